Source: an optimization exercise on an open RTL-to-GDS flow (aim: small area). Production flows keep margins and buffers that such runs may drop.
Function was checked by simulation only, so behaviour that the tests miss may differ from the original.
Order is by start time. A run may have started before the one above it ended, and the first run may already hold edits.
Not every run is shown, and edits may drop behaviour that the tests do not exercise.
No driver is modelled on the clock port, so clocking that relies on it looks cheaper here than on a real chip.
Power figures rest on the tool's default switching activity, not on a simulated workload.

--- design/flow/design.v ---
module vending_machine_topmodule(CLOCK_50, reset, KEY, SW, LEDG, HEX0, HEX1, HEX2, HEX3, LEDR);
  input CLOCK_50;
  input reset;
  input [2:0] KEY;
  input [7:0] SW;
  output [7:0] LEDG;
  output [6:0] HEX0, HEX1, HEX2, HEX3;
  output [3:0] LEDR;
  wire [11:0] money;
  wire clk;
  wire btnC,btnR,btnL;
  wire [3:0] thos,huns,tens,ones;
  assign btnC = KEY[2];
  assign btnR = KEY[0];
  assign btnL = KEY[1];
  assign clk = CLOCK_50;
  assign LEDR = 4'b0000;
  vending_machine vm( .clk(clk), .reset(reset), .coin1(btnR), .coin2(btnL), .select(SW[3:0]), .buy(btnC),
                      .load(SW[7:4]), .money(money), .products(LEDG[3:0]), .outofstock(LEDG[7:4]));
  binarytoBCD bcd1(money,thos,huns,tens,ones);
  decoder_7seg inst0 (ones, HEX0);
  decoder_7seg inst1 (tens, HEX1);
  decoder_7seg inst2 (huns, HEX2);
  decoder_7seg inst3 (thos, HEX3);
endmodule
module vending_machine(clk,reset,coin1,coin2,select,buy,load,money,products,outofstock);
  input clk;
  input reset;  
  input coin1;  
  input coin2;  
  input [3:0] select;
  input buy;
  input [3:0] load;
  output reg [11:0] money;
  output reg [3:0] products;
  output reg [3:0] outofstock;
  reg coin1_prev,coin2_prev;
  reg buy_prev;
  reg [3:0] stock1;
  reg [3:0] stock2;
  reg [3:0] stock3;
  reg [3:0] stock4;
  always @ (posedge clk) begin
   if (reset) begin
    money <= 12'd0; products <= 4'b0000; outofstock <= 4'b0000;
    coin1_prev <= 1'b0; coin2_prev <= 1'b0; buy_prev <= 1'b0;
    stock1 <= 4'b1111; stock2 <= 4'b1111; stock3 <= 4'b1111; stock4 <= 4'b1111;
   end else begin
    coin1_prev <= coin1; coin2_prev <= coin2; buy_prev <= buy;
    if (coin1_prev == 1'b0 && coin1 == 1'b1) money <= money + 12'd25;
    else if (coin2_prev == 1'b0 && coin2 == 1'b1) money <= money + 12'd100;
    else if (buy_prev == 1'b0 && buy == 1'b1)  begin
      case (select)
        4'b0001: 
          if (money >= 12'd25 && stock1 > 0) begin
	    products[0] <= 1'b1; stock1 <= stock1 - 1'b1; money <= money - 12'd25;
	  end
        4'b0010:
          if (money >= 12'd75 && stock2 > 0) begin
            products[1] <= 1'b1; stock2 <= stock2 - 1'b1; money <= money - 12'd75;
          end
        4'b0100:
          if (money >= 12'd150 && stock3 > 0) begin
            products[2] <= 1'b1; stock3 <= stock3 - 1'b1; money <= money - 12'd150;
          end
        4'b1000:
          if (money >= 12'd200 && stock4 > 0) begin
            products[3] <= 1'b1; stock4 <= stock4 - 1'b1; money <= money - 12'd200;
          end
      endcase
    end
    else if (buy_prev == 1'b1 && buy == 1'b0) begin
      products[0] <= 1'b0; products[1] <= 1'b0; products[2] <= 1'b0;    products[3] <= 1'b0;
    end
    else begin
      if (stock1 == 4'b0) outofstock[0] <= 1'b1; else outofstock[0] <= 1'b0;
      if (stock2 == 4'b0) outofstock[1] <= 1'b1; else outofstock[1] <= 1'b0;
      if (stock3 == 4'b0) outofstock[2] <= 1'b1; else outofstock[2] <= 1'b0;
      if (stock4 == 4'b0) outofstock[3] <= 1'b1; else outofstock[3] <= 1'b0;
      case (load)
        4'b0001: stock1 <= 4'b1111;
        4'b0010: stock2 <= 4'b1111;
        4'b0100: stock3 <= 4'b1111;
        4'b1000: stock4 <= 4'b1111;
      endcase
    end
   end
  end
endmodule
module binarytoBCD(binary,thos,huns,tens,ones);
  input [11:0] binary;
  output reg [3:0] thos, huns, tens, ones;
  reg [11:0] bcd_data;
  always @ (binary) begin
    bcd_data = binary;
    thos = bcd_data / 1000;
    bcd_data = bcd_data % 1000;
    huns = bcd_data / 100;
    bcd_data = bcd_data % 100;
    tens = bcd_data / 10;
    ones = bcd_data % 10;
  end
endmodule
module decoder_7seg(in1,out1);
  input [3:0] in1;
  output reg [6:0] out1;
  always @ (in1)
    case (in1)
      4'b0000 : out1=7'b1000000;  
      4'b0001 : out1=7'b1111001;  
      4'b0010 : out1=7'b0100100;  
      4'b0011 : out1=7'b0110000;  
      4'b0100 : out1=7'b0011001;  
      4'b0101 : out1=7'b0010010;  
      4'b0110 : out1=7'b0000010;  
      4'b0111 : out1=7'b1111000;  
      4'b1000 : out1=7'b0000000;  
      4'b1001 : out1=7'b0010000;  
      4'b1010 : out1=7'b0001000;  
      4'b1011 : out1=7'b0000011;  
      4'b1100 : out1=7'b1000110;  
      4'b1101 : out1=7'b0100001;  
      4'b1110 : out1=7'b0000110;  
      4'b1111 : out1=7'b0001110;  
    endcase
endmodule
--- design/flow/run.sh ---
#!/bin/bash
# synth_recipe.tcl (not shown) runs the flow's synth.tcl, then flattens the netlist and writes it again
# the make line also repeats each setting of config.mk as NAME=value (left out here)
make -C /OpenROAD-flow-scripts/flow DESIGN_CONFIG=/design/flow/config.mk WORK_HOME=/design/flow/orfs CLKGATE_MAP_FILE= SYNTH_SCRIPT=/design/flow/synth_recipe.tcl finish
--- design/flow/config.mk ---
export PLATFORM = sky130hd
export DESIGN_NAME = vending_machine_topmodule
export DESIGN_NICKNAME = vending_machine_topmodule
export VERILOG_FILES = /design/flow/design.v
export SDC_FILE = /design/flow/constraint.sdc
export NUM_CORES = 4
export LEC_CHECK = 0
export CAP_MARGIN = 20
export CORE_MARGIN = 2
export CORE_UTILIZATION = 40
export PLACE_DENSITY = 0.6
export SLEW_MARGIN = 20
--- design/flow/constraint.sdc ---
create_clock -name core_clock -period 30.0 [get_ports {CLOCK_50}]
set_input_delay 6.0000 -clock core_clock [delete_from_list [all_inputs] [get_ports {CLOCK_50}]]
set_output_delay 6.0000 -clock core_clock [all_outputs]
set_load 0.01 [all_outputs]
==> metrics.md, run 1 <==
| Metric | Value |
|---|---|
| Hold_buf cts | `0` |
| Worst Path Max Fanout | `17` |
| Status | `finished clean` |
| Worst-Skew Late Latency | `0.29 ns` |
| Fin. Hold Viols | `0` |
| RSZ-0062 raised after global routing | `false` |
| Number of library cell types mapped by synthesis | `118` |
| Gr usage total | `22.4%` |
| Yosys Warn Count | `3` |
| Final setup fails | `0` |
| Mean area per synthesized cell | `6.83 um^2` |
| Core Util, Final | `44.5%` |
| Min-Delay Path Class | `reg2reg` |
| # clock sinks | `39` |
| Max Slew Vio Count | `0` |
| Worst path buffer plus inverter count | `7` |
| Reg2Reg Launch Point | `vm.money[3]` |
| Final HPWL DP | `19300 um` |
| Syn Inst Count | `1249` |
| ANT cells | `0` |
| Crit-path leading delay family | `compound AO/OA/AOI/OAI gates` |
| Setup CP Type | `reg2out` |
| Largest net degree at the start of global routing | `35` |
| Layout Nets | `1319` |
| Setup tns final | `0 ns` |
| Postcts setup bufs | `0` |
| CP max stage delay | `0.76 ns` |
| Max cap viols | `0` |
| First-pass GRT wire length | `42700 um` |
| Layout cells sized above 1 | `8.21%` |
| Crit start category | `flip-flop` |
| Antenna violations before repair | `0` |
| Tightest Pin Transition | `0.959 ns` |
| Die area | `22500 um^2` |
| Top FF cell, synth | `dfxtp_1` |
| Min cycle time layout | `23.66 ns` |
| Port buffer count | `48` |
| Via count | `9506` |
| Worst Skew | `0.00881 ns` |
| FP Rows | `53` |
| Worst R2R Setup Slack | `26.04 ns` |
| Post-Synthesis Cell Area | `8540 um^2` |
| Required time of the worst setup path | `24.00 ns` |
| RR Endpoint | `vm.money[8]` |
| Pre-Repair DR Iteration Count | `5` |
| Worst R2R Path Depth | `13` |
| Core Area | `21000 um^2` |
| 1st-iter DRT viols | `737` |
| Sequential share of the synthesized area | `9.15%` |
| EDFF count, synth | `0` |
| Vias in the first global route | `8495` |
| CTS tree | `yes` |
| Most frequent cells in the layout | `nor2_1, nand2_1, a21oi_1` |
| Most common cell after layout, fill and taps aside | `nor2_1` |
| Period utilization | `78.9%` |
| Area grow syn2layout | `9.23%` |
| Gr ovfl total | `0` |
| Post-placement cell count | `1521` |
| Drt total wl | `25700 um` |
| ANT nets after route | `0` |
| Worst Path Arrival | `17.66 ns` |
| Placer Congestion | `0.943` |
| Kind of end point of the critical path | `output port` |
| Clock transition at path regs | `0.07 ns` |
| Hold depth | `2` |
| DR WL/cell | `16.8 um` |
| IO Pins | `53` |
| Crit path max-delay cell type | `nor2_1` |
| #FFs+latches synth | `39` |
| CP most frequent cell | `ha_1` |
| Clock buffer depth | `2` |
| Hold Path End | `vm.outofstock[1]` |
| Drc violations | `0` |
| Fmax | `42.3 MHz` |
| CTS Buf Count | `5` |
| Relative slew slack | `35.6%` |
| Width of the die | `150 um` |
| Vias per cell | `6.22` |
| Final non-filler cell total | `1529` |
| Hold Startpoint | `vm.outofstock[1]` |
| Die Y | `150 um` |
| Asr flop ratio synth | `0%` |
| Post-cts gate resize count | `0` |
| H-tree Lvls | `2` |
| Starting Density | `40.7%` |
| Root Driver | `clkbuf_16` |
## flip-flops by register name (all words and copies together) (netlist names)
name           count
vm.coin1_prev      1
vm.stock3          4
vm.stock1          4
vm.stock2          4
vm.stock4          4
vm.money          12
vm.products        4
vm.buy_prev        1
vm.coin2_prev      1
vm.outofstock      4
## through the flow
step / instance area, um^2 / hold WS, ns / worst slack (ns)
after global routing: 9320 / 0.476 / 4.65
final: 9320 / 0.462 / 6.34
after floorplan: 8550 / 0.481 / 10.05
after detailed placement: 9180 / 0.453 / 6.79
after CTS: 9320 / 0.466 / 6.44
after global placement: 9180 / 0.449 / 7.18
## area by class of cell
cell class              count  area [um^2]
well taps                 275          344
inverters                  36          135
flip-flops and latches     39          781
clock inverters             2         12.5
multi-input cells        1107         7320
fillers                  2222        11600
repair buffers             64          601
clock buffers               6          129
## kinds of logic after synthesis
group                    after synthesis  share of synthesized area [%]
flip-flops                            39                           9.15
other                                  1                         0.0439
adder cells (fa/ha/maj)               57                           8.25
multiplexers                          27                           3.50
AO/OA/AOI/OAI                        453                           38.0
buffers and inverters                106                           5.28
XOR/XNOR                              52                           5.51
AND/OR/NAND/NOR                      514                           30.2
## worst max-delay path by stage
stage	startpoint	endpoint	slack [ns]	depth (start not counted)
after CTS	vm.money[2]	HEX0[1]	6.44	62
after detailed placement	vm.money[2]	HEX0[1]	6.79	62
final	vm.money[2]	HEX0[1]	6.34	62
after floorplan	vm.money[3]	HEX0[3]	10.05	64
after global routing	vm.money[2]	HEX0[1]	4.65	62
after global placement	vm.money[2]	HEX0[1]	7.18	63
## cells in the mapped netlist, types with 33 or more instances
library cell,count,share of area [%]
clkbuf_1,38,1.7
nand3_1,45,2.6
o21ai_0,83,4.9
ha_1,53,7.8
xnor2_1,42,4.3
nand2_1,125,5.5
dfxtp_1,39,9.1
inv_1,33,1.5
a21oi_1,89,5.2
nor2_1,135,5.9
nor3_1,51,3.0
## tightest hold or removal path, delay by kind of cell (launching register included)
kind	cells	cell delay [ns]
AO/OA/AOI/OAI	1	0.05
flip-flops	1	0.31
AND/OR/NAND/NOR	1	0.05
## metal layers
metal | vias to the layer above | share of wire [%] | global-route usage [%] | wire, um
li1 | 4703 | - | - | -
met1 | 4427 | 48 | 32.0 | 12200
met2 | 346 | 45 | 36.5 | 11600
met5 | - | 0 | 0 | 0
met4 | 0 | 1.4 | 4.10 | 356
met3 | 30 | 5.9 | 2.35 | 1510
Power of run 1 is left out: the tool's default activity adds up to more than one toggle a clock period on the data nets, which glitch-free logic cannot reach.
==> inputs of run 2 (changes only) <==
==> design/flow/design.v (replaced) <==
module vending_machine_topmodule(CLOCK_50, reset, KEY, SW, LEDG, HEX0, HEX1, HEX2, HEX3, LEDR);
  input CLOCK_50;
  input reset;
  input [2:0] KEY;
  input [7:0] SW;
  output [7:0] LEDG;
  output [6:0] HEX0, HEX1, HEX2, HEX3;
  output [3:0] LEDR;
  reg [2:0] th;           
  reg [3:0] hu, te, on;   
  reg [3:0] products, outofstock;
  reg c1p, c2p, bp;
  reg [3:0] st1, st2, st3, st4;
  function [6:0] seg_on(input [3:0] c);
    begin
      seg_on[0] = (~c[3] & c[2]) | (~c[3] & ~c[1] & c[0]);
      seg_on[1] = (c[3] & ~c[2] & ~c[1]);
      seg_on[2] = (~c[3] & c[1] & ~c[0]);
      seg_on[3] = (~c[3] & c[2]) | (~c[3] & ~c[1] & c[0]) | (c[3] & c[1] & ~c[0]);
      seg_on[4] = (~c[3] & c[0]) | (c[3] & ~c[0]) | (c[2]);
      seg_on[5] = (~c[3] & c[0]) | (c[1] & ~c[0]);
      seg_on[6] = (~c[3] & ~c[2] & ~c[1]) | (c[3] & c[1] & ~c[0]);
    end
  endfunction
  function [6:0] seg_te(input [3:0] c);
    begin
      seg_te[0] = (~c[3] & c[2]) | (~c[3] & ~c[1] & c[0]);
      seg_te[1] = (c[3] & ~c[2] & ~c[1]);
      seg_te[2] = (~c[3] & c[1] & ~c[0]);
      seg_te[3] = (~c[3] & c[2]) | (~c[3] & ~c[1] & c[0]) | (c[3] & c[1] & ~c[0]);
      seg_te[4] = (~c[3] & c[0]) | (c[3] & ~c[0]) | (c[2]);
      seg_te[5] = (~c[3] & c[0]) | (c[1] & ~c[0]);
      seg_te[6] = (~c[3] & ~c[2] & ~c[1]) | (c[3] & c[1] & ~c[0]);
    end
  endfunction
  function [6:0] seg_hu(input [3:0] c);
    begin
      seg_hu[0] = (~c[3] & ~c[2] & ~c[1] & c[0]) | (c[2] & ~c[1] & ~c[0]);
      seg_hu[1] = (c[2] & ~c[1] & c[0]) | (c[2] & c[1] & ~c[0]);
      seg_hu[2] = (~c[2] & c[1] & ~c[0]);
      seg_hu[3] = (~c[3] & ~c[2] & ~c[1] & c[0]) | (c[2] & ~c[1] & ~c[0]) | (c[2] & c[1] & c[0]);
      seg_hu[4] = (c[2] & ~c[1]) | (c[0]);
      seg_hu[5] = (~c[3] & ~c[2] & c[0]) | (~c[2] & c[1]) | (c[1] & c[0]);
      seg_hu[6] = (~c[3] & ~c[2] & ~c[1]) | (c[2] & c[1] & c[0]);
    end
  endfunction
  function [6:0] seg_th(input [2:0] c);
    begin
      seg_th[0] = (c[2]) | (~c[1] & c[0]);
      seg_th[1] = 1'b0;
      seg_th[2] = (c[1] & ~c[0]);
      seg_th[3] = (c[2]) | (~c[1] & c[0]);
      seg_th[4] = (c[2]) | (c[0]);
      seg_th[5] = (c[1]) | (c[0]);
      seg_th[6] = (~c[2] & ~c[1]);
    end
  endfunction
  function [11:0] on_ops(input [3:0] c);
    begin
      on_ops[0] = (c[2]) | (c[1] & ~c[0]);
      on_ops[1] = (c[2]) | (c[1] & c[0]);
      on_ops[2] = (~c[2] & ~c[1] & ~c[0]);
      on_ops[3] = (~c[3] & c[2]) | (~c[3] & c[1]) | (~c[3] & c[0]) | (c[3] & ~c[2] & ~c[1] & ~c[0]);
      on_ops[4] = (c[2]) | (c[1] & ~c[0]);
      on_ops[5] = (c[2]) | (c[1] & c[0]);
      on_ops[6] = (~c[2] & ~c[1] & ~c[0]);
      on_ops[7] = (~c[3] & ~c[2] & ~c[1] & ~c[0]) | (c[3] & c[2]) | (c[3] & c[1]) | (c[3] & c[0]);
      on_ops[8] = (c[0]);
      on_ops[9] = (c[1]);
      on_ops[10] = (c[2]);
      on_ops[11] = (~c[3]);
    end
  endfunction
  function [2:0] on_flags(input [3:0] c);
    begin
      on_flags[0] = (c[3] & c[2]) | (c[3] & c[1]) | (c[3] & c[0]);
      on_flags[1] = (~c[3] & ~c[2] & ~c[1] & ~c[0]);
      on_flags[2] = (c[3]);
    end
  endfunction
  function [4:0] te_p2_0(input [3:0] c);
    begin
      te_p2_0[0] = (c[3] & c[2]) | (c[3] & c[1] & c[0]);
      te_p2_0[1] = (c[2]) | (~c[1] & c[0]);
      te_p2_0[2] = (~c[2] & ~c[1]);
      te_p2_0[3] = (c[1] & ~c[0]);
      te_p2_0[4] = (~c[3] & c[2]) | (~c[3] & c[1] & c[0]) | (c[3] & ~c[2] & ~c[1]) | (c[3] & ~c[2] & ~c[0]);
    end
  endfunction
  function [4:0] te_p2_1(input [3:0] c);
    begin
      te_p2_1[0] = (c[3] & c[2]) | (c[3] & c[1]);
      te_p2_1[1] = (~c[2] & ~c[1] & ~c[0]) | (c[1] & c[0]);
      te_p2_1[2] = (~c[1] & ~c[0]);
      te_p2_1[3] = (~c[1] & c[0]);
      te_p2_1[4] = (~c[3] & c[2]) | (~c[3] & c[1]) | (c[3] & ~c[2] & ~c[1]);
    end
  endfunction
  function [4:0] te_m2_0(input [3:0] c);
    begin
      te_m2_0[0] = (~c[3] & ~c[2] & ~c[1]);
      te_m2_0[1] = (~c[2] & ~c[1] & ~c[0]) | (c[1] & c[0]);
      te_m2_0[2] = (~c[1] & ~c[0]);
      te_m2_0[3] = (~c[1] & c[0]);
      te_m2_0[4] = (~c[3] & ~c[2] & ~c[1]) | (c[3] & c[2]) | (c[3] & c[1]);
    end
  endfunction
  function [4:0] te_m2_1(input [3:0] c);
    begin
      te_m2_1[0] = (~c[3] & ~c[2] & ~c[1]) | (~c[3] & ~c[2] & ~c[0]);
      te_m2_1[1] = (c[2]) | (~c[1] & c[0]);
      te_m2_1[2] = (~c[2] & ~c[1]);
      te_m2_1[3] = (c[1] & ~c[0]);
      te_m2_1[4] = (~c[3] & ~c[2] & ~c[1]) | (~c[3] & ~c[2] & ~c[0]) | (c[3] & c[2]) | (c[3] & c[1] & c[0]);
    end
  endfunction
  function [4:0] te_m7_0(input [3:0] c);
    begin
      te_m7_0[0] = (~c[3]) | (~c[2] & ~c[1]);
      te_m7_0[1] = (~c[2] & ~c[1] & ~c[0]) | (c[1] & c[0]);
      te_m7_0[2] = (~c[1] & ~c[0]);
      te_m7_0[3] = (~c[1] & c[0]);
      te_m7_0[4] = (~c[3] & c[2]) | (~c[3] & c[1]) | (c[3] & ~c[2] & ~c[1]);
    end
  endfunction
  function [4:0] te_m7_1(input [3:0] c);
    begin
      te_m7_1[0] = (~c[3]) | (~c[2] & ~c[1]) | (~c[2] & ~c[0]);
      te_m7_1[1] = (c[2]) | (~c[1] & c[0]);
      te_m7_1[2] = (~c[2] & ~c[1]);
      te_m7_1[3] = (c[1] & ~c[0]);
      te_m7_1[4] = (~c[3] & c[2]) | (~c[3] & c[1] & c[0]) | (c[3] & ~c[2] & ~c[1]) | (c[3] & ~c[2] & ~c[0]);
    end
  endfunction
  function [4:0] te_m5_0(input [3:0] c);
    begin
      te_m5_0[0] = (~c[3]);
      te_m5_0[1] = (c[0]);
      te_m5_0[2] = (c[1]);
      te_m5_0[3] = (c[2]);
      te_m5_0[4] = (~c[3]);
    end
  endfunction
  function [4:0] te_m5_1(input [3:0] c);
    begin
      te_m5_1[0] = (~c[3]) | (~c[2] & ~c[1] & ~c[0]);
      te_m5_1[1] = (c[2]) | (c[1] & ~c[0]);
      te_m5_1[2] = (c[2]) | (c[1] & c[0]);
      te_m5_1[3] = (~c[2] & ~c[1] & ~c[0]);
      te_m5_1[4] = (~c[3] & c[2]) | (~c[3] & c[1]) | (~c[3] & c[0]) | (c[3] & ~c[2] & ~c[1] & ~c[0]);
    end
  endfunction
  function [4:0] te_p0_0(input [3:0] c);
    begin
      te_p0_0[0] = 1'b0;
      te_p0_0[1] = (c[0]);
      te_p0_0[2] = (c[1]);
      te_p0_0[3] = (c[2]);
      te_p0_0[4] = (c[3]);
    end
  endfunction
  function [4:0] te_p0_1(input [3:0] c);
    begin
      te_p0_1[0] = (c[3] & c[2]);
      te_p0_1[1] = (~c[2] & ~c[0]);
      te_p0_1[2] = (~c[1] & c[0]) | (c[1] & ~c[0]);
      te_p0_1[3] = (c[1] & c[0]);
      te_p0_1[4] = (~c[3] & c[2]) | (c[3] & ~c[2]);
    end
  endfunction
  function [4:0] hu_p0_0(input [3:0] c);
    begin
      hu_p0_0[0] = 1'b0;
      hu_p0_0[1] = (c[0]);
      hu_p0_0[2] = (c[1]);
      hu_p0_0[3] = (c[2]);
      hu_p0_0[4] = (c[3]);
    end
  endfunction
  function [4:0] hu_p0_1(input [3:0] c);
    begin
      hu_p0_1[0] = (c[3] & c[0]);
      hu_p0_1[1] = (~c[0]);
      hu_p0_1[2] = (~c[3] & ~c[1] & c[0]) | (c[1] & ~c[0]);
      hu_p0_1[3] = (~c[2] & c[1] & c[0]) | (c[2] & ~c[1]) | (c[2] & ~c[0]);
      hu_p0_1[4] = (c[3] & ~c[0]) | (c[2] & c[1] & c[0]);
    end
  endfunction
  function [4:0] hu_p1_0(input [3:0] c);
    begin
      hu_p1_0[0] = (c[3] & c[0]);
      hu_p1_0[1] = (~c[0]);
      hu_p1_0[2] = (~c[3] & ~c[1] & c[0]) | (c[1] & ~c[0]);
      hu_p1_0[3] = (~c[2] & c[1] & c[0]) | (c[2] & ~c[1]) | (c[2] & ~c[0]);
      hu_p1_0[4] = (c[3] & ~c[0]) | (c[2] & c[1] & c[0]);
    end
  endfunction
  function [4:0] hu_p1_1(input [3:0] c);
    begin
      hu_p1_1[0] = (c[3]);
      hu_p1_1[1] = (c[0]);
      hu_p1_1[2] = (~c[3] & ~c[1]);
      hu_p1_1[3] = (~c[2] & c[1]) | (c[2] & ~c[1]);
      hu_p1_1[4] = (c[2] & c[1]);
    end
  endfunction
  function [4:0] hu_m0_0(input [3:0] c);
    begin
      hu_m0_0[0] = 1'b0;
      hu_m0_0[1] = (c[0]);
      hu_m0_0[2] = (c[1]);
      hu_m0_0[3] = (c[2]);
      hu_m0_0[4] = (c[3]);
    end
  endfunction
  function [4:0] hu_m0_1(input [3:0] c);
    begin
      hu_m0_1[0] = (~c[3] & ~c[2] & ~c[1] & ~c[0]);
      hu_m0_1[1] = (~c[0]);
      hu_m0_1[2] = (c[3] & ~c[0]) | (c[2] & ~c[1] & ~c[0]) | (c[1] & c[0]);
      hu_m0_1[3] = (c[3] & ~c[0]) | (c[2] & c[1]) | (c[2] & c[0]);
      hu_m0_1[4] = (~c[3] & ~c[2] & ~c[1] & ~c[0]) | (c[3] & c[0]);
    end
  endfunction
  function [4:0] hu_m1_0(input [3:0] c);
    begin
      hu_m1_0[0] = (~c[3] & ~c[2] & ~c[1] & ~c[0]);
      hu_m1_0[1] = (~c[0]);
      hu_m1_0[2] = (c[3] & ~c[0]) | (c[2] & ~c[1] & ~c[0]) | (c[1] & c[0]);
      hu_m1_0[3] = (c[3] & ~c[0]) | (c[2] & c[1]) | (c[2] & c[0]);
      hu_m1_0[4] = (~c[3] & ~c[2] & ~c[1] & ~c[0]) | (c[3] & c[0]);
    end
  endfunction
  function [4:0] hu_m1_1(input [3:0] c);
    begin
      hu_m1_1[0] = (~c[3] & ~c[2] & ~c[1]);
      hu_m1_1[1] = (c[0]);
      hu_m1_1[2] = (c[3]) | (c[2] & ~c[1]);
      hu_m1_1[3] = (c[3]) | (c[2] & c[1]);
      hu_m1_1[4] = (~c[3] & ~c[2] & ~c[1]);
    end
  endfunction
  function [4:0] hu_m2_0(input [3:0] c);
    begin
      hu_m2_0[0] = (~c[3] & ~c[2] & ~c[1]);
      hu_m2_0[1] = (c[0]);
      hu_m2_0[2] = (c[3]) | (c[2] & ~c[1]);
      hu_m2_0[3] = (c[3]) | (c[2] & c[1]);
      hu_m2_0[4] = (~c[3] & ~c[2] & ~c[1]);
    end
  endfunction
  function [4:0] hu_m2_1(input [3:0] c);
    begin
      hu_m2_1[0] = (~c[3] & ~c[2] & ~c[1]) | (~c[3] & ~c[2] & ~c[0]);
      hu_m2_1[1] = (~c[0]);
      hu_m2_1[2] = (~c[3] & ~c[2] & ~c[1] & ~c[0]) | (c[3] & c[0]) | (c[2] & ~c[1] & c[0]) | (c[2] & c[1] & ~c[0]);
      hu_m2_1[3] = (c[3]) | (~c[2] & ~c[1] & ~c[0]) | (c[2] & c[1] & c[0]);
      hu_m2_1[4] = (~c[3] & ~c[2] & ~c[1] & c[0]) | (~c[2] & c[1] & ~c[0]);
    end
  endfunction
  function [5:0] te_pred(input [3:0] c);
    begin
      te_pred[0] = (c[3] & c[2]);
      te_pred[1] = (c[3]);
      te_pred[2] = (c[3] & c[1] & ~c[0]);
      te_pred[3] = (c[3] & c[2]) | (c[3] & c[1] & c[0]);
      te_pred[4] = (~c[3] & c[1] & ~c[0]);
      te_pred[5] = (c[3]) | (c[2]) | (c[1] & c[0]);
    end
  endfunction
  function [3:0] hu_pred(input [3:0] c);
    begin
      hu_pred[0] = (c[3] & c[0]);
      hu_pred[1] = (~c[3] & ~c[2] & ~c[1] & c[0]);
      hu_pred[2] = (c[3]) | (c[2]) | (c[1]);
      hu_pred[3] = (c[3]) | (c[2]) | (c[1]) | (c[0]);
    end
  endfunction
  function [2:0] th_pred(input [2:0] c);
    begin
      th_pred[0] = (c[1] & c[0]);
      th_pred[1] = (c[2]);
      th_pred[2] = (c[2]) | (c[1]) | (c[0]);
    end
  endfunction
  function [2:0] th_inc(input [2:0] c);
    begin
      th_inc[0] = (~c[2] & ~c[0]);
      th_inc[1] = (~c[1] & c[0]) | (c[1] & ~c[0]);
      th_inc[2] = (c[2]) | (c[1] & c[0]);
    end
  endfunction
  function [2:0] th_dec(input [2:0] c);
    begin
      th_dec[0] = (c[2]) | (c[1] & ~c[0]);
      th_dec[1] = (c[2]) | (c[1] & c[0]);
      th_dec[2] = 1'b0;
    end
  endfunction
  assign LEDR = 4'b0000;
  assign LEDG = {outofstock, products};
  assign HEX0 = seg_on(on);
  assign HEX1 = seg_te(te);
  assign HEX2 = seg_hu(hu);
  assign HEX3 = seg_th(th);
  wire r1 = KEY[0] & ~c1p;
  wire r2 = KEY[1] & ~c2p & ~r1;
  wire rb = KEY[2] & ~bp & ~KEY[0] | KEY[2] & ~bp & c1p;
  wire rbuy = KEY[2] & ~bp & ~r1 & ~(KEY[1] & ~c2p);
  wire fb = ~KEY[2] & bp & ~r1 & ~(KEY[1] & ~c2p);
  wire [2:0] onf = on_flags(on);
  wire on_ge5 = onf[2], on_eq0 = onf[1], on_ge6 = onf[0];
  wire [5:0] tp = te_pred(te);
  wire [3:0] hp = hu_pred(hu);
  wire [2:0] tq = th_pred(th);
  wire ge25  = tq[2] | hp[3] | tp[5] | (tp[4] & on_ge5);
  wire ge75  = tq[2] | hp[3] | tp[3] | (tp[2] & on_ge5);
  wire ge150 = tq[2] | hp[2] | (hp[1] & tp[1]);
  wire ge200 = tq[2] | hp[2];
  wire w25  = tq[1] & (tp[3] | (tp[2] & ~on_eq0));
  wire w100 = tq[1] | (tq[0] & hp[0] & tp[0] & on_ge6);
  wire b1 = rbuy & (SW[3:0] == 4'b0001) & ge25  & (st1 != 4'd0);
  wire b2 = rbuy & (SW[3:0] == 4'b0010) & ge75  & (st2 != 4'd0);
  wire b3 = rbuy & (SW[3:0] == 4'b0100) & ge150 & (st3 != 4'd0);
  wire b4 = rbuy & (SW[3:0] == 4'b1000) & ge200 & (st4 != 4'd0);
  wire A25 = r1 & ~w25, W25 = r1 & w25;
  wire A100 = r2 & ~w100, W100 = r2 & w100;
  wire [11:0] oo = on_ops(on);
  wire [3:0] n0 = (A25 | b1 | b2) ? oo[11:8] : W25 ? oo[7:4] : W100 ? oo[3:0] : on;
  wire cy1 = A25 ? on_ge5 : (b1 | b2) ? ~on_ge5 : W25 ? on_eq0 : W100 ? on_ge6 : 1'b0;
  wire [4:0] t_p2 = cy1 ? te_p2_1(te) : te_p2_0(te);
  wire [4:0] t_m2 = cy1 ? te_m2_1(te) : te_m2_0(te);
  wire [4:0] t_m7 = cy1 ? te_m7_1(te) : te_m7_0(te);
  wire [4:0] t_m5 = te_m5_0(te);
  wire [4:0] t_p0 = cy1 ? te_p0_1(te) : te_p0_0(te);
  wire [4:0] tt = A25 ? t_p2 : b1 ? t_m2 : (b2 | W25) ? t_m7 : b3 ? t_m5 :
                  (W100 & tq[1]) ? t_p0 : W100 ? {4'd0, 1'b0} : {te, 1'b0};
  wire [3:0] n1 = tt[4:1];
  wire cy2 = tt[0];
  wire [4:0] h_p = (A100 | cy2) ? hu_p0_1(hu) : hu_p0_0(hu);
  wire [4:0] h_m = cy2 ? hu_m0_1(hu) : hu_m0_0(hu);
  wire [4:0] h_m1 = cy2 ? hu_m1_1(hu) : hu_m1_0(hu);
  wire [4:0] h_m2 = hu_m2_0(hu);
  wire [4:0] hh = (A25 | A100) ? h_p : (b1 | b2) ? h_m : b3 ? h_m1 : b4 ? h_m2 :
                  W100 ? {4'd0, 1'b0} : {hu, 1'b0};
  wire [3:0] n2 = hh[4:1];
  wire cy3 = hh[0];
  wire [2:0] n3 = (W25 | W100) ? 3'd0 : ((A25 | A100) & cy3) ? th_inc(th) :
                  ((b1 | b2 | b3 | b4) & cy3) ? th_dec(th) : th;
  wire rule5 = ~r1 & ~(KEY[1] & ~c2p) & ~(KEY[2] & ~bp) & ~(~KEY[2] & bp);
  always @(posedge CLOCK_50) begin
    if (reset) begin
      th <= 3'd0; hu <= 4'd0; te <= 4'd0; on <= 4'd0;
      products <= 4'b0000; outofstock <= 4'b0000;
      c1p <= 1'b0; c2p <= 1'b0; bp <= 1'b0;
      st1 <= 4'hf; st2 <= 4'hf; st3 <= 4'hf; st4 <= 4'hf;
    end else begin
      c1p <= KEY[0]; c2p <= KEY[1]; bp <= KEY[2];
      th <= n3; hu <= n2; te <= n1; on <= n0;
      if (b1) begin products[0] <= 1'b1; st1 <= st1 - 1'b1; end
      if (b2) begin products[1] <= 1'b1; st2 <= st2 - 1'b1; end
      if (b3) begin products[2] <= 1'b1; st3 <= st3 - 1'b1; end
      if (b4) begin products[3] <= 1'b1; st4 <= st4 - 1'b1; end
      if (fb) products <= 4'b0000;
      if (rule5) begin
        outofstock <= {st4 == 4'd0, st3 == 4'd0, st2 == 4'd0, st1 == 4'd0};
        case (SW[7:4])
          4'b0001: st1 <= 4'hf;
          4'b0010: st2 <= 4'hf;
          4'b0100: st3 <= 4'hf;
          4'b1000: st4 <= 4'hf;
          default: ;
        endcase
      end
    end
  end
endmodule
==> design/flow/flow/run.sh (new file) <==
#!/bin/bash
# Own layout flow: the standard ORFS flow with
#  - synthesis: the standard synthesis script, but without the adder extraction
#    (ADDER_MAP_FILE empty) and with a stronger area-oriented ABC script (flow/area.abc);
#    registers come out of the same yosys passes, with the same names and cells
#  - port buffers: the smallest buffer (buf_1) instead of the default choice
# Each tool's output is logged to a file of its own in this folder.
set -euo pipefail
W=$(pwd)
F=$W/flow
# synthesis script: the standard flow's, with the abc call using our script
{
  head -n 1 $W/synth_recipe.tcl
  cat <<EOT
proc abc {args} {
  set out {}
  set skip 0
  foreach a \$args {
    if {\$skip} { set skip 0; continue }
    if {\$a eq "-script"} { set skip 1; continue }
    if {\$a eq "-constr"} { set skip 1; continue }
    lappend out \$a
  }
  yosys abc -script $F/area.abc {*}\$out
}
EOT
  tail -n +2 $W/synth_recipe.tcl
} > $W/own_synth.tcl

source $F/settings.sh
MK=(make -C $FLOW_HOME DESIGN_CONFIG=$FLOW_CONFIG WORK_HOME=$W/orfs CLKGATE_MAP_FILE=
    SYNTH_SCRIPT=$W/own_synth.tcl ADDER_MAP_FILE=
    "BUFFER_PORTS_ARGS=-buffer_cell sky130_fd_sc_hd__buf_1"
    "${SETTINGS[@]}")
"${MK[@]}" synth > $W/log_synth.txt 2>&1
"${MK[@]}" floorplan > $W/log_floorplan.txt 2>&1
"${MK[@]}" place > $W/log_place.txt 2>&1
"${MK[@]}" cts > $W/log_cts.txt 2>&1
"${MK[@]}" route > $W/log_route.txt 2>&1
"${MK[@]}" finish > $W/log_finish.txt 2>&1
R=$W/orfs/results/$FLOW_PLATFORM/vending_machine_topmodule/base
: # left out here: write the final layout as DEF
==> design/flow/flow/area.abc (new file) <==
strash
&get -n
&st
&deepsyn -T 20
&dch
&nf -R 1000
&put
==> design/flow/flow/settings.sh (new file) <==
SETTINGS=(ABC_AREA=1 CAP_MARGIN=20 CORE_MARGIN=2 CORE_UTILIZATION=70 PLACE_DENSITY=0.8 SLEW_MARGIN=20
  "CTS_BUF_LIST=sky130_fd_sc_hd__clkbuf_2 sky130_fd_sc_hd__clkbuf_4 sky130_fd_sc_hd__clkbuf_8")
==> design/flow/standard.sh (new file) <==
#!/bin/bash
# synth_recipe.tcl (not shown) runs the flow's synth.tcl, then flattens the netlist and writes it again
# the make line also repeats each setting of config.mk as NAME=value (left out here)
make -C /OpenROAD-flow-scripts/flow DESIGN_CONFIG=/design/flow/config.mk WORK_HOME=/design/flow/orfs CLKGATE_MAP_FILE= SYNTH_SCRIPT=/design/flow/synth_recipe.tcl "${@:-finish}"
--- a/design/flow/config.mk
+++ b/design/flow/config.mk
@@ -5,8 +5,10 @@
 export SDC_FILE = /design/flow/constraint.sdc
 export NUM_CORES = 4
 export LEC_CHECK = 0
+export ABC_AREA = 1
 export CAP_MARGIN = 20
 export CORE_MARGIN = 2
-export CORE_UTILIZATION = 40
-export PLACE_DENSITY = 0.6
+export CORE_UTILIZATION = 70
+export CTS_BUF_LIST = sky130_fd_sc_hd__clkbuf_2 sky130_fd_sc_hd__clkbuf_4 sky130_fd_sc_hd__clkbuf_8
+export PLACE_DENSITY = 0.8
 export SLEW_MARGIN = 20
removed: design/flow/run.sh
==> metrics.md, run 2 <==
| Metric | Value |
|---|---|
| Fin. Hold Viols | `0 (unchanged)` |
| ANT nets after route | `0 (unchanged)` |
| Postcts setup bufs | `0 (unchanged)` |
| Required time of the worst setup path | `30.29 ns (was 24.00 ns)` |
| Register cell area after layout | `841 um^2 (was 781 um^2)` |
| Vias per cell | `5.75 (was 6.22)` |
| Tightest Pin Transition | `0.918 ns (was 0.959 ns)` |
| Drt total wl | `5080 um (was 25700 um)` |
| Top-count cell post-synth | `dfxtp_1 (was nor2_1)` |
| Routed met2 length | `2350 um (was 11600 um)` |
| Final setup fails | `0 (unchanged)` |
| Pre-Repair DR Iteration Count | `5 (unchanged)` |
| 1st-iter DRT viols | `165 (was 737)` |
| Setup CP Type | `in2reg (was reg2out)` |
| Antenna violations before repair | `0 (unchanged)` |
| Mean area per synthesized cell | `7.58 um^2 (was 6.83 um^2)` |
| Fmax | `120 MHz (was 42.3 MHz)` |
| Syn Inst Count | `292 (was 1249)` |
| Area grow syn2layout | `12.8% (was 9.23%)` |
| Number of library cell types mapped by synthesis | `40 (was 118)` |
| Reg2Reg Launch Point | `hu[1] (was vm.money[3])` |
| Drc violations | `0 (unchanged)` |
| Kind of end point of the critical path | `flip-flop (was output port)` |
| Relative slew slack | `38.8% (was 35.6%)` |
| DR WL/cell | `13.0 um (was 16.8 um)` |
| Via count | `2238 (was 9506)` |
| Synth cell count leaders | `dfxtp_1, nand2_1, nor2_1, o21ai_0 (was nor2_1, nand2_1, a21oi_1, o21ai_0, ha_1)` |
| Worst R2R Path Depth | `14 (was 13)` |
| Crit start category | `input pin (was flip-flop)` |
| Setup tns final | `0 ns (unchanged)` |
| Core Area | `3030 um^2 (was 21000 um^2)` |
| IO Pins | `53 (unchanged)` |
| Starting Density | `73.1% (was 40.7%)` |
| Placer Congestion | `0.883 (was 0.943)` |
| Layout cells sized above 1 | `2.32% (was 8.21%)` |
| Hold depth | `2 (unchanged)` |
| First-pass GRT wire length | `8010 um (was 42700 um)` |
| Largest cells by area after synthesis | `dfxtp_1, nand2_1, nor2_1, o21ai_0, nand2b_1 (was dfxtp_1, ha_1, nor2_1, nand2_1, a21oi_1)` |
| DR top layer | `met4 (unchanged)` |
| Post-Synthesis Cell Area | `2210 um^2 (was 8540 um^2)` |
| ANT cells | `0 (unchanged)` |
| Most frequent cells in the layout | `buf_1, dfxtp_1, nand2_1 (was nor2_1, nand2_1, a21oi_1)` |
| Post-Layout Inst Area | `2500 um^2 (was 9320 um^2)` |
| Gr ovfl total | `0 (unchanged)` |
| # clock sinks | `42 (was 39)` |
| Post-synth top area cell | `dfxtp_1 (unchanged)` |
| Min cycle time layout | `8.31 ns (was 23.66 ns)` |
| RSZ-0062 raised after global routing | `false (unchanged)` |
| Die area | `3630 um^2 (was 22500 um^2)` |
| Vias in the first global route | `1834 (was 8495)` |
| Maximum VDD drop | `0.0374 mV` |
| Hold Path End | `st2[3] (was vm.outofstock[1])` |
| Worst Path Max Fanout | `5 (was 17)` |
| Post-cts gate resize count | `0 (unchanged)` |
| Worst Skew | `0.00812 ns (was 0.00881 ns)` |
| Root Driver | `clkbuf_4 (was clkbuf_16)` |
| Min-Delay Path Class | `reg2reg (unchanged)` |
| Status | `finished clean (unchanged)` |
| H-tree Lvls | `2 (unchanged)` |
| Period utilization | `27.7% (was 78.9%)` |
| #FFs+latches synth | `42 (was 39)` |
| Port buffer count | `47 (was 48)` |
| Largest net degree at the start of global routing | `20 (was 35)` |
| Final HPWL DP | `3760 um (was 19300 um)` |
| CTS tree | `yes (unchanged)` |
| Met3 WL | `323 um (was 1510 um)` |
| Sequential share of the synthesized area | `38.0% (was 9.15%)` |
| Dpl ws | `21.38 ns (was 6.79 ns)` |
| CTS Buf Count | `5 (unchanged)` |
| Yosys Warn Count | `1 (was 3)` |
| Post-place instance area | `2420 um^2 (was 9180 um^2)` |
| Width of the die | `60.2 um (was 150 um)` |
| Most common cell after layout, fill and taps aside | `buf_1 (was nor2_1)` |
| Fillers | `223 (was 2222)` |
| Gr usage total | `29.0% (was 22.4%)` |
| Multi-input logic area | `1290 um^2 (was 7320 um^2)` |
| Max cap viols | `0 (unchanged)` |
| Hold_buf cts | `0 (unchanged)` |
| RR Endpoint | `th[1] (was vm.money[8])` |
| EDFF count, synth | `0 (unchanged)` |
| Share of Yosys cell area claimed by the top area cell type | `38.0% (was 9.15%)` |
| Final WS setup | `21.69 ns (was 6.34 ns)` |
| Pwr Density | `48.2 nW/um^2` |
| Leakage Power | `1.00 nW` |
| Worst R2R Setup Slack | `26.85 ns (was 26.04 ns)` |
| FP Rows | `20 (was 53)` |
| Clock transition at path regs | `0.12 ns (was 0.07 ns)` |
| Layout Nets | `357 (was 1319)` |
| Worst-Skew Late Latency | `0.34 ns (was 0.29 ns)` |
| Top FF cell, synth | `dfxtp_1 (unchanged)` |
| Hold Startpoint | `st2[3] (was vm.outofstock[1])` |
| Asr flop ratio synth | `0% (unchanged)` |
| Die Y | `60.2 um (was 150 um)` |
| Clock buffer depth | `2 (unchanged)` |
| Worst Path Arrival | `8.61 ns (was 17.66 ns)` |
| WL met1 | `2360 um (was 12200 um)` |
| Max Slew Vio Count | `0 (unchanged)` |
[run 2: changes by cell type after synthesis, moves of 18 or more]
| cell | previous run | this run |
|---|---|---|
| xnor2_1 | 42 | 6 |
| o21ai_0 | 83 | 18 |
| ha_1 | 53 | 0 |
| inv_1 | 33 | 0 |
| a21oi_1 | 89 | 14 |
| and2_1 | 24 | 0 |
| clkbuf_1 | 38 | 0 |
| a31oi_1 | 24 | 6 |
| nor2_1 | 135 | 35 |
| nor3_1 | 51 | 5 |
| nand2_1 | 125 | 41 |
| buf_2 | 18 | 0 |
| o211ai_1 | 19 | 0 |
| nand3_1 | 45 | 11 |
[run 2: kinds of logic after synthesis]
logic type	after synthesis	synth area share, %
other	1	0.169
AOI/OAI and AO/OA	73	21.6
xor gates and xnor gates	6	2.37
and+or+nand+nor	149	33.1
DFF	42	38.0
muxes	1	0.452
buffers and inverters	20	4.41
[run 2: worst max-delay path by stage]
stage / endpoint / from / cells past startpoint
floorplan: th[1] / KEY[1] / 14
global placement: th[1] / KEY[1] / 15
detailed placement: th[1] / KEY[1] / 15
CTS: th[1] / KEY[1] / 15
global route: th[1] / KEY[1] / 15
finish: th[1] / KEY[1] / 15
[run 2: cell type report]
type | count | share of cell area [%]
tap | 44 | 2.20
inverter | 14 | 2.10
clock buffer | 6 | 1.80
multi-input combinational | 234 | 51.7
sequential | 42 | 33.7
timing repair buffer | 47 | 7.06
clock inverter | 2 | 1.50
[run 2: metrics by stage]
| step | utilization [%] | hold slack (ns) | total power [mW] | instances |
|---|---|---|---|---|
| 6_report | 82.5 | 0.458 | 0.120 | 389 |
| 4_1_cts | 82.5 | 0.454 | 0.121 | 389 |
| 2_1_floorplan | - | 0.416 | 0.0782 | 296 |
| 3_5_place_dp | 79.8 | 0.435 | 0.0847 | 381 |
| 3_3_place_gp | 79.8 | 0.429 | 0.0844 | 381 |
| 5_1_grt | 82.5 | 0.479 | 0.126 | 389 |
[run 2: power by group]
group	leakage (nW)	total (mW)	internal (mW)	switching [mW]
logic	0.617	0.0228	0.00875	0.0140
clock network	0.0419	0.0366	0.0185	0.0181
registers	0.341	0.0611	0.0574	0.00367
[run 2: worst max-delay path, stage by stage]
cell	delay [ns]
buf_1	0.09
nand2b_1	0.14
nand2_1	0.14
nor4_1	0.33
nand4_1	0.26
o21ai_0	0.36
o22a_1	0.27
nor2_1	0.06
a21oi_1	0.26
nand2b_1	0.12
nand2_1	0.14
o21a_1	0.15
o21ai_0	0.07
o21ai_0	0.07
and3_1	0.15
[run 2: layer usage]
layer	GRT usage [%]	vias to the layer above
met3	4.55	4
met2	46.0	83
li1	-	1135
met5	0	-
met1	40.2	1016
met4	9.21	0
==> inputs of run 3 (changes only) <==
==> design/flow/flow/settings.sh (replaced) <==
SETTINGS=(ABC_AREA=1 CAP_MARGIN=20 CORE_MARGIN=2 CORE_UTILIZATION=70 PLACE_DENSITY=0.8 SLEW_MARGIN=20
  "CTS_ARGS=-sink_clustering_enable -repair_clock_nets -dont_use_dummy_load -buf_list sky130_fd_sc_hd__clkbuf_8 -root_buf sky130_fd_sc_hd__clkbuf_8 -sink_clustering_size 16")
==> metrics.md, run 3 <==
| Metric | Value |
|---|---|
| CP max stage delay | `0.36 ns (about the same)` |
| Sequential share of the synthesized area | `38.0% (unchanged)` |
| Drt total wl | `5120 um (was 5080 um)` |
| Core Area | `3030 um^2 (unchanged)` |
| Hold Startpoint | `st3[3] (was st2[3])` |
| Worst path cell trace | `buf_1, nand2b_1, nand2_1, nor4_1, nand4_1, o21ai_0, o22a_1, nor2_1, a21oi_1, nand2b_1, nand2_1, o21a_1, o21ai_0, o21ai_0, and3_1 (unchanged)` |
| Final HPWL DP | `3760 um (unchanged)` |
| Relative slew slack | `37.8% (was 38.8%)` |
| #FFs+latches synth | `42 (unchanged)` |
| Mean area per synthesized cell | `7.58 um^2 (unchanged)` |
| Die area | `3630 um^2 (unchanged)` |
| Top FF cell, synth | `dfxtp_1 (unchanged)` |
| ANT nets after route | `0 (unchanged)` |
| Final setup fails | `0 (unchanged)` |
| Pwr Density | `46.8 nW/um^2 (was 48.2 nW/um^2)` |
| Setup CP Type | `in2reg (unchanged)` |
| Reg2Reg Launch Point | `hu[1] (unchanged)` |
| Via count | `2246 (was 2238)` |
| H-tree Lvls | `2 (unchanged)` |
| RSZ-0062 raised after global routing | `false (unchanged)` |
| Share of Yosys cell area claimed by the top area cell type | `38.0% (unchanged)` |
| Worst R2R Path Depth | `14 (unchanged)` |
| Post-synth top area cell | `dfxtp_1 (unchanged)` |
| ANT cells | `0 (unchanged)` |
| FP Rows | `20 (unchanged)` |
| Routed met2 length | `2400 um (was 2350 um)` |
| Die Y | `60.2 um (unchanged)` |
| Placer Congestion | `0.883 (unchanged)` |
| Synth cell count leaders | `dfxtp_1, nand2_1, nor2_1, o21ai_0 (unchanged)` |
| IO Pins | `53 (unchanged)` |
| Max Slew Vio Count | `0 (unchanged)` |
| Setup tns final | `0 ns (unchanged)` |
| Vias per cell | `5.82 (was 5.75)` |
| Clock buffer depth | `2 (unchanged)` |
| Layout Nets | `357 (unchanged)` |
| 1st-iter DRT viols | `156 (was 165)` |
| Antenna violations before repair | `0 (unchanged)` |
| First-pass GRT wire length | `8150 um (was 8010 um)` |
| Number of library cell types mapped by synthesis | `40 (unchanged)` |
| Worst Path Max Fanout | `5 (unchanged)` |
| CTS tree | `yes (unchanged)` |
| Fmax | `120 MHz (about the same)` |
| Most common cell after layout, fill and taps aside | `buf_1 (unchanged)` |
| Top-count cell post-synth | `dfxtp_1 (unchanged)` |
| Status | `finished clean (unchanged)` |
| Largest cells by area after synthesis | `dfxtp_1, nand2_1, nor2_1, o21ai_0, nand2b_1 (unchanged)` |
| Port buffer count | `47 (unchanged)` |
| Max cap viols | `0 (unchanged)` |
| Worst Skew | `0.0126 ns (was 0.00812 ns)` |
| Clock transition at path regs | `0.08 ns (was 0.12 ns)` |
| EDFF count, synth | `0 (unchanged)` |
| Most frequent cells in the layout | `buf_1, dfxtp_1, nand2_1 (unchanged)` |
| Largest net degree at the start of global routing | `20 (unchanged)` |
| Maximum VDD drop | `0.0302 mV (was 0.0374 mV)` |
| Design Power | `116 uW (was 120 uW)` |
| Vias in the first global route | `1844 (was 1834)` |
| Pre-Repair DR Iteration Count | `4 (was 5)` |
| Layout cells sized above 1 | `1.46% (was 2.32%)` |
| Syn Inst Count | `292 (unchanged)` |
| Met3 WL | `334 um (was 323 um)` |
| RR Endpoint | `th[1] (unchanged)` |
| Drc violations | `0 (unchanged)` |
| Yosys Warn Count | `1 (unchanged)` |
| Hold_buf cts | `0 (unchanged)` |
| Gr ovfl total | `0 (unchanged)` |
| Post-cts gate resize count | `0 (unchanged)` |
| Width of the die | `60.2 um (unchanged)` |
| Min-Delay Path Class | `reg2reg (unchanged)` |
| Worst Path Arrival | `8.60 ns (was 8.61 ns)` |
| Post-place instance area | `2420 um^2 (unchanged)` |
| # clock sinks | `42 (unchanged)` |
| Period utilization | `27.9% (was 27.7%)` |
| CP most frequent cell | `o21ai_0 (unchanged)` |
| Area grow syn2layout | `12.2% (was 12.8%)` |
| DR top layer | `met4 (unchanged)` |
| Tightest Pin Transition | `0.932 ns (was 0.918 ns)` |
| Post-Layout Inst Area | `2480 um^2 (was 2500 um^2)` |
| Asr flop ratio synth | `0% (unchanged)` |
| Fin. Hold Viols | `0 (unchanged)` |
| Starting Density | `73.1% (unchanged)` |
| DR WL/cell | `13.3 um (was 13.0 um)` |
| Leakage Power | `0.994 nW (was 1.00 nW)` |
| Gr usage total | `30.0% (was 29.0%)` |
| Crit start category | `input pin (unchanged)` |
| Required time of the worst setup path | `30.23 ns (was 30.29 ns)` |
| Hold Path End | `st3[3] (was st2[3])` |
| Root Driver | `clkbuf_8 (was clkbuf_4)` |
| CTS Buf Count | `5 (unchanged)` |
| Post-Synthesis Cell Area | `2210 um^2 (unchanged)` |
| Min cycle time layout | `8.36 ns (was 8.31 ns)` |
| Worst-Skew Late Latency | `0.30 ns (was 0.34 ns)` |
| WL met1 | `2320 um (was 2360 um)` |
| Worst R2R Setup Slack | `26.84 ns (was 26.85 ns)` |
| Postcts setup bufs | `0 (unchanged)` |
| Crit path max-delay cell type | `o21ai_0 (unchanged)` |
| Kind of end point of the critical path | `flip-flop (unchanged)` |
| Hold depth | `2 (unchanged)` |
==> run 3: cell counts after synthesis <==
Identical to the previous run, type by type.
==> run 3: kinds of logic after synthesis <==
kind of cell	share of synthesized area, %
compound gates	21.6
mux	0.452
simple gates	33.1
buf+inv	4.41
other cells	0.169
flops	38.0
xor+xnor	2.37
==> run 3: power by group <==
group	internal [mW]	switching, mW	total [mW]
combinational	0.00876	0.0141	0.0229
sequential	0.0574	0.00370	0.0611
clock	0.0150	0.0174	0.0324
total	0.0811	0.0352	0.116
==> run 3: per-stage QoR <==
step	hold WS, ns	std cells	utilization, %	setup WS (ns)
final	0.454	386	82.1	21.64
after global routing	0.473	386	82.1	21.31
after CTS	0.448	386	82.1	21.66
after detailed placement	0.435	381	79.8	21.38
after global placement	0.429	381	79.8	21.54
after floorplan	0.416	296	-	21.87
==> run 3: worst max-delay path by stage <==
stage	startpoint	endpoint	slack (ns)	cells after the start
2_1_floorplan	KEY[1]	th[1]	21.87	14
3_3_place_gp	KEY[1]	th[1]	21.54	15
3_5_place_dp	KEY[1]	th[1]	21.38	15
4_1_cts	KEY[1]	th[1]	21.66	15
5_1_grt	KEY[1]	th[1]	21.31	15
6_report	KEY[1]	th[1]	21.64	15
==> run 3: final cells by class <==
type / count / area [um^2]
Multi-Input combinational cell: 234 / 1290
Tap cell: 44 / 55.1
Timing Repair Buffer: 47 / 176
Inverter: 14 / 52.6
Fill cell: 223 / 543
Clock buffer: 5 / 68.8
Sequential cell: 42 / 841
==> run 3: worst max-delay path: cells and delay by family <==
family | cells | cell delay [ns]
buffers and inverters | 1 | 0.09
and+or+nand+nor | 8 | 1.33
AOI/OAI and AO/OA | 6 | 1.18
==> run 3: layer usage <==
| metal | global-route usage (%) | vias to the layer above |
|---|---|---|
| met3 | 5.84 | 11 |
| met1 | 39.9 | 1018 |
| met2 | 47.4 | 83 |
| met4 | 12.1 | 0 |
| met5 | 0 | - |
| li1 | - | 1134 |
==> inputs of run 4 (changes only) <==
==> design/flow/flow/run.sh (replaced) <==
#!/bin/bash
# Own layout flow: the standard ORFS flow with
#  - synthesis: the standard flow's synthesis script (same yosys passes, so the same registers
#    with the same names and cells), but without the adder extraction
#    (ADDER_MAP_FILE empty) and with an area-oriented ABC script; the combinational
#    logic is mapped with several ABC random seeds and the smallest result is kept
#  - port buffers: the smallest buffer (buf_1)
#  - clock tree: settings in flow/settings.sh
# Each tool's output is logged to a file of its own in this folder.
set -euo pipefail
W=$(pwd)
F=$W/flow
source $F/settings.sh
# ABC scripts, one per seed
for s in $ABC_SEEDS; do
  sed "s/@SEED@/$s/" $F/area.abc > $W/area_$s.abc
done
# synthesis script: the standard flow's, with the abc call replaced
{
  head -n 1 $W/synth_recipe.tcl
  cat <<EOT
proc abc {args} {
  set out {}
  set skip 0
  foreach a \$args {
    if {\$skip} { set skip 0; continue }
    if {\$a eq "-script" || \$a eq "-constr"} { set skip 1; continue }
    lappend out \$a
  }
  yosys design -save pre_abc
  set best 1e30
  foreach s {$ABC_SEEDS} {
    yosys design -load pre_abc
    yosys abc -script $W/area_\$s.abc {*}\$out
    yosys tee -q -o $W/abc_stat_\$s.txt stat -liberty [lindex \$::env(LIB_FILES) 0]
    set fh [open $W/abc_stat_\$s.txt r]
    set txt [read \$fh]
    close \$fh
    regexp {Chip area for module[^:]*: *([0-9.]+)} \$txt -> area
    puts "abc seed \$s: area \$area"
    if {\$area < \$best} {
      set best \$area
      yosys design -save best_abc
    }
  }
  yosys design -load best_abc
  puts "abc best area \$best"
}
EOT
  tail -n +2 $W/synth_recipe.tcl
} > $W/own_synth.tcl

MK=(make -C $FLOW_HOME DESIGN_CONFIG=$FLOW_CONFIG WORK_HOME=$W/orfs CLKGATE_MAP_FILE=
    SYNTH_SCRIPT=$W/own_synth.tcl ADDER_MAP_FILE=
    "BUFFER_PORTS_ARGS=-buffer_cell sky130_fd_sc_hd__buf_1"
    "${SETTINGS[@]}")
"${MK[@]}" synth > $W/log_synth.txt 2>&1
"${MK[@]}" floorplan > $W/log_floorplan.txt 2>&1
"${MK[@]}" place > $W/log_place.txt 2>&1
"${MK[@]}" cts > $W/log_cts.txt 2>&1
"${MK[@]}" route > $W/log_route.txt 2>&1
"${MK[@]}" finish > $W/log_finish.txt 2>&1
R=$W/orfs/results/$FLOW_PLATFORM/vending_machine_topmodule/base
: # left out here: write the final layout as DEF
==> design/flow/flow/area.abc (replaced) <==
strash
&get -n
&st
&deepsyn -T 20 -S @SEED@
&dch
&nf -R 1000
&put
==> design/flow/flow/settings.sh (replaced) <==
ABC_SEEDS="1 2 3 4 5 6"
SETTINGS=(ABC_AREA=1 CAP_MARGIN=20 CORE_MARGIN=2 CORE_UTILIZATION=70 PLACE_DENSITY=0.8 SLEW_MARGIN=20
  SKIP_REPAIR_TIE_FANOUT=1
  "CTS_ARGS=-sink_clustering_enable -repair_clock_nets -dont_use_dummy_load -buf_list sky130_fd_sc_hd__clkbuf_8 -root_buf sky130_fd_sc_hd__clkbuf_8 -sink_clustering_size 16")
==> metrics.md, run 4 <==
| Metric | Value |
|---|---|
| Status | `finished clean (unchanged)` |
| IO Pins | `53 (unchanged)` |
| Drt total wl | `4990 um (was 5120 um)` |
| Width of the die | `59.8 um (was 60.2 um)` |
| RSZ-0062 raised after global routing | `false (unchanged)` |
| Share of Yosys cell area claimed by the top area cell type | `38.6% (was 38.0%)` |
| Post-synth top area cell | `dfxtp_1 (unchanged)` |
| ANT nets after route | `0 (unchanged)` |
| Vias in the first global route | `1853 (was 1844)` |
| Reg2Reg Launch Point | `hu[1] (unchanged)` |
| Final WS setup | `21.80 ns (was 21.64 ns)` |
| Port buffer count | `47 (unchanged)` |
| CP max stage delay | `0.32 ns (was 0.36 ns)` |
| Fin. Hold Viols | `0 (unchanged)` |
| Design Power | `105 uW (was 116 uW)` |
| Via count | `2230 (was 2246)` |
| Max cap viols | `0 (unchanged)` |
| Top-count cell post-synth | `dfxtp_1 (unchanged)` |
| Worst path cell trace | `buf_1, nand2b_1, nand2_1, nor3_1, nand2_1, a21o_1, a31oi_1, a21o_1, and2_0, and4_1, nand2_1, o21ai_0, a221oi_1, nor2_1 (was buf_1, nand2b_1, nand2_1, nor4_1, nand4_1, o21ai_0, o22a_1, nor2_1, a21oi_1, nand2b_1, nand2_1, o21a_1, o21ai_0, o21ai_0, and3_1)` |
| Mean area per synthesized cell | `7.56 um^2 (was 7.58 um^2)` |
| Setup CP Type | `in2reg (unchanged)` |
| RR Endpoint | `th[2] (was th[1])` |
| Crit start category | `input pin (unchanged)` |
| Largest cells by area after synthesis | `dfxtp_1, nor2_1, nand2_1, o21ai_0, a21oi_1 (was dfxtp_1, nand2_1, nor2_1, o21ai_0, nand2b_1)` |
| DR WL/cell | `13.5 um (was 13.3 um)` |
| Number of library cell types mapped by synthesis | `37 (was 40)` |
| Area grow syn2layout | `11.4% (was 12.2%)` |
| Crit-path leading delay family | `simple AND/OR/NAND/NOR gates (unchanged)` |
| Starting Density | `72.5% (was 73.1%)` |
| CTS tree | `yes (unchanged)` |
| Die Y | `59.8 um (was 60.2 um)` |
| Drc violations | `0 (unchanged)` |
| Fillers | `236 (was 223)` |
| Critical Path Sink | `te[1] (was th[1])` |
| Yosys Warn Count | `1 (unchanged)` |
| Worst Skew | `0.0143 ns (was 0.0126 ns)` |
| Synth cell count leaders | `dfxtp_1, nor2_1, nand2_1, o21ai_0, clkinv_1 (was dfxtp_1, nand2_1, nor2_1, o21ai_0)` |
| Worst R2R Path Depth | `12 (was 14)` |
| Core Util, Final | `80.8% (was 82.1%)` |
| Layout cells sized above 1 | `1.79% (was 1.46%)` |
| Clock buffer depth | `2 (unchanged)` |
| Layout Nets | `350 (was 357)` |
| Max Slew Vio Count | `0 (unchanged)` |
| Post-cts gate resize count | `0 (unchanged)` |
| CTS Buf Count | `5 (unchanged)` |
| Worst path depth | `14 (was 15)` |
| Setup tns final | `0 ns (unchanged)` |
| Final HPWL DP | `3740 um (was 3760 um)` |
| Kind of end point of the critical path | `flip-flop (unchanged)` |
| H-tree Lvls | `2 (unchanged)` |
| Pwr Density | `43.2 nW/um^2 (was 46.8 nW/um^2)` |
| Postcts setup bufs | `0 (unchanged)` |
| Root Driver | `clkbuf_8 (unchanged)` |
| Post-Synthesis Cell Area | `2180 um^2 (was 2210 um^2)` |
| Core Area | `3000 um^2 (was 3030 um^2)` |
| Antenna violations before repair | `0 (unchanged)` |
| Syn Inst Count | `288 (was 292)` |
| Crit path max-delay cell type | `a31oi_1 (was o21ai_0)` |
| Min-Delay Path Class | `reg2reg (unchanged)` |
| # clock sinks | `42 (unchanged)` |
| Final setup fails | `0 (unchanged)` |
| Most common cell after layout, fill and taps aside | `buf_1 (unchanged)` |
| Dpl ws | `21.57 ns (was 21.38 ns)` |
| Worst path buffer plus inverter count | `1 (unchanged)` |
| Clock transition at path regs | `0.07 ns (was 0.08 ns)` |
| Worst Path Max Fanout | `7 (was 5)` |
| Sequential share of the synthesized area | `38.6% (was 38.0%)` |
| Relative slew slack | `36.9% (was 37.8%)` |
| Die area | `3570 um^2 (was 3630 um^2)` |
| 1st-iter DRT viols | `220 (was 156)` |
| Period utilization | `27.3% (was 27.9%)` |
| Maximum VDD drop | `0.0311 mV (was 0.0302 mV)` |
| Tightest Pin Transition | `0.946 ns (was 0.932 ns)` |
| Worst-Skew Late Latency | `0.30 ns (about the same)` |
| Vias per cell | `6.06 (was 5.82)` |
| Hold WS | `0.443 ns (was 0.454 ns)` |
| CP most frequent cell | `nand2_1 (was o21ai_0)` |
| FP Rows | `20 (unchanged)` |
| Most frequent cells in the layout | `buf_1, dfxtp_1, nor2_1 (was buf_1, dfxtp_1, nand2_1)` |
| #FFs+latches synth | `42 (unchanged)` |
| ANT cells | `0 (unchanged)` |
| Top FF cell, synth | `dfxtp_1 (unchanged)` |
| Largest net degree at the start of global routing | `21 (was 20)` |
| Worst Path Arrival | `8.41 ns (was 8.60 ns)` |
| Required time of the worst setup path | `30.21 ns (was 30.23 ns)` |
| Pre-Repair DR Iteration Count | `5 (was 4)` |
| Asr flop ratio synth | `0% (unchanged)` |
| Min cycle time layout | `8.20 ns (was 8.36 ns)` |
| Worst Setup SP | `KEY[0] (was KEY[1])` |
| Hold depth | `2 (unchanged)` |
| Gr ovfl total | `0 (unchanged)` |
| Gr usage total | `29.2% (was 30.0%)` |
| First-pass GRT wire length | `7980 um (was 8150 um)` |
| Hold_buf cts | `0 (unchanged)` |
| Fmax | `122 MHz (was 120 MHz)` |
| Worst R2R Setup Slack | `26.70 ns (was 26.84 ns)` |
| EDFF count, synth | `0 (unchanged)` |
| Placer Congestion | `0.852 (was 0.883)` |
| Leakage Power | `0.860 nW (was 0.994 nW)` |
run 4: worst min path at each step:
stage          slack, ns    from  endpoint
4_1_cts             0.45  st3[3]    st3[3]
3_5_place_dp        0.44  st3[3]    st3[3]
6_report            0.44  st3[3]    st3[3]
3_3_place_gp        0.43  st3[3]    st3[3]
5_1_grt             0.48  st3[3]    st3[3]
2_1_floorplan       0.42  st3[3]    st3[3]
run 4: final cells by class:
cell class              instances  area [um^2]  area share [%]
inverters                      18         67.6            2.78
repair buffers                 48          184            7.58
multi-input cells             222         1220            50.5
well taps                      33         41.3            1.70
clock buffers                   5         68.8            2.84
flip-flops and latches         42          841            34.6
run 4: stage by stage:
stage                     cells  area [um^2]
after floorplan             288         2180
after global placement      363         2360
after detailed placement    363         2360
after CTS                   368         2430
after global routing        368         2430
final                       368         2430
run 4: cell families after synthesis:
kind of cell | after synthesis | share of synthesized area, %
flops | 42 | 38.6
mux | 1 | 0.517
simple gates | 140 | 31.0
buf+inv | 24 | 5.17
other cells | 1 | 0.172
xor+xnor | 8 | 3.22
compound gates | 72 | 21.3
run 4: worst register-to-register path: stages, from the launching register on:
cell	delay, ns
dfxtp_1	0.37
or3_1	0.44
or3_1	0.42
nor2_1	0.16
nand2_1	0.08
nand3_1	0.22
o221ai_1	0.19
a211oi_1	0.52
nor2_1	0.17
a21oi_1	0.32
nor3_1	0.11
a21oi_1	0.15
nor2_1	0.05
run 4: per-layer routing:
metal / share of wire [%] / track usage (%) / up-vias
li1: - / - / 1110
met1: 43 / 37.5 / 1014
met2: 48 / 47.7 / 95
met3: 6.8 / 6.28 / 11
met4: 1.7 / 11.4 / 0
met5: 0 / 0 / -
run 4: where the power goes:
group / internal (mW) / total (mW) / switching [mW] / leakage (nW)
clock: 0.0150 / 0.0324 / 0.0174 / 0.0359
sequential: 0.0567 / 0.0583 / 0.00163 / 0.341
combinational: 0.00482 / 0.0141 / 0.00925 / 0.484
==> inputs of run 5 (changes only) <==
--- a/design/flow/flow/run.sh
+++ b/design/flow/flow/run.sh
@@ -5,7 +5,8 @@
 #    (ADDER_MAP_FILE empty) and with an area-oriented ABC script; the combinational
 #    logic is mapped with several ABC random seeds and the smallest result is kept
 #  - port buffers: the smallest buffer (buf_1)
-#  - clock tree: settings in flow/settings.sh
+#  - clock tree: flow/clock_buffer.tcl (run before CTS) puts one clock buffer per
+#    quarter of the registers, driven from the clock port
 # Each tool's output is logged to a file of its own in this folder.
 set -euo pipefail
 W=$(pwd)
==> design/flow/flow/clock_buffer.tcl (new file) <==
set block [ord::get_db_block]
set dbu [[ord::get_db_tech] getDbUnitsPerMicron]
set regs {}
foreach inst [$block getInsts] {
  if {[[$inst getMaster] isSequential]} {
    set bb [$inst getBBox]
    lappend regs [list [$inst getName] [expr {([$bb xMin] + [$bb xMax]) / 2.0 / $dbu}] \
      [expr {([$bb yMin] + [$bb yMax]) / 2.0 / $dbu}]]
  }
}
# balanced groups: split at the median x, then each half at its median y
proc halves {rs idx} {
  set s [lsort -real -index $idx $rs]
  set h [expr {[llength $s] / 2}]
  return [list [lrange $s 0 [expr {$h - 1}]] [lrange $s $h end]]
}
set groups {}
foreach half [halves $regs 1] {
  foreach q [halves $half 2] { lappend groups $q }
}
set k [llength $groups]
set cx {}
set cy {}
foreach g $groups {
  set sx 0; set sy 0
  foreach r $g { set sx [expr {$sx + [lindex $r 1]}]; set sy [expr {$sy + [lindex $r 2]}] }
  lappend cx [expr {$sx / [llength $g]}]
  lappend cy [expr {$sy / [llength $g]}]
}
set skip {}
for {set i 0} {$i < $k} {incr i} {
  set g [lindex $groups $i]
  if {[llength $g] == 0} continue
  set pins {}
  foreach r $g { lappend pins [get_pins [lindex $r 0]/CLK] }
  puts "clock leaf $i: [llength $g] registers at [lindex $cx $i] [lindex $cy $i]"
  insert_buffer -buffer_cell $::env(CLOCK_BUFFER_CELL) -net CLOCK_50 -load_pins $pins \
    -location [list [lindex $cx $i] [lindex $cy $i]] -buffer_name clkleaf_$i -net_name clkleaf_net_$i
  lappend skip [get_name [get_nets -of_objects [get_pins clkleaf_${i}*/X]]]
}
puts "clock leaf nets: $skip"
set_cts_config -skip_nets $skip
==> design/flow/flow/settings.sh (replaced) <==
ABC_SEEDS="1 2 3 4 5 6 7 8 9 10"
SETTINGS=(ABC_AREA=1 CAP_MARGIN=20 CORE_MARGIN=2 CORE_UTILIZATION=70 PLACE_DENSITY=0.8 SLEW_MARGIN=20
  SKIP_REPAIR_TIE_FANOUT=1 CLOCK_BUFFER_CELL=sky130_fd_sc_hd__clkbuf_4
  PRE_CTS_TCL=$F/clock_buffer.tcl)
==> metrics.md, run 5 <==
| Metric | Value |
|---|---|
| Core Area | `3000 um^2 (unchanged)` |
| Worst Setup SP | `KEY[0] (unchanged)` |
| Post-Synthesis Cell Area | `2180 um^2 (unchanged)` |
| Leakage Power | `0.843 nW (was 0.860 nW)` |
| Mean area per synthesized cell | `7.56 um^2 (unchanged)` |
| Yosys Warn Count | `1 (unchanged)` |
| Number of library cell types mapped by synthesis | `37 (unchanged)` |
| Via count | `2233 (was 2230)` |
| Gr ovfl total | `0 (unchanged)` |
| Crit start category | `input pin (unchanged)` |
| EDFF count, synth | `0 (unchanged)` |
| Largest net degree at the start of global routing | `21 (unchanged)` |
| Sequential share of the synthesized area | `38.6% (unchanged)` |
| Hold_buf cts | `0 (unchanged)` |
| Layout cells sized above 1 | `1.50% (was 1.79%)` |
| Post-placement cell count | `363 (unchanged)` |
| Drc violations | `0 (unchanged)` |
| Share of Yosys cell area claimed by the top area cell type | `38.6% (unchanged)` |
| Final non-filler cell total | `367 (was 368)` |
| Drt total wl | `4850 um (was 4990 um)` |
| Fin. Hold Viols | `0 (unchanged)` |
| Die Y | `59.8 um (unchanged)` |
| 1st-iter DRT viols | `189 (was 220)` |
| Syn Inst Count | `288 (unchanged)` |
| Reg2Reg Launch Point | `hu[1] (unchanged)` |
| Layout Nets | `349 (was 350)` |
| Most frequent cells in the layout | `buf_1, dfxtp_1, nor2_1 (unchanged)` |
| Worst R2R Path Depth | `12 (unchanged)` |
| Post-cts gate resize count | `0 (unchanged)` |
| ANT nets after route | `0 (unchanged)` |
| Worst R2R Setup Slack | `26.72 ns (was 26.70 ns)` |
| Clock transition at path regs | `0.10 ns (was 0.07 ns)` |
| Worst-Skew Late Latency | `0.17 ns (was 0.30 ns)` |
| Maximum VDD drop | `0.0364 mV (was 0.0311 mV)` |
| Pwr Density | `38.6 nW/um^2 (was 43.2 nW/um^2)` |
| Worst Path Arrival | `8.41 ns (about the same)` |
| Relative slew slack | `39.2% (was 36.9%)` |
| Hold WS | `0.446 ns (was 0.443 ns)` |
| Hold depth | `2 (unchanged)` |
| Worst Skew | `0.0201 ns (was 0.0143 ns)` |
| Final WS setup | `21.69 ns (was 21.80 ns)` |
| Most common cell after layout, fill and taps aside | `buf_1 (unchanged)` |
| Max cap viols | `0 (unchanged)` |
| RR Endpoint | `th[2] (unchanged)` |
| Width of the die | `59.8 um (unchanged)` |
| Pre-Repair DR Iteration Count | `5 (unchanged)` |
| Post-synth top area cell | `dfxtp_1 (unchanged)` |
| Design Power | `92.2 uW (was 105 uW)` |
| Setup tns final | `0 ns (unchanged)` |
| Min-Delay Path Class | `reg2reg (unchanged)` |
| Vias per cell | `6.08 (was 6.06)` |
| First-pass GRT wire length | `7780 um (was 7980 um)` |
| Placer Congestion | `0.852 (unchanged)` |
| Status | `finished clean (unchanged)` |
| Synth cell count leaders | `dfxtp_1, nor2_1, nand2_1, o21ai_0, clkinv_1 (unchanged)` |
| Starting Density | `72.5% (unchanged)` |
| DR WL/cell | `13.2 um (was 13.5 um)` |
| Fmax | `120 MHz (was 122 MHz)` |
| Antenna violations before repair | `0 (unchanged)` |
| Tightest Pin Transition | `0.911 ns (was 0.946 ns)` |
| Gr usage total | `26.9% (was 29.2%)` |
| Dpl ws | `21.57 ns (unchanged)` |
| Asr flop ratio synth | `0% (unchanged)` |
| Top-count cell post-synth | `dfxtp_1 (unchanged)` |
| Postcts setup bufs | `0 (unchanged)` |
| Setup CP Type | `in2reg (unchanged)` |
| FP Rows | `20 (unchanged)` |
| ANT cells | `0 (unchanged)` |
| Required time of the worst setup path | `30.10 ns (was 30.21 ns)` |
| Kind of end point of the critical path | `flip-flop (unchanged)` |
| RSZ-0062 raised after global routing | `false (unchanged)` |
| IO Pins | `53 (unchanged)` |
| Largest cells by area after synthesis | `dfxtp_1, nor2_1, nand2_1, o21ai_0, a21oi_1 (unchanged)` |
| #FFs+latches synth | `42 (unchanged)` |
| Area grow syn2layout | `9.65% (was 11.4%)` |
| Top FF cell, synth | `dfxtp_1 (unchanged)` |
| Die area | `3570 um^2 (unchanged)` |
| Period utilization | `27.7% (was 27.3%)` |
| Vias in the first global route | `1791 (was 1853)` |
| Min cycle time layout | `8.31 ns (was 8.20 ns)` |
| Worst Path Max Fanout | `7 (unchanged)` |
| Critical Path Sink | `te[2] (was te[1])` |
| Final HPWL DP | `3740 um (unchanged)` |
| Max Slew Vio Count | `0 (unchanged)` |
| Port buffer count | `47 (unchanged)` |
| Final setup fails | `0 (unchanged)` |
[run 5: layout make-up, without the clock buffers]
| class | count | area [um^2] |
|---|---|---|
| fillers | 244 | 614 |
| inverters | 18 | 67.6 |
| multi-input cells | 222 | 1220 |
| flip-flops and latches | 42 | 841 |
| well taps | 33 | 41.3 |
| repair buffers | 48 | 184 |
[run 5: report_power, final]
group / leakage [nW] / internal (mW) / switching (mW)
Sequential: 0.341 / 0.0567 / 0.00164
Clock: 0.0184 / 0.00640 / 0.0134
Combinational: 0.484 / 0.00482 / 0.00920
[run 5: logic make-up after synthesis]
| kind of cell | Yosys count | synth area share (%) |
|---|---|---|
| other | 1 | 0.172 |
| and+or+nand+nor | 140 | 31.0 |
| muxes | 1 | 0.517 |
| AOI/OAI and AO/OA | 72 | 21.3 |
| buffers and inverters | 24 | 5.17 |
| DFF | 42 | 38.6 |
| xor gates and xnor gates | 8 | 3.22 |
[run 5: layer usage]
layer  part of all wire [%]  global-route usage, %  vias up
li1                       -                      -     1114
met1                     44                   37.4     1026
met2                     49                   46.3       90
met4                   0.78                   4.13        0
met5                      0                      0        -
met3                    6.2                   2.38        3
[run 5: worst max-delay path: stages]
cell      delay (ns)
buf_1           0.10
nand2b_1        0.22
nand2_1         0.15
nor3_1          0.21
nand2_1         0.12
a21o_1          0.25
a31oi_1         0.31
a21o_1          0.14
and2_0          0.18
and4_1          0.28
nand2_1         0.07
o21ai_0         0.14
a222oi_1        0.13
nor2_1          0.10
[run 5: worst min-delay path by stage]
stage                      start  slack (ns)      to
after floorplan           st3[3]        0.42  st3[3]
after global placement    st3[3]        0.43  st3[3]
after detailed placement  st3[3]        0.44  st3[3]
after CTS                 st3[3]        0.44  st3[3]
after global routing      st3[3]        0.49  st3[3]
final                     st3[3]        0.45  st3[3]
[run 5: per-stage QoR]
stage	util, %	cell area [um^2]
2_1_floorplan	-	2180
3_3_place_gp	78.5	2360
3_5_place_dp	78.5	2360
4_1_cts	79.5	2390
5_1_grt	79.5	2390
6_report	79.5	2390
==> inputs of run 6 (changes only) <==
==> design/flow/flow/area.abc (replaced) <==
strash
&get -n
&st
&deepsyn -T 20 -S @SEED@
&dch -x -p
&nf -R 1000 -p
&put
==> design/flow/flow/settings.sh (replaced) <==
ABC_SEEDS="1 2 3 4 5 6 7 8 9 10 11 12"
SETTINGS=(ABC_AREA=1 CAP_MARGIN=20 CORE_MARGIN=2 CORE_UTILIZATION=70 PLACE_DENSITY=0.8 SLEW_MARGIN=20
  SKIP_REPAIR_TIE_FANOUT=1 CLOCK_BUFFER_CELL=sky130_fd_sc_hd__clkbuf_4
  PRE_CTS_TCL=$F/clock_buffer.tcl)
==> metrics.md, run 6 <==
| Metric | Value |
|---|---|
| Status | `finished clean (unchanged)` |
| Die Y | `59.7 um (was 59.8 um)` |
| Post-synth top area cell | `dfxtp_1 (unchanged)` |
| Area grow syn2layout | `9.33% (was 9.65%)` |
| Die area | `3560 um^2 (was 3570 um^2)` |
| Number of library cell types mapped by synthesis | `37 (unchanged)` |
| Layout Nets | `348 (was 349)` |
| Final WS setup | `21.24 ns (was 21.69 ns)` |
| #FFs+latches synth | `42 (unchanged)` |
| Port buffer count | `47 (unchanged)` |
| Asr flop ratio synth | `0% (unchanged)` |
| 1st-iter DRT viols | `90 (was 189)` |
| Crit start category | `input pin (unchanged)` |
| Drc violations | `0 (unchanged)` |
| Largest family of logic cells by synthesized area | `simple AND/OR/NAND/NOR gates (unchanged)` |
| Final setup fails | `0 (unchanged)` |
| Tightest Pin Transition | `0.965 ns (was 0.911 ns)` |
| Max Slew Vio Count | `0 (unchanged)` |
| Post-Synthesis Cell Area | `2170 um^2 (was 2180 um^2)` |
| Core Area | `3000 um^2 (unchanged)` |
| Maximum VDD drop | `0.0318 mV (was 0.0364 mV)` |
| FP Rows | `20 (unchanged)` |
| Switching fraction of total power | `30.1% (was 26.3%)` |
| Vias per cell | `5.86 (was 6.08)` |
| ANT nets after route | `0 (unchanged)` |
| Post-place instance area | `2340 um^2 (was 2360 um^2)` |
| Largest cells by area after synthesis | `dfxtp_1, o21ai_0, nand2_1, nor2_1, nand3_1 (was dfxtp_1, nor2_1, nand2_1, o21ai_0, a21oi_1)` |
| Sequential share of the synthesized area | `38.7% (was 38.6%)` |
| Pre-Repair DR Iteration Count | `4 (was 5)` |
| Most frequent cells in the layout | `buf_1, dfxtp_1, nand2_1 (was buf_1, dfxtp_1, nor2_1)` |
| Design Power | `102 uW (was 92.2 uW)` |
| Placer Congestion | `0.901 (was 0.852)` |
| Final HPWL DP | `3720 um (was 3740 um)` |
| P_int | `71.4 uW (was 67.9 uW)` |
| First-pass GRT wire length | `7610 um (was 7780 um)` |
| Post-cts gate resize count | `0 (unchanged)` |
| Clock transition at path regs | `0.11 ns (was 0.10 ns)` |
| Max cap viols | `0 (unchanged)` |
| Top-count cell post-synth | `dfxtp_1 (unchanged)` |
| Setup CP Type | `in2reg (unchanged)` |
| Yosys Warn Count | `1 (unchanged)` |
| Min-Delay Path Class | `reg2reg (unchanged)` |
| Dpl ws | `21.07 ns (was 21.57 ns)` |
| Combinational share of power | `21.2% (was 15.2%)` |
| Synth Area in Simple Gates | `32.0% (was 31.0%)` |
| Worst-Skew Late Latency | `0.17 ns (about the same)` |
| Post-synthesis adder-cell area fraction | `0% (unchanged)` |
| Post-Synth XOR/XNOR Area | `0.806% (was 3.22%)` |
| DR WL/cell | `13.2 um (about the same)` |
| Worst Skew | `0.00653 ns (was 0.0201 ns)` |
| Part of the power in the clock network | `19.5% (was 21.5%)` |
| Drt total wl | `4820 um (was 4850 um)` |
| Part of the power in registers | `59.2% (was 63.3%)` |
| Worst Path Arrival | `8.79 ns (was 8.41 ns)` |
| Most common cell after layout, fill and taps aside | `buf_1 (unchanged)` |
| Mean area per synthesized cell | `7.54 um^2 (was 7.56 um^2)` |
| Syn Inst Count | `288 (unchanged)` |
| Post-Layout Inst Area | `2370 um^2 (was 2390 um^2)` |
| Compound-Gate Fraction of Synth Area | `23.8% (was 21.3%)` |
| P_sw | `30.7 uW (was 24.3 uW)` |
| Required time of the worst setup path | `30.02 ns (was 30.10 ns)` |
| Antenna violations before repair | `0 (unchanged)` |
| Leakage Power | `0.875 nW (was 0.843 nW)` |
| Period utilization | `29.2% (was 27.7%)` |
| Width of the die | `59.7 um (was 59.8 um)` |
| Layout cells sized above 1 | `1.20% (was 1.50%)` |
| CP max stage delay | `0.55 ns (was 0.31 ns)` |
| Min cycle time layout | `8.76 ns (was 8.31 ns)` |
| Synth cell count leaders | `dfxtp_1, nand2_1, o21ai_0, nor2_1, nand3_1 (was dfxtp_1, nor2_1, nand2_1, o21ai_0, clkinv_1)` |
| Crit path max-delay cell type | `or4_1 (was a31oi_1)` |
| Share of Yosys cell area claimed by the top area cell type | `38.7% (was 38.6%)` |
| Gr ovfl total | `0 (unchanged)` |
| Pwr Density | `43.0 nW/um^2 (was 38.6 nW/um^2)` |
| Worst path cell trace | `buf_1, clkinv_1, or4_1, or4_1, a21o_1, nor2_1, o21ai_0, a21oi_1, and2_0, a31oi_1, nand2b_1, o21ai_0, a22oi_1, nor3_1 (was buf_1, nand2b_1, nand2_1, nor3_1, nand2_1, a21o_1, a31oi_1, a21o_1, and2_0, and4_1, nand2_1, o21ai_0, a222oi_1, nor2_1)` |
| Gr usage total | `26.6% (was 26.9%)` |
| Setup tns final | `0 ns (unchanged)` |
| Fmax | `114 MHz (was 120 MHz)` |
| EDFF count, synth | `0 (unchanged)` |
| Relative slew slack | `35.6% (was 39.2%)` |
| Hold_buf cts | `0 (unchanged)` |
| Via count | `2146 (was 2233)` |
| Vias in the first global route | `1828 (was 1791)` |
| Starting Density | `72.3% (was 72.5%)` |
| Postcts setup bufs | `0 (unchanged)` |
| Mux cell area share after synthesis | `0% (was 0.517%)` |
| IO Pins | `53 (unchanged)` |
| ANT cells | `0 (unchanged)` |
| Kind of end point of the critical path | `flip-flop (unchanged)` |
| RSZ-0062 raised after global routing | `false (unchanged)` |
| Largest net degree at the start of global routing | `23 (was 21)` |
| Top FF cell, synth | `dfxtp_1 (unchanged)` |
| Worst Path Max Fanout | `7 (unchanged)` |
| Fin. Hold Viols | `0 (unchanged)` |
## run 6: cell types whose count changed after synthesis, moves of 5 or more
cell     delta
nor2_1     -12
nand3_1     +5
o21ai_0    +10
nor2b_1     +6
xor2_1      -5
## run 6: critical path, delay by kind of cell
| kind | cells | cell delay [ns] |
|---|---|---|
| and+or+nand+nor | 6 | 1.65 |
| AOI/OAI and AO/OA | 6 | 0.91 |
| buffers and inverters | 2 | 0.24 |
## run 6: area by class of cell, without the clock buffers
cell class / instances / area [um^2]
tap: 33 / 41.3
inverter: 14 / 52.6
multi-input combinational: 226 / 1230
fill: 228 / 628
sequential: 42 / 841
timing repair buffer: 47 / 176
## run 6: kinds of logic (layout without fill, tap and decap cells)
family	count (synthesis)	in the layout
compound gates	83	83
xor+xnor	2	2
buf+inv	20	65
flops	42	42
other cells	1	1
simple gates	140	140
## run 6: routing by layer
| metal | GRT usage [%] | routed length (um) |
|---|---|---|
| met4 | 3.81 | 34 |
| met1 | 35.6 | 2290 |
| met5 | 0 | 0 |
| met3 | 3.03 | 178 |
| met2 | 47.0 | 2320 |
## run 6: metrics by stage
stage                     std cells  util [%]  hold WS [ns]
after detailed placement        362      78.1         0.448
after global routing            366      79.1         0.487
after global placement          362      78.1         0.429
final                           366      79.1         0.463
after floorplan                 288         -         0.416
after CTS                       366      79.1         0.451
## run 6: worst paths after layout
check	from	endpoint	slack (ns)	depth (start not counted)
max	KEY[2]	th[1]	21.24	14
min	products[0]	products[0]	0.46	2
max reg2reg	hu[1]	th[1]	26.69	13
min reg2reg	products[0]	products[0]	0.46	2
## run 6: power groups by stage
stage	sequential [mW]	clock [mW]	combinational (mW)
final	0.0605	0.0199	0.0217
after global routing	0.0608	0.0221	0.0248
after CTS	0.0617	0.0149	0.0216
after detailed placement	0.0617	0	0.0215
after global placement	0.0616	0	0.0211
after floorplan	0.0608	0	0.0158
==> inputs of run 7 (changes only) <==
==> design/flow/flow/settings.sh (replaced) <==
ABC_SEEDS="$(seq -s " " 1 24)"
SETTINGS=(ABC_AREA=1 CAP_MARGIN=20 CORE_MARGIN=2 CORE_UTILIZATION=70 PLACE_DENSITY=0.8 SLEW_MARGIN=20
  SKIP_REPAIR_TIE_FANOUT=1 CLOCK_BUFFER_CELL=sky130_fd_sc_hd__clkbuf_4
  PRE_CTS_TCL=$F/clock_buffer.tcl)
==> metrics.md, run 7 <==
| Metric | Value |
|---|---|
| Status | `finished clean (unchanged)` |
| Worst Path Arrival | `8.79 ns (about the same)` |
| Min cycle time layout | `8.76 ns (unchanged)` |
| Tightest Pin Transition | `0.965 ns (unchanged)` |
| Largest cells by area after synthesis | `dfxtp_1, o21ai_0, nand2_1, nor2_1, nand3_1 (unchanged)` |
| Asr flop ratio synth | `0% (unchanged)` |
| Vias per cell | `5.86 (unchanged)` |
| Post-place instance area | `2340 um^2 (unchanged)` |
| Core Area | `3000 um^2 (unchanged)` |
| Die Y | `59.7 um (unchanged)` |
| RR Endpoint | `th[1] (unchanged)` |
| Hold Startpoint | `products[0] (unchanged)` |
| Register cell area after layout | `841 um^2 (unchanged)` |
| Worst-Skew Late Latency | `0.17 ns (about the same)` |
| Worst Skew | `0.00653 ns (unchanged)` |
| Period utilization | `29.2% (unchanged)` |
| #FFs+latches synth | `42 (unchanged)` |
| Fmax | `114 MHz (unchanged)` |
| Maximum VDD drop | `0.0318 mV (unchanged)` |
| Kind of end point of the critical path | `flip-flop (unchanged)` |
| Top-count cell post-synth | `dfxtp_1 (unchanged)` |
| Antenna violations before repair | `0 (unchanged)` |
| Pre-Repair DR Iteration Count | `4 (unchanged)` |
| Clock transition at path regs | `0.11 ns (about the same)` |
| ANT cells | `0 (unchanged)` |
| Setup CP Type | `in2reg (unchanged)` |
| Layout cells sized above 1 | `1.20% (unchanged)` |
| ANT nets after route | `0 (unchanged)` |
| Final HPWL DP | `3720 um (unchanged)` |
| Reg2Reg Launch Point | `hu[1] (unchanged)` |
| Crit path max-delay cell type | `or4_1 (unchanged)` |
| Relative slew slack | `35.6% (unchanged)` |
| Starting Density | `72.3% (unchanged)` |
| Number of library cell types mapped by synthesis | `37 (unchanged)` |
| First-pass GRT wire length | `7610 um (unchanged)` |
| Worst R2R Setup Slack | `26.69 ns (about the same)` |
| Mean area per synthesized cell | `7.54 um^2 (unchanged)` |
| Post-synth top area cell | `dfxtp_1 (unchanged)` |
| Syn Inst Count | `288 (unchanged)` |
| Worst path buffer plus inverter count | `2 (unchanged)` |
| Placer Congestion | `0.901 (unchanged)` |
| Post-placement cell count | `362 (unchanged)` |
| Required time of the worst setup path | `30.02 ns (about the same)` |
| Design Power | `102 uW (unchanged)` |
| Fillers | `228 (unchanged)` |
| EDFF count, synth | `0 (unchanged)` |
| Via count | `2146 (unchanged)` |
| Post-cts gate resize count | `0 (unchanged)` |
| Pwr Density | `43.0 nW/um^2 (unchanged)` |
| Yosys Warn Count | `1 (unchanged)` |
| Multi-input logic area | `1230 um^2 (unchanged)` |
| Area grow syn2layout | `9.33% (unchanged)` |
| Final setup fails | `0 (unchanged)` |
| Worst Path Max Fanout | `7 (unchanged)` |
| Synth cell count leaders | `dfxtp_1, nand2_1, o21ai_0, nor2_1, nand3_1 (unchanged)` |
| Max Slew Vio Count | `0 (unchanged)` |
| Gr ovfl total | `0 (unchanged)` |
| Drc violations | `0 (unchanged)` |
| Width of the die | `59.7 um (unchanged)` |
| Worst path cell trace | `buf_1, clkinv_1, or4_1, or4_1, a21o_1, nor2_1, o21ai_0, a21oi_1, and2_0, a31oi_1, nand2b_1, o21ai_0, a22oi_1, nor3_1 (unchanged)` |
| DR WL/cell | `13.2 um (unchanged)` |
| IO Pins | `53 (unchanged)` |
| Hold depth | `2 (unchanged)` |
| Post-Synthesis Cell Area | `2170 um^2 (unchanged)` |
| Core Util, Final | `79.1% (unchanged)` |
| Postcts setup bufs | `0 (unchanged)` |
| RSZ-0062 raised after global routing | `false (unchanged)` |
| Drt total wl | `4820 um (unchanged)` |
| 1st-iter DRT viols | `90 (unchanged)` |
| Gr usage total | `26.6% (unchanged)` |
| Top FF cell, synth | `dfxtp_1 (unchanged)` |
| Worst path depth | `14 (unchanged)` |
| Share of Yosys cell area claimed by the top area cell type | `38.7% (unchanged)` |
| Leakage Power | `0.875 nW (unchanged)` |
| Min-Delay Path Class | `reg2reg (unchanged)` |
| FP Rows | `20 (unchanged)` |
| Port buffer count | `47 (unchanged)` |
| Most common cell after layout, fill and taps aside | `buf_1 (unchanged)` |
| Worst R2R Path Depth | `13 (unchanged)` |
| Hold Path End | `products[0] (unchanged)` |
| Sequential share of the synthesized area | `38.7% (unchanged)` |
| Fin. Hold Viols | `0 (unchanged)` |
| Crit start category | `input pin (unchanged)` |
| Layout Nets | `348 (unchanged)` |
| Post-Layout Inst Area | `2370 um^2 (unchanged)` |
| Die area | `3560 um^2 (unchanged)` |
| CP max stage delay | `0.55 ns (about the same)` |
| Crit-path leading delay family | `simple AND/OR/NAND/NOR gates (unchanged)` |
| Most frequent cells in the layout | `buf_1, dfxtp_1, nand2_1 (unchanged)` |
| Largest net degree at the start of global routing | `23 (unchanged)` |
| Hold_buf cts | `0 (unchanged)` |
| Setup tns final | `0 ns (unchanged)` |
| Final non-filler cell total | `366 (unchanged)` |
| Max cap viols | `0 (unchanged)` |
| Worst Setup SP | `KEY[2] (unchanged)` |
| Vias in the first global route | `1828 (unchanged)` |
## run 7: cell counts in the layout (fill, tap and decap cells not counted)
No cell type changed its count.
## run 7: cell type report, without the clock buffers
type | count | share of cell area [%]
inverter | 14 | 2.21
multi-input combinational | 226 | 51.9
sequential | 42 | 35.4
tap | 33 | 1.74
timing repair buffer | 47 | 7.43
## run 7: power breakdown
part	total, mW	internal, mW	leakage [nW]	switching [mW]
clock	0.0199	0.00640	0.0184	0.0135
sequential	0.0605	0.0573	0.341	0.00318
combinational	0.0217	0.00768	0.515	0.0140
total	0.102	0.0714	0.875	0.0307
## run 7: worst max path at each step
stage,end,slack (ns)
global placement,th[1],21.25
global route,th[1],21.02
finish,th[1],21.24
detailed placement,th[1],21.07
floorplan,th[0],21.53
CTS,th[1],21.07
## run 7: kinds of logic (layout without fill, tap and decap cells)
| family | count (synthesis) | in the layout | synth area share, % |
|---|---|---|---|
| AO/OA/AOI/OAI | 83 | 83 | 23.8 |
| XOR/XNOR | 2 | 2 | 0.807 |
| buffers and inverters | 20 | 65 | 4.49 |
| flip-flops | 42 | 42 | 38.7 |
| other | 1 | 1 | 0.173 |
| AND/OR/NAND/NOR | 140 | 140 | 32.0 |
## run 7: worst reg2reg max path: cells and delay by family, from the launching register on
family | cells | cell delay, ns
AOI/OAI and AO/OA | 6 | 1.22
and+or+nand+nor | 7 | 1.63
DFF | 1 | 0.39
## run 7: stage by stage
stage	setup WS [ns]	hold slack, ns
2_1_floorplan	21.53	0.416
4_1_cts	21.07	0.451
5_1_grt	21.02	0.487
6_report	21.24	0.463
3_5_place_dp	21.07	0.448
3_3_place_gp	21.25	0.429
## run 7: metal layers
metal	vias to the layer above	global-route usage [%]	share of wire, %
met1	973	35.6	47
met2	48	47.0	48
met5	-	0	0
met4	0	3.81	0.71
met3	4	3.03	3.7
li1	1121	-	-

## separate check: timing with driven ports
How much do the figures lean on ideal ports? The routed layouts below were timed once more, with nothing changed but the port constraints. Step 1: set_driving_cell puts a clkbuf_16 on CLOCK_50 and a buf_2 on each other input, an assumption about the parent block. Step 2, shift: input delay + t, output delay - t, t = (earliest + latest rising clock arrival at the registers) / 2. This alone moves slack from input paths to output paths. Slacks: ideal / step 1 / step 2; pairs: ideal / step 1.
run	t (ns)	slack for setup (ns)	slew at the worst register clock pin (ns)
run 1	0.318	6.342 / 6.309 / 6.627	0.07 / 0.07
run 2	0.363	21.687 / 21.691 / 21.327	0.12 / 0.12
run 3	0.316	21.637 / 21.642 / 21.327	0.08 / 0.08
run 4	0.315	21.800 / 21.806 / 21.491	0.08 / 0.08
run 5	0.211	21.690 / 21.717 / 21.506	0.12 / 0.12
run 6	0.206	21.235 / 21.256 / 21.050	0.11 / 0.11
run 7	0.206	21.235 / 21.256 / 21.050	0.11 / 0.11
After both steps setup and hold are still met in every run listed. The setup slack of run 2, which loses most, moves by +0.004 ns with the drivers and by -0.360 ns with both steps.
